From an optimization exercise on the open Yosys and OpenROAD flow, aimed at small area and a short achievable clock period; shortcuts taken in it are not production practice.
At most, simulation tests tie the RTL to the original design; equivalence was not proved.
Runs are listed by start time; runs that overlapped did not see each other's results, and the first one shown may already differ from the original design.
The series may have gaps, and a smaller design here may also do less where the tests do not look.
Only the layout flow was run in run 1; the RTL was not checked for function there.

<file path="design.v">
`timescale 1ns / 1ps
module mul_calc #
(
    parameter ENRGY_DATA_WIDTH = 40,
    parameter AXI_DATA_WIDTH = 32
)
(
    input                       aclk,
    input                       aresetn,
    input wire signed [31:0]    Thresh,
    input wire signed [31:0]    Ratio,
    input wire [24:0]           num_fft_pts,
    input [ENRGY_DATA_WIDTH-1 : 0]  energy,
    input                           e_ready,
    output reg [AXI_DATA_WIDTH-1:0] m_axis_a_tdata,
    input                           m_axis_a_tready,
    output reg                      m_axis_a_tvalid,
    output reg [AXI_DATA_WIDTH-1:0] m_axis_b_tdata,
    input                           m_axis_b_tready,
    output reg                      m_axis_b_tvalid
);
reg [7:0] state;
reg [7:0] state_wait;
reg [31:0] counter;
reg done;
reg [ENRGY_DATA_WIDTH-1 : 0] data_reg;
reg [63:0] data_sum;
localparam IDLE = 8'd0;
localparam SUM = 8'd1;
localparam D_READY = 8'd0;
localparam WAIT_READY = 8'd1;
integer i;
always  @ (posedge  aclk or negedge  aresetn)
begin
   if(!aresetn)
   begin
    state <= IDLE;
    done <= 1'b0;
    counter <= 32'd0;
    data_sum <= 64'd0;
    data_reg <= {ENRGY_DATA_WIDTH{1'b0}};
    m_axis_a_tdata <= {AXI_DATA_WIDTH{1'b0}};
    m_axis_b_tdata <= {AXI_DATA_WIDTH{1'b0}};
   end
   else begin
    case(state)
        IDLE:
            begin
                done <= 0;
                if(e_ready)
                begin
                    state <= SUM;
                    data_reg <= energy;
                end
                else begin
                    data_reg <= data_reg;
                    state <= IDLE;
                end
            end 
        SUM:
            begin
                state <= IDLE;
                if(counter >= (num_fft_pts-1))
                begin
                    counter <= 0;
                    m_axis_a_tdata <= (((data_sum+data_reg)-Thresh)/Ratio)+Thresh;
                    m_axis_b_tdata <= (data_sum+data_reg);
                    done <= 1;
                    data_sum <= 64'd0;
                end
                else begin
                    data_sum <= data_sum + data_reg;
                    counter = counter + 1;
                end
            end
        default:
        begin
            state <= IDLE;
        end
    endcase
   end
end
always  @ (posedge  aclk or negedge  aresetn)
begin
   if(!aresetn)
   begin
	state_wait <= D_READY;
	m_axis_a_tvalid <= 1'b0;
	m_axis_b_tvalid <= 1'b0;
   end
   else begin
	case(state_wait)
		D_READY:
		begin
			m_axis_a_tvalid <= 1'b0;
			m_axis_b_tvalid <= 1'b0;
			if(done)
			begin 
				if(m_axis_a_tready & m_axis_b_tready)
				begin
					m_axis_a_tvalid <= 1'b1;
					m_axis_b_tvalid <= 1'b1;
					state_wait <= D_READY;
				end
				else begin
					state_wait <= WAIT_READY;
				end
			end
			else begin 
				state_wait <= D_READY; 
			end
		end
		WAIT_READY:
		begin
			if(m_axis_a_tready & m_axis_b_tready)
			begin
				m_axis_a_tvalid <= 1'b1;
				m_axis_b_tvalid <= 1'b1;
				state_wait <= D_READY;
			end
			else begin
				state_wait <= WAIT_READY;
			end
		end
		default:
		begin
		  state_wait <= D_READY;
          m_axis_a_tvalid <= 1'b0;
          m_axis_b_tvalid <= 1'b0;
		end
	endcase
   end
end
endmodule
</file>
<file path="config.mk">
export PLATFORM = sky130hd
export DESIGN_NAME = mul_calc
export DESIGN_NICKNAME = mul_calc
export VERILOG_FILES = /design/flow/design.v
export SDC_FILE = /design/flow/constraint.sdc
export NUM_CORES = 4
export LEC_CHECK = 0
export CAP_MARGIN = 20
export CORE_MARGIN = 2
export CORE_UTILIZATION = 40
export SLEW_MARGIN = 20
</file>
<file path="constraint.sdc">
create_clock -name core_clock -period 450.0 [get_ports {aclk}]
set_input_delay 90.0000 -clock core_clock [delete_from_list [all_inputs] [get_ports {aclk}]]
set_output_delay 90.0000 -clock core_clock [all_outputs]
set_load 0.01 [all_outputs]
</file>
<file path="run.sh">
#!/bin/bash
# synth_recipe.tcl (not shown) runs the flow's synth.tcl, then flattens the netlist and writes it again
# the make line also repeats each setting of config.mk as NAME=value (left out here)
make -C /OpenROAD-flow-scripts/flow DESIGN_CONFIG=/design/flow/config.mk WORK_HOME=/design/flow/orfs CLKGATE_MAP_FILE= SYNTH_SCRIPT=/design/flow/synth_recipe.tcl finish
</file>
==> reports/qor.csv, run 1 <==
stage;metric;value;unit
clock_network;Clock Sink Count;204;
routing;via count;114000;
routing;First DRT Iteration DRCs;9935;
critical_path;R2R Setup Slk;116.13;ns
critical_path;crit-path max FO;86;
hold_path;worst hold path startpoint;m_axis_b_tdata[26];
placement;IO Port Bufs;199;
critical_path;crit path launch;aresetn;
synthesis;ys flop type;dfrtp_1;
synthesis;ys async rst share;100;%
grt;vias in the first global route;104000;
placement;pre-CTS setup slack;22.23;ns
synthesis;Syn Inst Count;15200;
grt;GR Overflow Total;0;
synthesis;Synth Area per Inst;6.95;sq um
hold_path;Hold Path Class;reg -> reg;
sta;Clock Skews;0.0233;ns
die;starting density of the core;40.3;%
critical_path;Slowest-stage cell, CP;buf_4;
clock_network;# hold bufs at CTS;0;
sta;Slew Limit Fails;0;
synthesis;synth warn;1;
routing;Initial DRT Pass Iterations;7;
sta;final worst-path cycle share;93.6;%
cells_and_area;share of layout cells above drive strength 1;7.22;%
critical_path;crit-path most repeated cell;buf_4;
clock_network;Root Buffer;clkbuf_16;
die;Die ar.;269000;sq um
cells_and_area;Final #Nets;17000;
die;# rows;188;
critical_path;slowest cell delay on critical path;0.85;ns
clock_network;CTS tree;yes;
sta;total negative slack;0;ns
critical_path;R2R depth;1614;
critical_path;cell count along the critical path;3;
routing;DRC Markers;0;
clock_network;Max clock buf depth;3;
sta;final worst slack;28.67;ns
sta;Final Setup Violations;0;
synthesis;synthesized flop and latch total;204;
die;Die X;518;um
critical_path;kind of cell adding the most delay to the critical path;buffers and inverters;
grt;total track usage;27.4;%
critical_path;CP Capture Type;async pin;
critical_path;CP Cell Sequence;buf_8 > buf_4 > buf_4;
routing;Routed Antenna Nets;0;
placement;Placer Congestion;1.02;
placement;Post-DP Area;112000;sq um
synthesis;post-synth cell types;149;
synthesis;post-synthesis cell area;106000;sq um
critical_path;worst reg2reg endpoint;m_axis_a_tdata[31];
clock_network;H-tree levels;1;
grt;first-pass GRT wire length;600000;um
sta;Hold Violations, Final;0;
routing;Total Wirelength;388000;um
grt;pin count of the biggest net entering global routing;87;
grt;initial antenna violation count;11;
sta;fmax;2.37;MHz
routing;Avg WL per Cell;20.8;um
sta;fin crit period;421.33;ns
placement;hpwl dp;314000;um
synthesis;Post-synth EDFFs;0;
die;Core Area;263000;sq um
hold_path;hold endpoint;m_axis_b_tdata[26];
critical_path;Crit Path Class;in -> async;
die;# IOs;200;
clock_network;Num CTS Buffers;26;
critical_path;FF-to-FF Start;data_reg[4];
cells_and_area;design area;113000;sq um
cells_and_area;number of flip-flops in the largest register;64;
critical_path;Critical Path AT;92.34;ns
routing;via/cell ratio;6.09;
die;die height;518;um
clock_network;clk slew on worst S/H paths;0.07;ns
cells_and_area;area grow syn2layout;6.66;%
critical_path;Buf+Inv Stages, Crit Path;3;
outcome;status;complete, no violations;
clock_network;Skew-Pair Late Insertion Delay;0.65;ns
critical_path;CP Launch Type;input pin;
hold_path;Hold Crit Depth;2;
sta;worst rel slew slack;19.9;%
job;Max-Cap Viols;0;
critical_path;Setup crit end;m_axis_a_tdata[12];
critical_path;Required @ worst endpoint;450.64;ns
synthesis;syn_nets;17100;
synthesis;sequential area share after synthesis;4.82;%
sta;final hold slack;0.477;ns
## placed cells by master (no fill, tap or decap), types with 337 or more instances in the layout
| cell | n |
|---|---|
| nor2_1 | 1783 |
| xor2_1 | 535 |
| o21a_1 | 801 |
| o21ai_0 | 607 |
| a21o_1 | 337 |
| nand2_1 | 1278 |
| ha_1 | 1691 |
| inv_1 | 524 |
| a21oi_1 | 1410 |
| xnor2_1 | 583 |
| nor3_1 | 887 |
## layout make-up
cell class,instances,area (sq um)
Timing Repair Buffer,365,3270
Tap cell,3515,4400
Clock buffer,31,721
Fill cell,27500,150000
Inverter,583,2220
Clock inverter,17,234
Multi-Input combinational cell,14000,96900
Antenna cell,3,7.51
Sequential cell,204,5110
## synth_stat cells, types with 71 or more instances
cell,instances,area share [%]
nor2_1,1790,6.3
ha_1,1691,20
a21oi_1,1419,6.7
nand2_1,1283,4.6
nor3_1,890,4.2
o21a_1,805,5.7
o21ai_0,620,2.9
xnor2_1,584,4.8
inv_1,555,2.0
xor2_1,535,4.4
a21o_1,337,2.4
nand3_1,327,1.5
o31ai_1,320,2.3
mux2_2,300,3.2
clkbuf_1,282,1.0
or2_2,252,1.5
nor2b_1,217,1.3
dfrtp_1,204,4.8
nand2b_1,184,1.1
nand4_1,162,0.96
and2_1,152,0.90
a31oi_1,151,0.89
or3_1,130,0.77
and3_1,119,0.70
nor4_1,115,0.68
a211oi_1,97,0.69
o211ai_1,86,0.61
o21bai_1,84,0.60
buf_1,82,0.29
buf_2,77,0.36
mux2i_1,71,0.67
## cells by family (layout without fill, tap and decap cells)
family	count (synthesis)	count (layout)	synth area share [%]
compound gates	4798	4798	30.3
fa+ha+maj	1697	1697	20.1
mux	380	380	3.98
xor+xnor	1124	1124	9.34
flops	204	204	4.82
buf+inv	1062	996	4.02
simple gates	5958	5960	27.4
other cells	0	3	0
## repair_timing
item | in CTS | in global routing
resized for setup | 0 | 71
buffers inserted | 0 | 9
setup endpoints to repair | 0 | 32
## per-stage QoR
stage / std cells / utilization (%)
floorplan: 15200 / -
CTS: 18700 / 42.8
global route: 18700 / 43.0
detailed placement: 18600 / 42.4
finish: 18700 / 43.0
global placement: 18600 / 42.4
## per-layer routing
metal	wire, um	GRT usage [%]	share of wire, %
met3	25800	2.50	6.7
met5	62	0	0.016
met4	19600	11.6	5.0
met2	163000	42.8	42
met1	179000	38.3	46
Power of run 1 is not shown: the default activity estimate is doubtful for this run.
==> inputs of run 2 (changes only) <==
==> design.v (replaced) <==
`timescale 1ns / 1ps
module mul_calc #
(
    parameter ENRGY_DATA_WIDTH = 40,
    parameter AXI_DATA_WIDTH = 32
)
(
    input                       aclk,
    input                       aresetn,
    input wire signed [31:0]    Thresh,
    input wire signed [31:0]    Ratio,
    input wire [24:0]           num_fft_pts,
    input [ENRGY_DATA_WIDTH-1 : 0]  energy,
    input                           e_ready,
    output [AXI_DATA_WIDTH-1:0]     m_axis_a_tdata,
    input                           m_axis_a_tready,
    output reg                      m_axis_a_tvalid,
    output reg [AXI_DATA_WIDTH-1:0] m_axis_b_tdata,
    input                           m_axis_b_tready,
    output reg                      m_axis_b_tvalid
);
localparam K = 16;
function [2:0] qds;
    input [2:0] di;
    input [6:0] y;
    reg signed [6:0] m_n1, m_0, m_1, m_2;
    reg signed [6:0] ys;
    begin
        case (di)
            3'd0: begin m_n1 = -13; m_0 = -4; m_1 = 4; m_2 = 12; end
            3'd1: begin m_n1 = -15; m_0 = -6; m_1 = 4; m_2 = 14; end
            3'd2: begin m_n1 = -16; m_0 = -6; m_1 = 4; m_2 = 15; end
            3'd3: begin m_n1 = -18; m_0 = -6; m_1 = 4; m_2 = 16; end
            3'd4: begin m_n1 = -20; m_0 = -6; m_1 = 6; m_2 = 18; end
            3'd5: begin m_n1 = -20; m_0 = -6; m_1 = 6; m_2 = 20; end
            3'd6: begin m_n1 = -22; m_0 = -6; m_1 = 8; m_2 = 20; end
            default: begin m_n1 = -24; m_0 = -8; m_1 = 8; m_2 = 24; end
        endcase
        ys = y;
        if (ys >= m_2)       qds = 3'b110;
        else if (ys >= m_1)  qds = 3'b101;
        else if (ys >= m_0)  qds = 3'b000;
        else if (ys >= m_n1) qds = 3'b001;
        else                 qds = 3'b010;
    end
endfunction
function [68:0] srt_stage;    
    input [32:0] ps;
    input [32:0] pc;
    input [1:0]  xb;
    input [30:0] dl;
    reg [32:0] vs, vc, m, a, cy;
    reg [2:0] q;
    begin
        vs = {ps[30:0], xb};
        vc = {pc[30:0], 2'b00};
        q = qds(dl[30:28], ps[32:26] + pc[32:26]);
        m = ({33{q[0]}} & {2'b01, dl}) | ({33{q[1]}} & {1'b1, dl, 1'b0});
        a = m ^ {33{q[2]}};
        cy = (vs & vc) | (vs & a) | (vc & a);
        srt_stage = {q, vs ^ vc ^ a, cy[31:0], q[2]};
    end
endfunction
reg        state;           
reg [11:0] counter;
reg        done;
reg [ENRGY_DATA_WIDTH-1:0] data_reg;
reg [51:0] data_sum;
wire [51:0] sum_all = data_sum + data_reg;
wire [11:0] counter_inc = counter + 12'd1;
wire last = (counter_inc == num_fft_pts[11:0]);
wire [52:0] dsub = {1'b0, sum_all} - {21'd0, Thresh};
wire [63:0] dvd = {{12{dsub[52]}}, dsub[51:0]};
wire [31:0] r0 = Ratio;
wire z16 = ~|r0[31:16];
wire [31:0] r1 = z16 ? {r0[15:0], 16'd0} : r0;
wire z8 = ~|r1[31:24];
wire [31:0] r2 = z8 ? {r1[23:0], 8'd0} : r1;
wire z4 = ~|r2[31:28];
wire [31:0] r3 = z4 ? {r2[27:0], 4'd0} : r2;
wire z2 = ~|r3[31:30];
wire [31:0] r4 = z2 ? {r3[29:0], 2'd0} : r3;
wire z1 = ~r4[31];
wire [31:0] rn = z1 ? {r4[30:0], 1'd0} : r4;
wire [95:0] x0 = {32'd0, dvd};
wire [95:0] x1 = z16 ? {x0[79:0], 16'd0} : x0;
wire [95:0] x2 = z8  ? {x1[87:0], 8'd0}  : x1;
wire [95:0] x3 = z4  ? {x2[91:0], 4'd0}  : x2;
wire [95:0] x4 = z2  ? {x3[93:0], 2'd0}  : x3;
wire [95:0] xn = z1  ? {x4[94:0], 1'd0}  : x4;
wire [32:0] fps [33:K];
wire [32:0] fpc [33:K];
wire [2:0]  fq  [32:K];
assign fps[33] = {3'd0, xn[95:66]};
assign fpc[33] = 33'd0;
genvar gi;
generate
    for (gi = 32; gi >= K; gi = gi - 1) begin : front
        assign {fq[gi], fps[gi], fpc[gi]} =
            srt_stage(fps[gi+1], fpc[gi+1], xn[2*gi+1:2*gi], rn[30:0]);
    end
endgenerate
reg [31:0] fqp, fqn;
integer fi;
always @* begin
    fqp = 32'd0;
    fqn = 32'd0;
    for (fi = K; fi < 16; fi = fi + 1) begin
        if (fq[fi][2]) fqp[2*fi +: 2] = fq[fi][1:0];
        else           fqn[2*fi +: 2] = fq[fi][1:0];
    end
end
reg [32:0] ps_r, pc_r;
reg [30:0] dl_r;
reg [2*K-1:0] xl_r;
reg [31:0] t_r;
reg [31:0] qp_r, qn_r;
always @(posedge aclk or negedge aresetn) begin
    if (!aresetn) begin
        state <= 1'b0;
        done <= 1'b0;
        counter <= 12'd0;
        data_sum <= 52'd0;
        data_reg <= {ENRGY_DATA_WIDTH{1'b0}};
        m_axis_b_tdata <= {AXI_DATA_WIDTH{1'b0}};
        ps_r <= 33'd0;
        pc_r <= 33'd0;
        dl_r <= 31'd0;
        xl_r <= {2*K{1'b0}};
        t_r <= 32'd0;
        qp_r <= 32'd0;
        qn_r <= 32'd0;
    end else begin
        if (!state) begin
            done <= 1'b0;
            if (e_ready) begin
                state <= 1'b1;
                data_reg <= energy;
            end
        end else begin
            state <= 1'b0;
            if (last) begin
                counter <= 12'd0;
                data_sum <= 52'd0;
                done <= 1'b1;
                m_axis_b_tdata <= sum_all[31:0];
                ps_r <= fps[K];
                pc_r <= fpc[K];
                dl_r <= rn[30:0];
                xl_r <= xn[2*K-1:0];
                t_r <= Thresh;
                qp_r <= fqp;
                qn_r <= fqn;
            end else begin
                data_sum <= sum_all;
                counter <= counter_inc;
            end
        end
    end
end
wire [32:0] bps [K:0];
wire [32:0] bpc [K:0];
wire [2:0]  bq  [K-1:0];
assign bps[K] = ps_r;
assign bpc[K] = pc_r;
generate
    for (gi = K-1; gi >= 0; gi = gi - 1) begin : back
        assign {bq[gi], bps[gi], bpc[gi]} =
            srt_stage(bps[gi+1], bpc[gi+1], xl_r[2*gi+1:2*gi], dl_r);
    end
endgenerate
reg [31:0] qp, qn;
integer bi;
always @* begin
    qp = qp_r;
    qn = qn_r;
    for (bi = 0; bi < K; bi = bi + 1) begin
        if (bq[bi][2]) qp[2*bi +: 2] = bq[bi][1:0];
        else           qn[2*bi +: 2] = bq[bi][1:0];
    end
end
wire [32:0] rem = bps[0] + bpc[0];
wire rneg = rem[32];
wire [31:0] nqn = ~qn;
wire [31:0] cs_s = qp ^ nqn ^ t_r;
wire [31:0] cs_c = (qp & nqn) | (qp & t_r) | (nqn & t_r);
assign m_axis_a_tdata = cs_s + {cs_c[30:0], ~rneg};
reg state_wait;
always @(posedge aclk or negedge aresetn) begin
    if (!aresetn) begin
        state_wait <= 1'b0;
        m_axis_a_tvalid <= 1'b0;
        m_axis_b_tvalid <= 1'b0;
    end else begin
        if (!state_wait) begin
            m_axis_a_tvalid <= 1'b0;
            m_axis_b_tvalid <= 1'b0;
            if (done) begin
                if (m_axis_a_tready & m_axis_b_tready) begin
                    m_axis_a_tvalid <= 1'b1;
                    m_axis_b_tvalid <= 1'b1;
                end else begin
                    state_wait <= 1'b1;
                end
            end
        end else begin
            if (m_axis_a_tready & m_axis_b_tready) begin
                m_axis_a_tvalid <= 1'b1;
                m_axis_b_tvalid <= 1'b1;
                state_wait <= 1'b0;
            end
        end
    end
end
endmodule
==> run 2 against run 1 <==
  * Critical path depth up 291
  * Hold slack better by 0.010 ns
  * Worst setup slack better by 250 ns
  * Clock-buffer cell count is 15 higher
  * First-iteration DRC count down 42%
  * Via count decreased by 36%
  * Largest cell class unchanged
==> reports/qor.csv, run 2 <==
stage;metric;value;unit
cells_and_area;most frequent cells in the layout;xnor2_1, inv_1, fa_1;
sta;Slew Limit Fails;0;
critical_path;crit-path most repeated cell;inv_1;
sta;RSZ-0062 raised after global routing;no;
sta;Clock Skews;0.0559;ns
critical_path;CP Capture Type;output pin;
clock_network;Max clock buf depth;3;
grt;GR Overflow Total;0;
hold_path;hold endpoint;data_sum[39];
synthesis;synthesized flop and latch total;301;
routing;via/cell ratio;5.81;
clock_network;CTS tree;yes;
synthesis;syn_nets;12000;
critical_path;worst reg2reg endpoint;ps_r[16];
critical_path;Buf+Inv Stages, Crit Path;60;
synthesis;most common library cells after synthesis;xnor2_1, inv_1, fa_1, ha_1, nand2_1;
critical_path;Crit Path Class;reg -> out;
critical_path;CP Launch Type;flop;
clock_network;Skew-Pair Late Insertion Delay;0.59;ns
clock_network;Num CTS Buffers;36;
cells_and_area;share of layout cells above drive strength 1;6.37;%
clock_network;Post-CTS Resized;0;
sta;fmax;5.87;MHz
hold_path;worst hold path startpoint;data_sum[39];
sta;Final Setup Violations;0;
routing;Routed Antenna Nets;0;
synthesis;synth warn;1;
cells_and_area;area grow syn2layout;7.04;%
job;Max-Cap Viols;0;
sta;Hold Violations, Final;0;
synthesis;leading post-synthesis cells by cell area;fa_1, ha_1, xnor2_1, dfrtp_1, inv_1;
critical_path;crit-path max FO;32;
routing;Initial DRT Pass Iterations;8;
critical_path;Slowest-stage cell, CP;nor2b_1;
routing;First DRT Iteration DRCs;5724;
sta;total negative slack;0;ns
synthesis;post-synthesis cell area;86300;sq um
synthesis;largest area contributor in the netlist;fa_1;
routing;Total Wirelength;288000;um
sta;final hold slack;0.487;ns
synthesis;Post-synth EDFFs;0;
synthesis;sequential area share after synthesis;8.73;%
clock_network;H-tree levels;2;
clock_network;post-CTS setup repair buffer count;0;
placement;IO Port Bufs;186;
die;Core Area;214000;sq um
hold_path;Hold Crit Depth;1;
critical_path;FF-to-FF Start;data_reg[0];
synthesis;Synth Area per Inst;8.64;sq um
clock_network;# hold bufs at CTS;0;
clock_network;Clock Sink Count;301;
grt;total track usage;25.9;%
clock_network;Root Buffer;clkbuf_16;
die;# rows;170;
outcome;status;complete, no violations;
sta;worst slew pin tran;1.15;ns
cells_and_area;number of flip-flops in the largest register;52;
die;die height;468;um
grt;vias in the first global route;75100;
die;Die ar.;219000;sq um
critical_path;R2R Setup Slk;371.52;ns
die;starting density of the core;40.2;%
hold_path;Hold Path Class;reg -> reg;
placement;hpwl dp;221000;um
placement;Placer Congestion;0.954;
synthesis;Syn Inst Count;9981;
cells_and_area;final core utilization;43.1;%
synthesis;share of the synthesized area in the top cell type;23.1;%
critical_path;kind of cell adding the most delay to the critical path;adder cells;
clock_network;clk slew on worst S/H paths;0.06;ns
cells_and_area;commonest non-fill, non-tap cell in the layout;xnor2_1;
critical_path;Critical Path AT;80.45;ns
sta;fin crit period;170.45;ns
synthesis;ys async rst share;100;%
critical_path;R2R depth;289;
sta;final worst-path cycle share;37.9;%
die;# IOs;200;
die;Die X;468;um
critical_path;Required @ worst endpoint;360.00;ns
grt;pin count of the biggest net entering global routing;187;
routing;Avg WL per Cell;22.9;um
grt;first-pass GRT wire length;448000;um
routing;via count;73100;
synthesis;most common cell in the synthesized netlist;xnor2_1;
routing;DRC Markers;0;
cells_and_area;Final #Nets;11800;
synthesis;ys flop type;dfrtp_1;
grt;initial antenna violation count;7;
critical_path;slowest cell delay on critical path;0.95;ns
sta;worst rel slew slack;23.3;%
synthesis;post-synth cell types;111;
==> run 2: cell count changes in the layout (fill, tap and decap cells not counted), moves of 755 or more <==
cell and delta:
nor3_1 -831, a21oi_1 -882, fa_1 +992, o21a_1 -766
ha_1 -755, nor2_1 -1392
==> run 2: per-stage QoR <==
stage / setup slack [ns] / instances / area, sq um
finish: 279.55 / 12600 / 92300
global route: 274.06 / 12600 / 92300
CTS: 279.64 / 12600 / 92300
detailed placement: 280.32 / 12500 / 91100
global placement: 282.10 / 12500 / 91000
floorplan: 293.71 / 9981 / 86300
==> run 2: logic make-up after synthesis <==
logic type | Yosys count | share of synthesized area [%]
AND/OR/NAND/NOR | 1583 | 8.73
multiplexers | 262 | 3.26
flip-flops | 301 | 8.73
AO/OA/AOI/OAI | 2690 | 20.2
buffers and inverters | 1806 | 8.08
adder cells (fa/ha/maj) | 1931 | 36.7
XOR/XNOR | 1407 | 14.3
other | 1 | 0.00435
==> run 2: cell type report <==
cell class | count | area [sq um]
diodes | 3 | 7.51
clock inverters | 17 | 235
flip-flops and latches | 301 | 7540
well taps | 2838 | 3550
clock buffers | 46 | 998
multi-input cells | 7874 | 72400
fillers | 21200 | 122000
inverters | 1108 | 4160
repair buffers | 387 | 3410
==> run 2: per-layer routing <==
metal | wire (um) | vias to the layer above | track usage, %
li1 | - | 33600 | -
met1 | 122000 | 36700 | 33.7
met2 | 134000 | 2344 | 43.0
met3 | 21300 | 485 | 4.77
met4 | 10800 | 2 | 8.76
met5 | 14 | - | 0
==> run 2: how the worst max path moves through the flow <==
stage | start | end | slack, ns | cells past startpoint
6_report | dl_r[30] | m_axis_a_tdata[30] | 279.55 | 294
2_1_floorplan | dl_r[29] | m_axis_a_tdata[30] | 293.71 | 308
5_1_grt | dl_r[30] | m_axis_a_tdata[31] | 274.06 | 291
3_3_place_gp | dl_r[30] | m_axis_a_tdata[31] | 282.10 | 288
3_5_place_dp | dl_r[30] | m_axis_a_tdata[31] | 280.32 | 293
4_1_cts | dl_r[30] | m_axis_a_tdata[31] | 279.64 | 290
Power of run 2 is not shown: default switching activity piles up to over one toggle a cycle in this logic, so the estimate is an artifact.
==> inputs of run 3 (changes only) <==
--- a/design.v
+++ b/design.v
@@ -64,12 +64,21 @@
 reg        state;           
 reg [11:0] counter;
 reg        done;
-reg [ENRGY_DATA_WIDTH-1:0] data_reg;
-reg [51:0] data_sum;
-wire [51:0] sum_all = data_sum + data_reg;
+reg [51:0] data_sum;        
+wire [52:0] acc_c;
+wire [51:0] acc_b = {12'd0, energy};
+assign acc_c[0] = 1'b0;
+genvar gi;
+generate
+    for (gi = 0; gi < 52; gi = gi + 1) begin : acc
+        assign acc_c[gi+1] = (data_sum[gi] & acc_b[gi]) | (data_sum[gi] & acc_c[gi]) |
+                             (acc_b[gi] & acc_c[gi]);
+    end
+endgenerate
+wire [51:0] sum_in = data_sum ^ acc_b ^ acc_c[51:0];
 wire [11:0] counter_inc = counter + 12'd1;
 wire last = (counter_inc == num_fft_pts[11:0]);
-wire [52:0] dsub = {1'b0, sum_all} - {21'd0, Thresh};
+wire [52:0] dsub = {1'b0, data_sum} - {21'd0, Thresh};
 wire [63:0] dvd = {{12{dsub[52]}}, dsub[51:0]};
 wire [31:0] r0 = Ratio;
 wire z16 = ~|r0[31:16];
@@ -93,7 +102,6 @@
 wire [2:0]  fq  [32:K];
 assign fps[33] = {3'd0, xn[95:66]};
 assign fpc[33] = 33'd0;
-genvar gi;
 generate
     for (gi = 32; gi >= K; gi = gi - 1) begin : front
         assign {fq[gi], fps[gi], fpc[gi]} =
@@ -121,7 +129,6 @@
         done <= 1'b0;
         counter <= 12'd0;
         data_sum <= 52'd0;
-        data_reg <= {ENRGY_DATA_WIDTH{1'b0}};
         m_axis_b_tdata <= {AXI_DATA_WIDTH{1'b0}};
         ps_r <= 33'd0;
         pc_r <= 33'd0;
@@ -135,7 +142,7 @@
             done <= 1'b0;
             if (e_ready) begin
                 state <= 1'b1;
-                data_reg <= energy;
+                data_sum <= sum_in;
             end
         end else begin
             state <= 1'b0;
@@ -143,7 +150,7 @@
                 counter <= 12'd0;
                 data_sum <= 52'd0;
                 done <= 1'b1;
-                m_axis_b_tdata <= sum_all[31:0];
+                m_axis_b_tdata <= data_sum[31:0];
                 ps_r <= fps[K];
                 pc_r <= fpc[K];
                 dl_r <= rn[30:0];
@@ -152,7 +159,6 @@
                 qp_r <= fqp;
                 qn_r <= fqn;
             end else begin
-                data_sum <= sum_all;
                 counter <= counter_inc;
             end
         end
==> run 3 against run 2 <==
  * Clock-buffer cell count increased by 1
  * Still clean
  * Register-to-register slack gained 4.9 ns
  * Utilization increased by 0.25 points
  * Critical endpoint is now m_axis_a_tdata[31]
  * Via count fell by 3.6%
==> reports/qor.csv, run 3 <==
stage;metric;value;unit
die;Die ar.;209000;sq um
critical_path;Buf+Inv Stages, Crit Path;59;
synthesis;synthesized flop and latch total;261;
cells_and_area;share of layout cells above drive strength 1;5.36;%
routing;DRC Markers;0;
synthesis;Synth Area per Inst;8.64;sq um
critical_path;R2R depth;271;
clock_network;Num CTS Buffers;35;
cells_and_area;area of the multi-input gates;69600;sq um
critical_path;Critical Path AT;79.31;ns
clock_network;clk slew on worst S/H paths;0.06;ns
die;Core Area;205000;sq um
placement;Post-DP Area;87400;sq um
placement;placed insts;12000;
hold_path;Hold Path Class;reg -> reg;
critical_path;Crit Path Class;reg -> out;
sta;total negative slack;0;ns
sta;worst slew pin tran;1.11;ns
sta;worst rel slew slack;25.5;%
critical_path;slowest cell delay on critical path;0.86;ns
synthesis;post-synthesis cell area;82300;sq um
sta;RSZ-0062 raised after global routing;no;
synthesis;post-synth cell types;99;
clock_network;H-tree levels;2;
routing;via/cell ratio;5.86;
die;starting density of the core;40.2;%
critical_path;Setup crit end;m_axis_a_tdata[31];
routing;Total Wirelength;284000;um
sta;final worst-path cycle share;37.6;%
clock_network;# hold bufs at CTS;0;
synthesis;Syn Inst Count;9523;
die;# IOs;200;
placement;Placer Congestion;0.976;
job;Max-Cap Viols;0;
routing;Avg WL per Cell;23.6;um
synthesis;mux share of post-synthesis cell area;2.55;%
sta;Final Setup Violations;0;
synthesis;post-synthesis adder-cell area fraction;38.9;%
critical_path;cell count along the critical path;288;
sta;fin crit period;169.31;ns
clock_network;Clock Sink Count;261;
routing;Routed Antenna Nets;0;
cells_and_area;final core utilization;43.3;%
critical_path;crit-path most repeated cell;inv_1;
synthesis;ys flop type;dfrtp_1;
routing;via count;70500;
cells_and_area;design area;88600;sq um
routing;First DRT Iteration DRCs;5745;
synthesis;Post-synth EDFFs;0;
synthesis;Compound-Gate Fraction of Synth Area;19.9;%
synthesis;syn_nets;11600;
critical_path;Slowest-stage cell, CP;inv_2;
clock_network;Post-CTS Resized;0;
grt;total track usage;26.7;%
grt;GR Overflow Total;0;
critical_path;FF-to-FF Start;data_sum[0];
routing;Initial DRT Pass Iterations;6;
clock_network;Root Buffer;clkbuf_16;
die;Die X;458;um
critical_path;kind of cell adding the most delay to the critical path;adder cells;
synthesis;ys async rst share;100;%
grt;pin count of the biggest net entering global routing;159;
cells_and_area;Biggest register;data_sum;
critical_path;worst reg2reg endpoint;ps_r[5];
grt;first-pass GRT wire length;439000;um
critical_path;crit path launch;dl_r[29];
synthesis;most common library cells after synthesis;xnor2_1, inv_1, fa_1, ha_1, nand2_1;
synthesis;synth warn;1;
cells_and_area;commonest non-fill, non-tap cell in the layout;xnor2_1;
grt;initial antenna violation count;21;
placement;IO Port Bufs;186;
die;# rows;166;
sta;Slew Limit Fails;0;
clock_network;CTS tree;yes;
critical_path;CP Launch Type;flop;
synthesis;leading post-synthesis cells by cell area;fa_1, ha_1, xnor2_1, dfrtp_1, inv_1;
synthesis;xor/xnor cell area share of the yosys netlist;14.4;%
sta;fmax;5.91;MHz
grt;vias in the first global route;72500;
synthesis;sequential area share after synthesis;7.94;%
synthesis;share of the synthesized area in the top cell type;25.1;%
cells_and_area;number of flip-flops in the largest register;52;
outcome;status;complete, no violations;
cells_and_area;Final #Nets;11400;
sta;Clock Skews;0.0461;ns
critical_path;CP Capture Type;output pin;
clock_network;Skew-Pair Late Insertion Delay;0.59;ns
sta;Hold Violations, Final;0;
critical_path;Required @ worst endpoint;360.00;ns
synthesis;largest area contributor in the netlist;fa_1;
critical_path;crit-path max FO;41;
synthesis;largest family of logic cells by synthesized area;adder cells;
cells_and_area;Finished Layout Cells;12000;
cells_and_area;most frequent cells in the layout;xnor2_1, inv_1, fa_1;
synthesis;most common cell in the synthesized netlist;xnor2_1;
cells_and_area;area grow syn2layout;7.70;%
cells_and_area;# fillers;20100;
clock_network;Max clock buf depth;3;
cells_and_area;FF/Latch Area;6540;sq um
synthesis;post-synthesis simple-gate area fraction;7.89;%
critical_path;R2R Setup Slk;376.43;ns
clock_network;post-CTS setup repair buffer count;0;
die;die height;458;um
placement;hpwl dp;218000;um
[run 3: area by class of cell]
type / count / area share [%]
Clock inverter: 14 / 0.306
Inverter: 1177 / 4.99
Antenna cell: 6 / 0.0169
Sequential cell: 261 / 7.38
Clock buffer: 47 / 1.07
Tap cell: 2688 / 3.80
Multi-Input combinational cell: 7434 / 78.5
Timing Repair Buffer: 395 / 3.91
[run 3: cell families after synthesis]
| logic type | after synthesis |
|---|---|
| flops | 261 |
| simple gates | 1381 |
| other cells | 1 |
| fa+ha+maj | 1941 |
| compound gates | 2564 |
| xor+xnor | 1351 |
| mux | 196 |
| buf+inv | 1828 |
[run 3: worst min-delay path by stage]
stage | startpoint | endpoint | slack, ns | cells past startpoint
finish | m_axis_b_tdata[11] | m_axis_b_tdata[11] | 0.48 | 2
global route | m_axis_b_tdata[15] | m_axis_b_tdata[15] | 0.50 | 2
CTS | m_axis_b_tdata[11] | m_axis_b_tdata[11] | 0.48 | 2
detailed placement | m_axis_b_tdata[11] | m_axis_b_tdata[11] | 0.47 | 2
global placement | m_axis_b_tdata[0] | m_axis_b_tdata[0] | 0.47 | 2
floorplan | t_r[11] | t_r[11] | 0.45 | 2
[run 3: metal layers]
metal  vias to the layer above  track usage [%]  wire length (um)  part of all wire (%)
li1                      31800                -                 -                     -
met1                     35500             34.6            118000                    41
met2                      2531             44.4            133000                    47
met3                       605             2.72             17400                   6.1
met4                        10             12.8             15700                   5.5
met5                         -            0.390               166                 0.059
[run 3: worst reg2reg max path: cells and delay by family (launching register included)]
kind,cells,cell delay [ns]
xor+xnor,27,6.54
fa+ha+maj,65,26.50
compound gates,81,21.45
buf+inv,51,8.77
mux,8,1.51
flops,1,0.39
simple gates,39,8.20
[run 3: per-stage QoR]
step / setup WS, ns / hold WS (ns)
finish: 280.69 / 0.480
detailed placement: 281.49 / 0.472
floorplan: 294.68 / 0.450
CTS: 280.81 / 0.484
global route: 275.41 / 0.503
global placement: 282.70 / 0.466
Power of run 3 is left out for the same reason.
==> inputs of run 4 (changes only) <==
--- a/config.mk
+++ b/config.mk
@@ -5,6 +5,7 @@
 export SDC_FILE = /design/flow/constraint.sdc
 export NUM_CORES = 4
 export LEC_CHECK = 0
+export ABC_AREA = 1
 export CAP_MARGIN = 20
 export CORE_MARGIN = 2
 export CORE_UTILIZATION = 40
==> run 4 against run 3 <==
  * Still clean on timing, DRC and antenna
  * Design area rose by 0.75%
  * Final cell count grew 9.8%
  * Critical path depth rose by 28
  * Area after synthesis grew 1.2%
  * Utilization fell by 0.20 points
  * Clock skew is 0.023 ns lower
  * Die area increased by 1.2%
  * Fmax up 3.5%
  * Hold slack worse by 0.0023 ns
  * Flip-flop and latch count did not move
==> reports/qor.csv, run 4 <==
stage;metric;value;unit
critical_path;Buf+Inv Stages, Crit Path;72;
critical_path;Critical Path AT;73.66;ns
synthesis;post-synthesis adder-cell area fraction;38.5;%
hold_path;Hold Path Class;reg -> reg;
critical_path;Crit Path Class;reg -> out;
hold_path;worst hold path startpoint;pc_r[31];
synthesis;Compound-Gate Fraction of Synth Area;16.5;%
clock_network;# hold bufs at CTS;0;
sta;Hold Violations, Final;0;
sta;RSZ-0062 raised after global routing;no;
hold_path;Hold Crit Depth;2;
routing;Avg WL per Cell;20.0;um
synthesis;post-synthesis simple-gate area fraction;12.1;%
critical_path;kind of cell adding the most delay to the critical path;adder cells;
sta;Final Setup Violations;0;
routing;Total Wirelength;264000;um
sta;Slew Limit Fails;0;
cells_and_area;design area;89300;sq um
placement;hpwl dp;215000;um
synthesis;mux share of post-synthesis cell area;0.505;%
job;Max-Cap Viols;0;
critical_path;CP Capture Type;output pin;
cells_and_area;final core utilization;43.1;%
cells_and_area;area grow syn2layout;7.21;%
synthesis;Post-synth EDFFs;0;
critical_path;CP Launch Type;flop;
synthesis;syn_nets;12600;
grt;vias in the first global route;73400;
clock_network;H-tree levels;2;
grt;GR Overflow Total;0;
synthesis;post-synth cell types;68;
synthesis;leading post-synthesis cells by cell area;fa_1, ha_1, xor2_1, dfrtp_1, inv_1;
critical_path;Required @ worst endpoint;360.00;ns
cells_and_area;commonest non-fill, non-tap cell in the layout;inv_1;
hold_path;hold endpoint;pc_r[31];
sta;fmax;6.11;MHz
grt;total track usage;24.6;%
clock_network;clk slew on worst S/H paths;0.06;ns
cells_and_area;most frequent cells in the layout;inv_1, nand2_1, xor2_1;
routing;via/cell ratio;5.52;
die;# IOs;200;
cells_and_area;share of layout cells above drive strength 1;4.53;%
die;Core Area;207000;sq um
critical_path;worst reg2reg endpoint;ps_r[10];
grt;pin count of the biggest net entering global routing;109;
routing;Routed Antenna Nets;0;
clock_network;CTS tree;yes;
synthesis;sequential area share after synthesis;7.84;%
sta;Clock Skews;0.0231;ns
die;Die X;460;um
die;starting density of the core;40.2;%
synthesis;largest area contributor in the netlist;fa_1;
grt;first-pass GRT wire length;419000;um
clock_network;Max clock buf depth;3;
critical_path;R2R Setup Slk;378.33;ns
critical_path;FF-to-FF Start;data_sum[0];
die;Die ar.;212000;sq um
sta;fin crit period;163.66;ns
synthesis;Syn Inst Count;10600;
synthesis;xor/xnor cell area share of the yosys netlist;13.9;%
clock_network;Root Buffer;clkbuf_16;
cells_and_area;number of flip-flops in the largest register;52;
sta;worst rel slew slack;12.9;%
synthesis;synthesized flop and latch total;261;
critical_path;R2R depth;264;
cells_and_area;Finished Layout Cells;13200;
routing;DRC Markers;0;
placement;Placer Congestion;0.909;
grt;initial antenna violation count;8;
synthesis;ys flop type;dfrtp_1;
clock_network;Skew-Pair Late Insertion Delay;0.61;ns
sta;final worst-path cycle share;36.4;%
critical_path;crit-path max FO;34;
routing;Initial DRT Pass Iterations;6;
synthesis;post-synthesis cell area;83300;sq um
critical_path;Slowest-stage cell, CP;inv_1;
placement;placed insts;13100;
routing;via count;72900;
synthesis;most common library cells after synthesis;inv_1, nand2_1, xor2_1, fa_1, o22ai_1;
synthesis;share of the synthesized area in the top cell type;24.8;%
clock_network;Clock Sink Count;261;
synthesis;Synth Area per Inst;7.89;sq um
critical_path;crit-path most repeated cell;inv_1;
synthesis;synth warn;1;
clock_network;Post-CTS Resized;0;
die;# rows;167;
routing;First DRT Iteration DRCs;5354;
clock_network;post-CTS setup repair buffer count;0;
clock_network;Num CTS Buffers;34;
synthesis;most common cell in the synthesized netlist;inv_1;
cells_and_area;Biggest register;data_sum;
synthesis;ys async rst share;100;%
placement;Post-DP Area;88100;sq um
sta;total negative slack;0;ns
outcome;status;complete, no violations;
synthesis;largest family of logic cells by synthesized area;adder cells;
sta;worst slew pin tran;1.30;ns
cells_and_area;Final #Nets;12500;
critical_path;slowest cell delay on critical path;0.80;ns
die;die height;460;um
placement;IO Port Bufs;186;
## run 4: cell count changes after synthesis, sizes merged, moves of 184 or more
cell	change
inv	+538
o22ai	+501
xnor2	-1037
xor2	+1010
a21o	-184
a22oi	-500
nand2	+975
## run 4: worst max-delay path by stage
| stage | from | endpoint | slack (ns) | cells after the start |
|---|---|---|---|---|
| finish | dl_r[30] | m_axis_a_tdata[30] | 286.34 | 316 |
| global placement | Ratio[22] | ps_r[14] | 288.56 | 274 |
| floorplan | dl_r[30] | m_axis_a_tdata[31] | 298.16 | 313 |
| detailed placement | Ratio[22] | ps_r[10] | 287.66 | 281 |
| CTS | dl_r[30] | m_axis_a_tdata[30] | 286.83 | 313 |
| global route | dl_r[30] | m_axis_a_tdata[30] | 280.84 | 317 |
## run 4: final cells by class
cell class              count  area (sq um)
multi-input cells        7960         68100
inverters                1720          6460
diodes                     18          45.0
repair buffers            399          3480
clock inverters            16           189
fillers                 20900        118000
well taps                2788          3490
clock buffers              43           976
flip-flops and latches    261          6530
## run 4: through the flow
| step | hold WS, ns | setup slack (ns) |
|---|---|---|
| 5_1_grt | 0.502 | 280.84 |
| 3_3_place_gp | 0.463 | 288.56 |
| 6_report | 0.478 | 286.34 |
| 2_1_floorplan | 0.446 | 298.16 |
| 4_1_cts | 0.482 | 286.83 |
| 3_5_place_dp | 0.468 | 287.66 |
## run 4: cells by family (layout without fill, tap and decap cells)
| group | Yosys count | after routing |
|---|---|---|
| flops | 261 | 261 |
| other cells | 1 | 19 |
| buf+inv | 2333 | 2178 |
| mux | 42 | 42 |
| xor+xnor | 1324 | 1324 |
| simple gates | 2369 | 2369 |
| fa+ha+maj | 1941 | 1941 |
| compound gates | 2283 | 2283 |
## run 4: per-layer routing
layer	global-route usage (%)	wire length, um
met5	0	103
met4	12.0	14000
met3	2.25	12900
met2	41.8	127000
met1	31.3	110000
## run 4: worst min-delay path, delay by kind of cell, from the launching register on
family           cells  cell delay (ns)
DFF                  1             0.35
and+or+nand+nor      2             0.10
Power of run 4 is left out for the same reason.
==> inputs of run 5 (changes only) <==
==> flow/run.sh (new file) <==
#!/bin/bash
set -euo pipefail
bash standard.sh SETUP_SLACK_MARGIN=292 finish > standard_flow.log 2>&1
==> standard.sh (new file) <==
#!/bin/bash
# synth_recipe.tcl (not shown) runs the flow's synth.tcl, then flattens the netlist and writes it again
# the make line also repeats each setting of config.mk as NAME=value (left out here)
make -C /OpenROAD-flow-scripts/flow DESIGN_CONFIG=/design/flow/config.mk WORK_HOME=/design/flow/orfs CLKGATE_MAP_FILE= SYNTH_SCRIPT=/design/flow/synth_recipe.tcl "${@:-finish}"
removed: run.sh
==> run 5 against run 4 <==
  * Sequential share of layout area is 0.17 points lower
  * First-iteration DRC count is 3.4% higher
  * Die area stayed put
  * Largest cell class unchanged
  * Still clean
  * Via count is 1.0% higher
  * Area after synthesis stayed put
  * Utilization is 1.0 points higher
  * Non-clock buffer count is 55 higher
  * Fmax is 6.1% higher
  * Clock skew is 0.0024 ns higher
  * Final cell count is 0.52% higher
==> reports/qor.csv, run 5 <==
stage;metric;value;unit
cells_and_area;commonest non-fill, non-tap cell in the layout;inv_1;
grt;GR Util met1;31.6;%
critical_path;Crit Path Class;reg -> out;
clock_network;Root Buffer;clkbuf_16;
placement;Placer Congestion;0.909;
placement;hpwl dp;215000;um
critical_path;kind of cell adding the most delay to the critical path;adder cells;
grt;GR Layer Usage met3;2.26;%
synthesis;sequential area share after synthesis;7.84;%
synthesis;Syn Inst Count;10600;
grt;pin count of the biggest net entering global routing;109;
clock_network;Skew-Pair Late Insertion Delay;0.61;ns
grt;first-pass GRT wire length;422000;um
sta;Clock Skews;0.0255;ns
sta;fmax;6.48;MHz
grt;initial antenna violation count;8;
die;die height;460;um
clock_network;Max clock buf depth;3;
cells_and_area;Biggest register;data_sum;
synthesis;ys flop type;dfrtp_1;
critical_path;Required @ worst endpoint;360.00;ns
die;# IOs;200;
sta;fin crit period;154.27;ns
cells_and_area;Final #Nets;12500;
die;Die X;460;um
cells_and_area;area of the multi-input gates;69200;sq um
die;Die ar.;212000;sq um
sta;final worst-path cycle share;34.3;%
critical_path;Critical Path AT;64.27;ns
critical_path;Buf+Inv Stages, Crit Path;97;
critical_path;crit-path most repeated cell;inv_1;
sta;Hold Violations, Final;0;
routing;via/cell ratio;5.55;
routing;Total Wirelength;271000;um
synthesis;Synth Area per Inst;7.89;sq um
synthesis;most common cell in the synthesized netlist;inv_1;
clock_network;Num CTS Buffers;34;
clock_network;Clock Sink Count;261;
critical_path;CP Capture Type;output pin;
grt;met2 Use GR;42.1;%
synthesis;largest area contributor in the netlist;fa_1;
cells_and_area;share of layout cells above drive strength 1;6.44;%
synthesis;post-synth cell types;68;
cells_and_area;most frequent cells in the layout;inv_1, nand2_1, xor2_1;
grt;GR Overflow Total;0;
critical_path;slowest cell delay on critical path;0.62;ns
sta;worst slew pin tran;1.34;ns
die;starting density of the core;40.2;%
grt;Most Crowded Layer GR;met2;
cells_and_area;FF/Latch Area;6530;sq um
clock_network;H-tree levels;2;
clock_network;CTS tree;yes;
routing;First DRT Iteration DRCs;5535;
synthesis;synthesized flop and latch total;261;
synthesis;synth warn;1;
die;# rows;167;
cells_and_area;final core utilization;44.1;%
critical_path;CP Launch Type;flop;
hold_path;Hold Path Class;reg -> reg;
cells_and_area;number of flip-flops in the largest register;52;
routing;via count;73600;
routing;Routed Antenna Nets;0;
grt;total track usage;24.8;%
routing;DRC Markers;0;
synthesis;leading post-synthesis cells by cell area;fa_1, ha_1, xor2_1, dfrtp_1, inv_1;
sta;RSZ-0062 raised after global routing;no;
synthesis;most common library cells after synthesis;inv_1, nand2_1, xor2_1, fa_1, o22ai_1;
synthesis;Post-synth EDFFs;0;
synthesis;share of the synthesized area in the top cell type;24.8;%
critical_path;crit-path max FO;34;
routing;Avg WL per Cell;20.4;um
synthesis;ys async rst share;100;%
outcome;status;complete, no violations;
synthesis;post-synthesis cell area;83300;sq um
sta;Final Setup Violations;0;
placement;IO Port Bufs;186;
critical_path;Slowest-stage cell, CP;fa_1;
die;Core Area;207000;sq um
routing;Initial DRT Pass Iterations;5;
sta;worst rel slew slack;9.80;%
cells_and_area;# fillers;20700;
clock_network;clk slew on worst S/H paths;0.06;ns
cells_and_area;area grow syn2layout;9.72;%
sta;Slew Limit Fails;0;
synthesis;syn_nets;12600;
grt;vias in the first global route;73600;
sta;total negative slack;0;ns
job;Max-Cap Viols;0;
run 5: layout make-up:
cell class	count	share of cell area (%)
Timing Repair inverter	8	0.0438
Clock buffer	43	1.07
Clock inverter	16	0.207
Tap cell	2788	3.82
Timing Repair Buffer	454	4.77
Multi-Input combinational cell	7965	75.7
Sequential cell	261	7.15
Antenna cell	19	0.0520
Inverter	1720	7.21
run 5: kinds of logic (layout without fill, tap and decap cells):
logic type | after synthesis | count (layout) | share of synthesized area, %
and+or+nand+nor | 2369 | 2373 | 12.1
buffers and inverters | 2333 | 2241 | 10.7
AOI/OAI and AO/OA | 2283 | 2284 | 16.5
adders and majority gates | 1941 | 1941 | 38.5
xor gates and xnor gates | 1324 | 1324 | 13.9
DFF | 261 | 261 | 7.84
muxes | 42 | 42 | 0.505
other | 1 | 20 | 0.00450
run 5: stage by stage:
step | cell area (sq um) | instances | setup WS (ns) | hold slack [ns]
finish | 91400 | 13300 | 295.73 | 0.476
global route | 91400 | 13300 | 291.64 | 0.502
CTS | 89700 | 13200 | 292.02 | 0.482
detailed placement | 88100 | 13100 | 287.66 | 0.468
global placement | 88000 | 13100 | 288.56 | 0.463
floorplan | 83300 | 10600 | 298.16 | 0.446
run 5: layer usage:
layer	vias up	wire length [um]
met1	36600	112000
met2	2150	131000
met3	432	13300
li1	34500	-
met4	6	14400
met5	-	92
run 5: worst min-delay path, delay by kind of cell, from the launching register on:
family | cells | cell delay (ns)
and+or+nand+nor | 2 | 0.09
DFF | 1 | 0.35
run 5: timing repair:
action,in CTS,in global routing
hold buffers,0,0
pin swaps,1,32
setup endpoints to repair,98,98
gates resized for setup,84,249
buffers inserted,15,35
cloned,9,8
run 5: path summary, 6_finish.rpt:
| path | to | slack (ns) | depth (start not counted) | start |
|---|---|---|---|---|
| min in group asynchronous | t_r[1] | 89.44 | 1 | aresetn |
| max in group asynchronous | dl_r[30] | 358.24 | 3 | aresetn |
| max reg2reg | ps_r[16] | 386.10 | 312 | data_sum[0] |
| min reg2reg | pc_r[31] | 0.48 | 2 | pc_r[31] |
| min | pc_r[31] | 0.48 | 2 | pc_r[31] |
| max | m_axis_a_tdata[31] | 295.73 | 340 | dl_r[30] |
Power of run 5 is left out for the same reason.
==> inputs of run 6 (changes only) <==
==> flow/run.sh (replaced) <==
#!/bin/bash
set -euo pipefail
bash standard.sh SETUP_SLACK_MARGIN=288 finish > standard_flow.log 2>&1
==> run 6 against run 5 <==
  * Register-to-register slack lost 3.2 ns
  * Via count is 0.58% lower
  * Non-clock buffer count shrank 29
  * Die area did not move
  * Critical path type unchanged
  * Flip-flop and latch count stayed put
  * Utilization fell by 0.64 points
  * First-iteration DRC count is 3.1% lower
  * Global-route usage decreased by 0.22 points
  * Area after synthesis unchanged
  * Worst setup slack worse by 3.2 ns
==> reports/qor.csv, run 6 <==
stage;metric;value;unit
placement;Placer Congestion;0.909;
cells_and_area;commonest non-fill, non-tap cell in the layout;inv_1;
critical_path;crit-path max FO;34;
synthesis;most common library cells after synthesis;inv_1, nand2_1, xor2_1, fa_1, o22ai_1;
die;# rows;167;
grt;first-pass GRT wire length;419000;um
synthesis;ys flop type;dfrtp_1;
synthesis;xor/xnor cell area share of the yosys netlist;13.9;%
sta;Final Setup Violations;0;
routing;via/cell ratio;5.53;
critical_path;crit path launch;dl_r[30];
synthesis;post-synthesis cell area;83300;sq um
die;# IOs;200;
clock_network;Clock Sink Count;261;
critical_path;worst reg2reg endpoint;ps_r[27];
synthesis;largest family of logic cells by synthesized area;adder cells;
critical_path;Critical Path AT;67.46;ns
synthesis;ys async rst share;100;%
routing;Total Wirelength;267000;um
cells_and_area;most frequent cells in the layout;inv_1, nand2_1, xor2_1;
critical_path;FF-to-FF Start;data_sum[0];
clock_network;CTS tree;yes;
clock_network;Max clock buf depth;3;
synthesis;Synth Area per Inst;7.89;sq um
clock_network;clk slew on worst S/H paths;0.06;ns
die;Core Area;207000;sq um
synthesis;Post-synth EDFFs;0;
placement;IO Port Bufs;186;
sta;final worst slack;292.54;ns
synthesis;Compound-Gate Fraction of Synth Area;16.5;%
routing;First DRT Iteration DRCs;5363;
die;Die X;460;um
die;starting density of the core;40.2;%
die;die height;460;um
cells_and_area;area grow syn2layout;8.12;%
clock_network;Num CTS Buffers;34;
sta;Clock Skews;0.0248;ns
sta;worst rel slew slack;12.7;%
synthesis;leading post-synthesis cells by cell area;fa_1, ha_1, xor2_1, dfrtp_1, inv_1;
sta;Hold Violations, Final;0;
synthesis;post-synth cell types;68;
hold_path;worst hold path startpoint;pc_r[31];
hold_path;Hold Path Class;reg -> reg;
synthesis;most common cell in the synthesized netlist;inv_1;
routing;DRC Markers;0;
die;Die ar.;212000;sq um
synthesis;sequential area share after synthesis;7.84;%
grt;GR Overflow Total;0;
placement;pre-CTS setup slack;287.66;ns
critical_path;crit-path most repeated cell;inv_1;
critical_path;Slowest-stage cell, CP;fa_1;
sta;fin crit period;157.46;ns
sta;RSZ-0062 raised after global routing;no;
routing;Routed Antenna Nets;0;
clock_network;Skew-Pair Late Insertion Delay;0.61;ns
critical_path;R2R depth;283;
critical_path;CP Capture Type;output pin;
job;Max-Cap Viols;0;
critical_path;Setup crit end;m_axis_a_tdata[31];
grt;total track usage;24.6;%
synthesis;syn_nets;12600;
grt;vias in the first global route;73400;
critical_path;R2R Setup Slk;382.93;ns
synthesis;share of the synthesized area in the top cell type;24.8;%
synthesis;mux share of post-synthesis cell area;0.505;%
critical_path;slowest cell delay on critical path;0.60;ns
sta;fmax;6.35;MHz
routing;Initial DRT Pass Iterations;7;
cells_and_area;Biggest register;data_sum;
sta;total negative slack;0;ns
synthesis;synth warn;1;
cells_and_area;# fillers;20800;
synthesis;post-synthesis adder-cell area fraction;38.5;%
critical_path;Required @ worst endpoint;360.00;ns
synthesis;post-synthesis simple-gate area fraction;12.1;%
grt;pin count of the biggest net entering global routing;109;
sta;final worst-path cycle share;35.0;%
routing;via count;73200;
cells_and_area;number of flip-flops in the largest register;52;
sta;Slew Limit Fails;0;
clock_network;H-tree levels;2;
outcome;status;complete, no violations;
clock_network;Root Buffer;clkbuf_16;
cells_and_area;share of layout cells above drive strength 1;5.43;%
critical_path;Crit Path Class;reg -> out;
grt;initial antenna violation count;8;
clock_network;# hold bufs at CTS;0;
synthesis;Syn Inst Count;10600;
synthesis;largest area contributor in the netlist;fa_1;
routing;Avg WL per Cell;20.2;um
cells_and_area;FF/Latch Area;6530;sq um
placement;hpwl dp;215000;um
cells_and_area;area of the multi-input gates;68400;sq um
synthesis;synthesized flop and latch total;261;
critical_path;CP Launch Type;flop;
cells_and_area;Final #Nets;12500;
sta;worst slew pin tran;1.30;ns
==> run 6: cell counts after synthesis <==
Identical to the previous run, type by type.
==> run 6: through the flow <==
step	cells	util, %	cell area [sq um]	hold slack, ns
floorplan	10600	-	83300	0.446
global placement	13100	42.5	88000	0.463
detailed placement	13100	42.5	88100	0.468
CTS	13200	43.1	89300	0.482
global route	13200	43.5	90000	0.502
finish	13200	43.5	90000	0.478
==> run 6: worst max-delay path, delay by kind of cell (launching register included) <==
family / cells / cell delay, ns
flops: 1 / 0.47
xor+xnor: 33 / 7.67
buf+inv: 91 / 13.08
compound gates: 78 / 14.69
simple gates: 67 / 8.08
fa+ha+maj: 61 / 22.40
==> run 6: cell families (layout without fill, tap and decap cells) <==
group	Yosys count	count (layout)
adders and majority gates	1941	1941
AOI/OAI and AO/OA	2283	2284
DFF	261	261
buffers and inverters	2333	2212
xor gates and xnor gates	1324	1324
muxes	42	42
and+or+nand+nor	2369	2370
other	1	19
==> run 6: worst min-delay path by stage <==
| stage | endpoint | slack (ns) | cells past startpoint |
|---|---|---|---|
| after floorplan | pc_r[30] | 0.45 | 2 |
| final | pc_r[31] | 0.48 | 2 |
| after detailed placement | pc_r[31] | 0.47 | 2 |
| after global routing | m_axis_b_tdata[4] | 0.50 | 2 |
| after global placement | pc_r[31] | 0.46 | 2 |
| after CTS | pc_r[31] | 0.48 | 2 |
==> run 6: what timing repair did <==
action                                  in CTS  in global routing
buffers inserted                             1                 24
gates cloned                                 1                  9
gates resized for setup                     10                119
endpoints found under the setup margin      17                 98
pin swaps                                    0                  3
==> run 6: metal layers <==
| metal | track usage [%] | vias to the layer above | share of wire, % |
|---|---|---|---|
| met5 | 0 | - | 0.016 |
| met4 | 12.2 | 6 | 5.6 |
| met3 | 2.24 | 428 | 5.2 |
| met2 | 41.7 | 2069 | 48 |
| met1 | 31.4 | 36300 | 41 |
| li1 | - | 34400 | - |
==> run 6: cell type report <==
type | count | share of cell area (%)
multi-input cells | 7962 | 76.0
flip-flops and latches | 261 | 7.25
inverters | 1720 | 7.25
repair buffers | 425 | 4.21
well taps | 2788 | 3.87
clock buffers | 43 | 1.08
clock inverters | 16 | 0.210
diodes | 18 | 0.0500
repair inverters | 8 | 0.0445
Power of run 6 is left out for the same reason.
==> inputs of run 7 (changes only) <==
==> flow/run.sh (replaced) <==
#!/bin/bash
set -euo pipefail
bash standard.sh SETUP_SLACK_MARGIN=292 finish > standard_flow.log 2>&1
--- a/config.mk
+++ b/config.mk
@@ -5,7 +5,6 @@
 export SDC_FILE = /design/flow/constraint.sdc
 export NUM_CORES = 4
 export LEC_CHECK = 0
-export ABC_AREA = 1
 export CAP_MARGIN = 20
 export CORE_MARGIN = 2
 export CORE_UTILIZATION = 40
==> run 7 against run 6 <==
  * Hold slack gained 0.0029 ns
  * Critical path depth shrank 56
  * Area after synthesis is 1.2% lower
  * Flip-flop and latch count did not move
  * Still clean on timing, DRC and antenna
  * Synthesized cell count decreased by 9.8%
  * Worst setup slack better by 2.3 ns
  * Sequential share of layout area is 0.19 points lower
  * Via count is 2.3% lower
  * Design area increased by 2.8%
==> reports/qor.csv, run 7 <==
stage;metric;value;unit
critical_path;slowest cell delay on critical path;0.64;ns
grt;first-pass GRT wire length;442000;um
cells_and_area;# fillers;19700;
cells_and_area;design area;92600;sq um
sta;Slew Limit Fails;0;
synthesis;most common library cells after synthesis;xnor2_1, inv_1, fa_1, ha_1, nand2_1;
die;starting density of the core;40.2;%
sta;Clock Skews;0.0448;ns
clock_network;H-tree levels;2;
sta;worst slew pin tran;1.15;ns
critical_path;crit-path most repeated cell;inv_1;
synthesis;Syn Inst Count;9523;
critical_path;R2R Setup Slk;384.66;ns
routing;via/cell ratio;5.89;
hold_path;Hold Path Class;reg -> reg;
routing;DRC Markers;0;
synthesis;post-synth cell types;99;
grt;initial antenna violation count;23;
synthesis;Post-synth EDFFs;0;
placement;Placer Congestion;0.976;
synthesis;largest area contributor in the netlist;fa_1;
clock_network;CTS tree;yes;
cells_and_area;Biggest register;data_sum;
grt;vias in the first global route;72900;
sta;worst rel slew slack;22.5;%
routing;via count;71500;
synthesis;synthesized flop and latch total;261;
grt;GR Overflow Total;0;
clock_network;Skew-Pair Late Insertion Delay;0.58;ns
grt;total track usage;26.9;%
critical_path;crit-path max FO;33;
sta;Final Setup Violations;0;
synthesis;synth warn;1;
critical_path;Crit Path Class;in -> reg;
synthesis;ys async rst share;100;%
grt;pin count of the biggest net entering global routing;159;
placement;hpwl dp;218000;um
synthesis;most common cell in the synthesized netlist;xnor2_1;
sta;total negative slack;0;ns
synthesis;syn_nets;11600;
critical_path;Critical Path AT;155.62;ns
critical_path;Slowest-stage cell, CP;or4_4;
clock_network;Num CTS Buffers;35;
clock_network;Max clock buf depth;3;
synthesis;ys flop type;dfrtp_1;
die;# rows;166;
cells_and_area;number of flip-flops in the largest register;52;
sta;fin crit period;155.17;ns
sta;RSZ-0062 raised after global routing;no;
cells_and_area;most frequent cells in the layout;inv_1, xnor2_1, fa_1;
die;Core Area;205000;sq um
cells_and_area;share of layout cells above drive strength 1;9.38;%
clock_network;Root Buffer;clkbuf_16;
job;Max-Cap Viols;0;
routing;Avg WL per Cell;24.1;um
clock_network;clk slew on worst S/H paths;0.06;ns
sta;final hold slack;0.481;ns
cells_and_area;Final #Nets;11500;
synthesis;share of the synthesized area in the top cell type;25.1;%
synthesis;Synth Area per Inst;8.64;sq um
critical_path;CP Launch Type;input pin;
cells_and_area;final core utilization;45.2;%
synthesis;post-synthesis cell area;82300;sq um
critical_path;Required @ worst endpoint;450.45;ns
outcome;status;complete, no violations;
synthesis;sequential area share after synthesis;7.94;%
sta;Hold Violations, Final;0;
placement;Post-DP Area;87400;sq um
die;Die X;458;um
routing;Initial DRT Pass Iterations;7;
sta;fmax;6.44;MHz
routing;Routed Antenna Nets;0;
clock_network;Clock Sink Count;261;
die;Die ar.;209000;sq um
cells_and_area;commonest non-fill, non-tap cell in the layout;inv_1;
die;die height;458;um
routing;Total Wirelength;293000;um
synthesis;leading post-synthesis cells by cell area;fa_1, ha_1, xnor2_1, dfrtp_1, inv_1;
routing;First DRT Iteration DRCs;5896;
cells_and_area;area grow syn2layout;12.5;%
die;# IOs;200;
sta;final worst-path cycle share;34.5;%
placement;IO Port Bufs;186;
critical_path;CP Capture Type;flop;
run 7: changes by cell type after synthesis, moves of 131 or more:
cell,before,now
xnor2_1,144,1179
xor2_1,1180,170
nand2_1,1454,526
inv_1,1669,1160
o22ai_1,977,476
a22oi_1,3,503
a21o_1,13,197
nand3_1,271,95
a21oi_1,366,522
nand2b_1,0,137
nor2b_1,0,131
run 7: area by class of cell:
cell class              count  area, sq um  area share (%)
repair inverters            2         17.5          0.0189
multi-input cells        7436        71400            77.1
repair buffers            523         5510            5.95
well taps                2688         3360            3.63
clock buffers              47          951            1.03
inverters                1177         4540            4.91
clock inverters            14          272           0.293
diodes                      7         17.5          0.0189
flip-flops and latches    261         6540            7.07
run 7: cell families (layout without fill, tap and decap cells):
kind of cell / after synthesis / after routing / share of synthesized area, %
other: 1 / 8 / 0.00456
and+or+nand+nor: 1381 / 1382 / 7.89
muxes: 196 / 196 / 2.55
DFF: 261 / 261 / 7.94
buffers and inverters: 1828 / 1763 / 8.41
xor gates and xnor gates: 1351 / 1351 / 14.4
adders and majority gates: 1941 / 1941 / 38.9
AOI/OAI and AO/OA: 2564 / 2565 / 19.9
run 7: routing by layer:
metal  part of all wire [%]  GRT usage (%)
met4                    5.9           13.1
met2                     47           44.7
met3                    6.6           2.97
met5                  0.063          0.390
met1                     41           34.6
run 7: worst max-delay path, delay by kind of cell:
family / cells / cell delay [ns]
compound gates: 86 / 16.46
xor+xnor: 25 / 4.72
fa+ha+maj: 63 / 26.13
buf+inv: 56 / 7.98
mux: 5 / 1.17
simple gates: 39 / 8.81
run 7: what timing repair did:
item | 4_1_cts | 5_1_grt
hold buffers | 0 | 0
setup endpoints to repair | 98 | 93
cloned | 4 | 20
gates resized for setup | 224 | 364
pin swaps | 10 | 79
buffers inserted | 14 | 94
run 7: final timing paths:
kind	cells past startpoint	from	endpoint
min in group asynchronous	1	aresetn	t_r[31]
setup / recovery	274	Ratio[17]	ps_r[5]
hold reg to reg	2	m_axis_b_tdata[13]	m_axis_b_tdata[13]
hold / removal	2	m_axis_b_tdata[13]	m_axis_b_tdata[13]
max in group asynchronous	2	aresetn	dl_r[5]
setup reg to reg	278	data_sum[0]	ps_r[5]
run 7: through the flow:
step	setup WS (ns)	std cells
floorplan	294.68	9523
global placement	282.70	12000
detailed placement	281.49	12000
CTS	292.00	12000
global route	291.42	12200
finish	294.83	12200
Power of run 7 is left out for the same reason.
==> inputs of run 8 (changes only) <==
==> flow/run.sh (replaced) <==
#!/bin/bash
set -euo pipefail
bash standard.sh SETUP_SLACK_MARGIN=294 finish > standard_flow.log 2>&1
--- a/config.mk
+++ b/config.mk
@@ -5,6 +5,7 @@
 export SDC_FILE = /design/flow/constraint.sdc
 export NUM_CORES = 4
 export LEC_CHECK = 0
+export ABC_AREA = 1
 export CAP_MARGIN = 20
 export CORE_MARGIN = 2
 export CORE_UTILIZATION = 40
==> run 8 against run 7 <==
  * Still clean on timing, DRC and antenna
  * Clock skew is 0.018 ns lower
  * Design area is 0.21% higher
  * Register-to-register slack better by 3.0 ns
  * Die area is 1.2% higher
  * Wire length is 6.2% lower
  * Highest routed layer unchanged
==> reports/qor.csv, run 8 <==
stage;metric;value;unit
outcome;status;complete, no violations;
sta;Final Setup Violations;0;
die;# rows;167;
synthesis;ys flop type;dfrtp_1;
synthesis;post-synth cell types;68;
critical_path;CP Capture Type;output pin;
critical_path;R2R Setup Slk;387.71;ns
sta;worst slew pin tran;1.31;ns
critical_path;slowest cell delay on critical path;0.62;ns
clock_network;Clock Sink Count;261;
routing;Initial DRT Pass Iterations;6;
sta;final worst-path cycle share;33.9;%
placement;hpwl dp;215000;um
critical_path;Crit Path Class;reg -> out;
critical_path;Critical Path AT;62.49;ns
synthesis;post-synthesis cell area;83300;sq um
synthesis;most common cell in the synthesized netlist;inv_1;
clock_network;Num CTS Buffers;34;
sta;Slew Limit Fails;0;
critical_path;Buf+Inv Stages, Crit Path;91;
grt;vias in the first global route;73700;
die;Die X;460;um
job;Max-Cap Viols;0;
hold_path;Hold Path Class;reg -> reg;
sta;Hold Violations, Final;0;
cells_and_area;commonest non-fill, non-tap cell in the layout;inv_1;
clock_network;clk slew on worst S/H paths;0.06;ns
synthesis;largest area contributor in the netlist;fa_1;
routing;via/cell ratio;5.56;
die;Core Area;207000;sq um
clock_network;Skew-Pair Late Insertion Delay;0.61;ns
die;starting density of the core;40.2;%
cells_and_area;Biggest register;data_sum;
die;# IOs;200;
grt;pin count of the biggest net entering global routing;109;
critical_path;crit-path max FO;34;
critical_path;Required @ worst endpoint;360.00;ns
synthesis;Post-synth EDFFs;0;
synthesis;leading post-synthesis cells by cell area;fa_1, ha_1, xor2_1, dfrtp_1, inv_1;
placement;IO Port Bufs;186;
synthesis;ys async rst share;100;%
clock_network;Max clock buf depth;3;
synthesis;share of the synthesized area in the top cell type;24.8;%
synthesis;synthesized flop and latch total;261;
sta;Clock Skews;0.0266;ns
synthesis;synth warn;1;
routing;DRC Markers;0;
routing;Total Wirelength;275000;um
sta;fmax;6.56;MHz
synthesis;syn_nets;12600;
clock_network;H-tree levels;2;
cells_and_area;share of layout cells above drive strength 1;7.39;%
grt;GR Overflow Total;0;
critical_path;CP Launch Type;flop;
clock_network;CTS tree;yes;
routing;First DRT Iteration DRCs;5599;
cells_and_area;number of flip-flops in the largest register;52;
synthesis;Synth Area per Inst;7.89;sq um
grt;total track usage;24.9;%
sta;worst rel slew slack;12.2;%
sta;total negative slack;0;ns
die;die height;460;um
routing;Avg WL per Cell;20.6;um
clock_network;Root Buffer;clkbuf_16;
critical_path;crit-path most repeated cell;inv_1;
routing;via count;74100;
cells_and_area;most frequent cells in the layout;inv_1, nand2_1, xor2_1;
die;Die ar.;212000;sq um
grt;first-pass GRT wire length;424000;um
synthesis;most common library cells after synthesis;inv_1, nand2_1, xor2_1, fa_1, o22ai_1;
cells_and_area;# fillers;20500;
grt;initial antenna violation count;9;
placement;Placer Congestion;0.909;
sta;RSZ-0062 raised after global routing;no;
critical_path;kind of cell adding the most delay to the critical path;adder cells;
sta;fin crit period;152.49;ns
cells_and_area;area grow syn2layout;11.4;%
cells_and_area;Final #Nets;12600;
synthesis;sequential area share after synthesis;7.84;%
clock_network;# hold bufs at CTS;0;
routing;Routed Antenna Nets;0;
synthesis;Syn Inst Count;10600;
critical_path;Slowest-stage cell, CP;fa_2;
run 8: changes by cell type after synthesis, moves of 137 or more:
| cell | delta |
|---|---|
| xnor2_1 | -1035 |
| a21o_1 | -184 |
| inv_1 | +509 |
| o22ai_1 | +501 |
| a22oi_1 | -500 |
| nand3_1 | +176 |
| nand2_1 | +928 |
| xor2_1 | +1010 |
| a21oi_1 | -156 |
| nand2b_1 | -137 |
run 8: timing repair:
action                     CTS  global route
setup endpoints to repair   98            98
hold endpoints to repair     0             0
resized for setup          159           325
setup buffers               24            69
cloned                      10            18
pin swaps                   10            61
run 8: worst reg2reg max path: cells and delay by family (launching register included):
family	cells	cell delay, ns
DFF	1	0.38
xor gates and xnor gates	29	6.23
buffers and inverters	52	7.48
AOI/OAI and AO/OA	62	10.69
and+or+nand+nor	115	13.02
adders and majority gates	59	24.34
run 8: final timing paths:
check,from,to,depth (start not counted)
max reg2reg,data_sum[0],ps_r[15],317
min reg2reg,pc_r[31],pc_r[31],2
max,dl_r[30],m_axis_a_tdata[31],335
max in group asynchronous,aresetn,dl_r[30],3
min in group asynchronous,aresetn,t_r[1],1
min,pc_r[31],pc_r[31],2
run 8: stage by stage:
step                std cells  util [%]  cell area [sq um]  hold WS [ns]  worst slack, ns
CTS                     13200      43.6              90200         0.482           294.05
finish                  13300      44.8              92800         0.476           297.51
detailed placement      13100      42.5              88100         0.468           287.66
global route            13300      44.8              92800         0.502           293.49
floorplan               10600         -              83300         0.446           298.16
global placement        13100      42.5              88000         0.463           288.56
run 8: metal layers:
layer,GRT usage [%],part of all wire (%),vias to the layer above
met5,0,0.012,-
met4,12.2,5.8,4
met3,2.27,5.0,480
met2,42.3,48,2304
met1,31.8,41,36700
li1,-,-,34600
run 8: area by class of cell:
class / count / area, sq um / share of cell area (%)
multi-input cells: 7966 / 69600 / 75.1
inverters: 1720 / 6610 / 7.12
flip-flops and latches: 261 / 6530 / 7.04
repair buffers: 507 / 5260 / 5.67
well taps: 2788 / 3490 / 3.76
clock buffers: 43 / 976 / 1.05
clock inverters: 16 / 189 / 0.204
diodes: 20 / 50.0 / 0.0540
repair inverters: 8 / 40.0 / 0.0432
run 8: kinds of logic after synthesis:
| group | after synthesis | share of synthesized area [%] |
|---|---|---|
| and+or+nand+nor | 2369 | 12.1 |
| buffers and inverters | 2333 | 10.7 |
| AOI/OAI and AO/OA | 2283 | 16.5 |
| adders and majority gates | 1941 | 38.5 |
| xor gates and xnor gates | 1324 | 13.9 |
| DFF | 261 | 7.84 |
| muxes | 42 | 0.505 |
| other | 1 | 0.00450 |
Power of run 8 is left out for the same reason.
==> inputs of run 9 (changes only) <==
==> flow/run.sh (replaced) <==
#!/bin/bash
set -euo pipefail
bash standard.sh SETUP_SLACK_MARGIN=292 SKIP_PIN_SWAP=1 SKIP_GATE_CLONING=1 finish > standard_flow.log 2>&1
==> run 9 against run 8 <==
  * Register-to-register slack got worse by 1.3 ns
  * Global-route usage decreased by 0.17 points
  * First-iteration DRC count decreased by 4.1%
  * Worst setup slack got worse by 1.7 ns
  * Wire length decreased by 2.5%
  * Still clean
  * Hold slack got worse by 0.0011 ns
  * Synthesized cell count unchanged
==> reports/qor.csv, run 9 <==
stage;metric;value;unit
cells_and_area;Final #Nets;12500;
critical_path;CP Capture Type;output pin;
clock_network;clk slew on worst S/H paths;0.06;ns
placement;hpwl dp;215000;um
sta;fin crit period;154.15;ns
critical_path;CP Launch Type;flop;
sta;Slew Limit Fails;0;
routing;Total Wirelength;268000;um
sta;worst rel slew slack;10.9;%
grt;Most Crowded Layer GR;met2;
clock_network;Max clock buf depth;3;
synthesis;synth warn;1;
grt;pin count of the biggest net entering global routing;109;
hold_path;Hold Path Class;reg -> reg;
routing;DRC Markers;0;
cells_and_area;area grow syn2layout;9.48;%
die;Die ar.;212000;sq um
die;die height;460;um
synthesis;most common cell in the synthesized netlist;inv_1;
cells_and_area;Biggest register;data_sum;
cells_and_area;# fillers;20700;
synthesis;ys async rst share;100;%
die;# rows;167;
die;Core Area;207000;sq um
grt;GR Layer Usage met3;2.19;%
synthesis;sequential area share after synthesis;7.84;%
cells_and_area;most frequent cells in the layout;inv_1, nand2_1, xor2_1;
cells_and_area;commonest non-fill, non-tap cell in the layout;inv_1;
synthesis;post-synth cell types;68;
outcome;status;complete, no violations;
synthesis;Syn Inst Count;10600;
routing;Avg WL per Cell;20.2;um
grt;GR Overflow Total;0;
clock_network;Root Buffer;clkbuf_16;
grt;met2 Use GR;42.0;%
cells_and_area;number of flip-flops in the largest register;52;
sta;Hold Violations, Final;0;
critical_path;crit-path max FO;34;
sta;worst slew pin tran;1.33;ns
synthesis;leading post-synthesis cells by cell area;fa_1, ha_1, xor2_1, dfrtp_1, inv_1;
synthesis;ys flop type;dfrtp_1;
routing;via/cell ratio;5.53;
routing;via count;73400;
synthesis;synthesized flop and latch total;261;
placement;IO Port Bufs;186;
grt;GR Util met1;31.6;%
critical_path;Critical Path AT;64.15;ns
cells_and_area;FF/Latch Area;6530;sq um
grt;first-pass GRT wire length;421000;um
clock_network;Num CTS Buffers;34;
clock_network;H-tree levels;2;
die;starting density of the core;40.2;%
clock_network;Clock Sink Count;261;
critical_path;crit-path most repeated cell;inv_1;
synthesis;share of the synthesized area in the top cell type;24.8;%
sta;RSZ-0062 raised after global routing;yes;
clock_network;CTS tree;yes;
die;Die X;460;um
synthesis;Post-synth EDFFs;0;
routing;First DRT Iteration DRCs;5369;
routing;Initial DRT Pass Iterations;8;
die;# IOs;200;
synthesis;largest area contributor in the netlist;fa_1;
sta;fmax;6.49;MHz
critical_path;R2R Setup Slk;386.37;ns
cells_and_area;area of the multi-input gates;68900;sq um
job;Max-Cap Viols;0;
critical_path;slowest cell delay on critical path;0.60;ns
critical_path;Slowest-stage cell, CP;fa_1;
sta;Clock Skews;0.0254;ns
critical_path;kind of cell adding the most delay to the critical path;adder cells;
sta;total negative slack;0;ns
clock_network;Skew-Pair Late Insertion Delay;0.61;ns
synthesis;syn_nets;12600;
placement;Placer Congestion;0.909;
routing;Routed Antenna Nets;0;
clock_network;# hold bufs at CTS;0;
synthesis;Synth Area per Inst;7.89;sq um
grt;vias in the first global route;73500;
grt;total track usage;24.8;%
sta;Final Setup Violations;0;
cells_and_area;share of layout cells above drive strength 1;6.26;%
sta;final worst-path cycle share;34.3;%
synthesis;most common library cells after synthesis;inv_1, nand2_1, xor2_1, fa_1, o22ai_1;
critical_path;Buf+Inv Stages, Crit Path;92;
synthesis;post-synthesis cell area;83300;sq um
grt;initial antenna violation count;7;
critical_path;Crit Path Class;reg -> out;
critical_path;Required @ worst endpoint;360.00;ns
==> run 9: cell counts after synthesis <==
Identical to the previous run, type by type.
==> run 9: final timing paths <==
check	startpoint	end	depth (start not counted)
min in group asynchronous	aresetn	t_r[1]	1
min	pc_r[31]	pc_r[31]	2
min reg2reg	pc_r[31]	pc_r[31]	2
max in group asynchronous	aresetn	dl_r[30]	3
max	dl_r[30]	m_axis_a_tdata[31]	331
max reg2reg	data_sum[0]	ps_r[15]	313
==> run 9: area by class of cell <==
| class | instances | area share (%) |
|---|---|---|
| tap | 2788 | 3.83 |
| clock inverter | 16 | 0.207 |
| clock buffer | 43 | 1.07 |
| multi-input combinational | 7960 | 75.5 |
| timing repair buffer | 468 | 4.95 |
| sequential | 261 | 7.16 |
| antenna | 16 | 0.0439 |
| inverter | 1720 | 7.21 |
==> run 9: layer usage <==
metal / vias up / wire, um
met5: - / 107
met4: 8 / 15000
met3: 463 / 12600
met2: 2011 / 129000
met1: 36400 / 111000
li1: 34500 / -
==> run 9: kinds of logic after synthesis <==
kind of cell	share of synthesized area, %
AO/OA/AOI/OAI	16.5
XOR/XNOR	13.9
AND/OR/NAND/NOR	12.1
buffers and inverters	10.7
adder cells (fa/ha/maj)	38.5
flip-flops	7.84
other	0.00450
multiplexers	0.505
==> run 9: per-stage QoR <==
stage          utilization (%)  instance area (sq um)  setup slack [ns]  hold slack [ns]  instances
2_1_floorplan                -                  83300            298.16            0.446      10600
3_3_place_gp              42.5                  88000            288.56            0.463      13100
3_5_place_dp              42.5                  88100            287.66            0.468      13100
4_1_cts                   43.3                  89700            292.02            0.482      13200
5_1_grt                   44.0                  91200            291.59            0.502      13300
6_report                  44.0                  91200            295.85            0.475      13300
==> run 9: timing repair <==
action | 4_1_cts | 5_1_grt
setup endpoints to repair | 98 | 98
setup buffers | 17 | 51
pin swaps | 0 | 0
resized for setup | 75 | 214
hold endpoints to repair | 0 | 0
==> run 9: worst min-delay path, stage by stage (launching register included) <==
cell and delay [ns]:
dfrtp_1 0.34, nand2_1 0.05, nand2_1 0.04
Power of run 9 is left out for the same reason.
==> inputs of run 10 (changes only) <==
--- a/config.mk
+++ b/config.mk
@@ -8,5 +8,6 @@
 export ABC_AREA = 1
 export CAP_MARGIN = 20
 export CORE_MARGIN = 2
-export CORE_UTILIZATION = 40
+export CORE_UTILIZATION = 55
+export PLACE_DENSITY = 0.7
 export SLEW_MARGIN = 20
==> run 10 against run 9 <==
  * Still clean on timing, DRC and antenna
  * Register-to-register slack better by 0.11 ns
  * Via count grew 1.0%
  * Worst setup slack got worse by 0.26 ns
  * Hold slack improved by 0.0041 ns
  * First-iteration DRC count increased by 10%
  * Clock skew is 0.0099 ns higher
  * Design area shrank 1.1%
  * Critical path type unchanged
  * Critical endpoint unchanged
==> reports/qor.csv, run 10 <==
stage;metric;value;unit
synthesis;Post-synth EDFFs;0;
critical_path;crit-path most repeated cell;inv_1;
die;# IOs;200;
routing;Avg WL per Cell;20.7;um
grt;GR Overflow Total;0;
routing;Initial DRT Pass Iterations;6;
routing;DRC Markers;0;
critical_path;CP Capture Type;output pin;
grt;total track usage;33.2;%
synthesis;share of the synthesized area in the top cell type;24.8;%
cells_and_area;commonest non-fill, non-tap cell in the layout;inv_1;
clock_network;# hold bufs at CTS;0;
synthesis;ys flop type;dfrtp_1;
sta;RSZ-0062 raised after global routing;no;
critical_path;CP Launch Type;flop;
hold_path;Hold Crit Depth;2;
critical_path;Slowest-stage cell, CP;fa_1;
synthesis;Synth Area per Inst;7.89;sq um
clock_network;Clock Sink Count;261;
routing;Total Wirelength;259000;um
clock_network;CTS tree;yes;
placement;Placer Congestion;0.946;
synthesis;synthesized flop and latch total;261;
die;Die ar.;155000;sq um
grt;pin count of the biggest net entering global routing;159;
synthesis;largest area contributor in the netlist;fa_1;
die;Core Area;150000;sq um
sta;final worst-path cycle share;34.3;%
sta;Final Setup Violations;0;
clock_network;Max clock buf depth;3;
synthesis;post-synth cell types;68;
sta;Slew Limit Fails;0;
synthesis;most common library cells after synthesis;inv_1, nand2_1, xor2_1, fa_1, o22ai_1;
critical_path;R2R depth;314;
sta;total negative slack;0;ns
die;Die X;393;um
cells_and_area;Final #Nets;12500;
critical_path;crit-path max FO;34;
synthesis;synth warn;1;
die;starting density of the core;55.5;%
die;# rows;142;
placement;hpwl dp;205000;um
grt;vias in the first global route;74000;
outcome;status;complete, no violations;
clock_network;Num CTS Buffers;34;
cells_and_area;Biggest register;data_sum;
critical_path;Required @ worst endpoint;360.00;ns
hold_path;Hold Path Class;reg -> reg;
sta;Clock Skews;0.0353;ns
grt;first-pass GRT wire length;410000;um
grt;initial antenna violation count;6;
critical_path;Crit Path Class;reg -> out;
critical_path;slowest cell delay on critical path;0.66;ns
synthesis;syn_nets;12600;
synthesis;Syn Inst Count;10600;
critical_path;Critical Path AT;64.41;ns
cells_and_area;number of flip-flops in the largest register;52;
clock_network;Root Buffer;clkbuf_16;
synthesis;ys async rst share;100;%
routing;First DRT Iteration DRCs;5920;
die;die height;393;um
sta;worst rel slew slack;25.0;%
routing;via/cell ratio;5.93;
cells_and_area;most frequent cells in the layout;inv_1, nand2_1, xor2_1;
sta;worst slew pin tran;1.12;ns
routing;Routed Antenna Nets;0;
synthesis;sequential area share after synthesis;7.84;%
cells_and_area;area grow syn2layout;8.33;%
placement;IO Port Bufs;186;
sta;Hold Violations, Final;0;
job;Max-Cap Viols;0;
sta;fmax;6.48;MHz
clock_network;clk slew on worst S/H paths;0.07;ns
clock_network;H-tree levels;2;
synthesis;most common cell in the synthesized netlist;inv_1;
clock_network;Skew-Pair Late Insertion Delay;0.60;ns
cells_and_area;share of layout cells above drive strength 1;6.29;%
synthesis;leading post-synthesis cells by cell area;fa_1, ha_1, xor2_1, dfrtp_1, inv_1;
routing;via count;74100;
synthesis;post-synthesis cell area;83300;sq um
sta;fin crit period;154.41;ns
[run 10: worst paths after layout]
check	start	to	slack, ns
min in group asynchronous	aresetn	m_axis_b_tdata[6]	89.34
worst min-delay path	pc_r[30]	pc_r[30]	0.48
worst max register to register	data_sum[0]	ps_r[3]	386.48
max in group asynchronous	aresetn	dl_r[29]	358.58
worst min register to register	pc_r[30]	pc_r[30]	0.48
worst max-delay path	ps_r[26]	m_axis_a_tdata[31]	295.59
[run 10: layer usage]
layer,vias up,track usage (%),part of all wire [%]
li1,34500,-,-
met1,36400,41.8,40
met2,2663,55.2,47
met3,582,3.04,5.8
met4,0,20.1,7.2
met5,-,0,0
[run 10: timing repair]
action                                  4_1_cts  5_1_grt
endpoints found under the setup margin       98       98
cloned                                        0        0
buffers inserted                             30       54
resized for setup                            77      202
[run 10: cell families after synthesis]
kind of cell / count (synthesis) / share of synthesized area (%)
simple gates: 2369 / 12.1
buf+inv: 2333 / 10.7
compound gates: 2283 / 16.5
fa+ha+maj: 1941 / 38.5
xor+xnor: 1324 / 13.9
flops: 261 / 7.84
mux: 42 / 0.505
other cells: 1 / 0.00450
[run 10: worst max-delay path: cells and delay by family, from the launching register on]
| family | cells | cell delay (ns) |
|---|---|---|
| adders and majority gates | 59 | 22.79 |
| AOI/OAI and AO/OA | 76 | 12.77 |
| buffers and inverters | 96 | 10.84 |
| and+or+nand+nor | 74 | 9.35 |
| xor gates and xnor gates | 32 | 7.22 |
| DFF | 1 | 0.42 |
[run 10: cell type report]
class	instances	area, sq um
Fill cell	13600	59900
Clock buffer	44	950
Inverter	1720	6570
Multi-Input combinational cell	7960	68900
Timing Repair Buffer	466	4550
Clock inverter	17	158
Sequential cell	261	6530
Tap cell	2016	2520
Antenna cell	15	37.5
[run 10: per-stage QoR]
stage                     utilization, %  area [sq um]  hold slack [ns]  worst slack, ns  instances
final                               60.1         90200            0.479           295.59      12500
after global routing                60.1         90200            0.502           291.54      12500
after CTS                           59.1         88700            0.483           291.99      12400
after detailed placement            57.9         87000            0.470           286.97      12300
after global placement              57.9         86900            0.461           288.09      12300
after floorplan                        -         83300            0.446           298.16      10600
Power of run 10 is left out for the same reason.
==> inputs of run 11 (changes only) <==
==> flow/run.sh (replaced) <==
#!/bin/bash
set -euo pipefail
bash standard.sh SETUP_SLACK_MARGIN=290 SKIP_PIN_SWAP=1 SKIP_GATE_CLONING=1 finish > standard_flow.log 2>&1
--- a/config.mk
+++ b/config.mk
@@ -8,6 +8,5 @@
 export ABC_AREA = 1
 export CAP_MARGIN = 20
 export CORE_MARGIN = 2
-export CORE_UTILIZATION = 55
-export PLACE_DENSITY = 0.7
+export CORE_UTILIZATION = 40
 export SLEW_MARGIN = 20
==> run 11 against run 10 <==
  * Still clean on timing, DRC and antenna
  * Hold slack got worse by 0.0040 ns
  * Utilization down 16 points
  * Global-route usage decreased by 8.4 points
  * Sequential share of layout area is essentially flat
  * Critical endpoint unchanged
==> reports/qor.csv, run 11 <==
stage;metric;value;unit
job;Max-Cap Viols;0;
cells_and_area;Finished Layout Cells;13300;
cells_and_area;# fillers;20800;
critical_path;Critical Path AT;65.87;ns
hold_path;hold endpoint;pc_r[31];
synthesis;leading post-synthesis cells by cell area;fa_1, ha_1, xor2_1, dfrtp_1, inv_1;
critical_path;FF-to-FF Start;data_sum[0];
clock_network;Num CTS Buffers;34;
clock_network;CTS tree;yes;
synthesis;sequential area share after synthesis;7.84;%
synthesis;synth warn;1;
grt;vias in the first global route;73500;
routing;via/cell ratio;5.53;
synthesis;ys async rst share;100;%
synthesis;largest area contributor in the netlist;fa_1;
critical_path;worst reg2reg endpoint;ps_r[15];
hold_path;Hold Path Class;reg -> reg;
die;# IOs;200;
hold_path;worst hold path startpoint;pc_r[31];
grt;initial antenna violation count;8;
routing;First DRT Iteration DRCs;5336;
outcome;status;complete, no violations;
critical_path;Slowest-stage cell, CP;fa_1;
cells_and_area;share of layout cells above drive strength 1;5.77;%
synthesis;Syn Inst Count;10600;
placement;placed insts;13100;
clock_network;Max clock buf depth;3;
critical_path;crit-path most repeated cell;inv_1;
die;Die ar.;212000;sq um
die;# rows;167;
clock_network;H-tree levels;2;
clock_network;Root Buffer;clkbuf_16;
sta;Final Setup Violations;0;
cells_and_area;most frequent cells in the layout;inv_1, nand2_1, xor2_1;
synthesis;ys flop type;dfrtp_1;
cells_and_area;Biggest register;data_sum;
sta;Clock Skews;0.0241;ns
routing;DRC Markers;0;
sta;worst slew pin tran;1.34;ns
synthesis;most common cell in the synthesized netlist;inv_1;
critical_path;slowest cell delay on critical path;0.60;ns
die;die height;460;um
critical_path;Crit Path Class;reg -> out;
clock_network;Skew-Pair Late Insertion Delay;0.61;ns
placement;IO Port Bufs;186;
sta;Slew Limit Fails;0;
routing;Avg WL per Cell;20.1;um
sta;worst rel slew slack;10.1;%
synthesis;post-synthesis cell area;83300;sq um
critical_path;R2R depth;302;
grt;first-pass GRT wire length;421000;um
synthesis;most common library cells after synthesis;inv_1, nand2_1, xor2_1, fa_1, o22ai_1;
routing;Routed Antenna Nets;0;
cells_and_area;FF/Latch Area;6530;sq um
sta;fin crit period;155.87;ns
sta;fmax;6.42;MHz
grt;total track usage;24.7;%
die;starting density of the core;40.2;%
cells_and_area;area grow syn2layout;8.71;%
synthesis;syn_nets;12600;
hold_path;Hold Crit Depth;2;
sta;RSZ-0062 raised after global routing;no;
grt;pin count of the biggest net entering global routing;109;
cells_and_area;Final #Nets;12500;
critical_path;Required @ worst endpoint;360.00;ns
routing;Total Wirelength;267000;um
die;Core Area;207000;sq um
cells_and_area;area of the multi-input gates;68600;sq um
routing;via count;73300;
clock_network;Clock Sink Count;261;
cells_and_area;commonest non-fill, non-tap cell in the layout;inv_1;
critical_path;CP Launch Type;flop;
cells_and_area;number of flip-flops in the largest register;52;
routing;Initial DRT Pass Iterations;8;
placement;Placer Congestion;0.909;
sta;total negative slack;0;ns
synthesis;synthesized flop and latch total;261;
sta;Hold Violations, Final;0;
synthesis;share of the synthesized area in the top cell type;24.8;%
clock_network;clk slew on worst S/H paths;0.06;ns
sta;final worst-path cycle share;34.6;%
placement;hpwl dp;215000;um
sta;final worst slack;294.14;ns
critical_path;CP Capture Type;output pin;
die;Die X;460;um
synthesis;Synth Area per Inst;7.89;sq um
synthesis;Post-synth EDFFs;0;
synthesis;post-synth cell types;68;
critical_path;crit-path max FO;34;
grt;GR Overflow Total;0;
critical_path;R2R Setup Slk;384.73;ns
placement;pre-CTS setup slack;287.66;ns
[run 11: cell counts after synthesis]
Identical to the previous run, type by type.
[run 11: cell families after synthesis]
| kind of cell | synth area share [%] |
|---|---|
| AOI/OAI and AO/OA | 16.5 |
| xor gates and xnor gates | 13.9 |
| adders and majority gates | 38.5 |
| buffers and inverters | 10.7 |
| DFF | 7.84 |
| muxes | 0.505 |
| other | 0.00450 |
| and+or+nand+nor | 12.1 |
[run 11: area by class of cell]
type / instances / share of cell area (%)
Antenna cell: 18 / 0.0498
Clock buffer: 43 / 1.08
Clock inverter: 16 / 0.209
Inverter: 1720 / 7.23
Multi-Input combinational cell: 7960 / 75.8
Sequential cell: 261 / 7.22
Tap cell: 2788 / 3.85
Timing Repair Buffer: 450 / 4.58
[run 11: how the worst max path moves through the flow]
stage / from / end / cells past startpoint
6_report: dl_r[30] / m_axis_a_tdata[31] / 333
4_1_cts: dl_r[30] / m_axis_a_tdata[31] / 332
3_5_place_dp: Ratio[22] / ps_r[10] / 281
3_3_place_gp: Ratio[22] / ps_r[14] / 274
5_1_grt: dl_r[30] / m_axis_a_tdata[31] / 341
2_1_floorplan: dl_r[30] / m_axis_a_tdata[31] / 313
[run 11: through the flow]
step                utilization, %  area (sq um)  hold slack (ns)
global route                  43.7         90500            0.502
floorplan                        -         83300            0.446
CTS                           43.2         89500            0.482
global placement              42.5         88000            0.463
finish                        43.7         90500            0.475
detailed placement            42.5         88100            0.468
[run 11: critical path, delay by kind of cell, from the launching register on]
family	cells	cell delay, ns
adders and majority gates	58	22.05
AOI/OAI and AO/OA	79	14.55
buffers and inverters	91	12.20
and+or+nand+nor	72	8.37
xor gates and xnor gates	33	7.18
DFF	1	0.47
[run 11: what timing repair did]
action | in CTS | in global routing
gates resized for setup | 32 | 156
endpoints found under the setup margin | 92 | 98
buffers inserted | 10 | 40
hold buffers | 0 | 0
[run 11: layer usage]
metal	GRT usage (%)	wire, um
met2	41.9	128000
met4	12.3	14600
met1	31.5	111000
met5	0	103
met3	2.24	12800
Power of run 11 is left out for the same reason.

port drivers added, routing unchanged:
Ports are ideal in the flow. The routed layouts listed here were re-timed in OpenROAD. Step 1 (the two cells are an assumption about what drives the block):
set clk [get_ports {aclk}]
set_driving_cell -lib_cell sky130_fd_sc_hd__clkbuf_16 $clk
set_driving_cell -lib_cell sky130_fd_sc_hd__buf_2 [delete_from_list [all_inputs] $clk]
Step 2, shift: input delay + t, output delay - t, t = (earliest + latest rising clock arrival at the registers) / 2. This alone moves slack from input paths to output paths. a / b / c = no drivers / after step 1 / after step 2; a / b = the first two.
| run | t (ns) | setup slack, ns | worst data-port slew with drivers (ns) |
|---|---|---|---|
| run 1 | 0.712 | 28.673 / 28.714 / 28.002 | 0.16 |
| run 2 | 0.620 | 279.554 / 279.494 / 280.114 | 0.16 |
| run 3 | 0.619 | 280.694 / 280.639 / 281.258 | 0.16 |
| run 4 | 0.676 | 286.344 / 286.267 / 286.894 | 0.06 |
| run 5 | 0.674 | 295.731 / 295.654 / 295.844 | 0.06 |
| run 6 | 0.676 | 292.537 / 292.460 / 291.967 | 0.06 |
| run 7 | 0.621 | 294.829 / 294.805 / 294.184 | 0.15 |
| run 8 | 0.676 | 297.510 / 297.433 / 297.486 | 0.06 |
| run 9 | 0.675 | 295.846 / 295.770 / 296.098 | 0.06 |
| run 10 | 0.661 | 295.590 / 295.517 / 295.924 | 0.08 |
| run 11 | 0.676 | 294.135 / 294.057 / 293.978 | 0.06 |
After both steps setup and hold are still met in every run listed. For run 1, which loses most, drivers alone change the setup slack by +0.041 ns; drivers and shift together by -0.671 ns.
